This design comes from an exercise in tuning for small area on the open sky130 flow, not from production work.
Where RTL was checked, it was by simulation tests only, not by an equivalence proof against the original.
The runs stand in the order in which they began. Some may have run side by side, so a run need not build on the results above it, and the first need not be the original design.
Not every run is shown, and edits may drop behaviour that the tests do not exercise.
No functional check of the RTL was part of runs 9 and 13.
In runs 7, 8 and 10 to 14 the design's own scripts or RTL, not TritonCTS, make the clock network.
The clock port is modelled as an ideal driver, which makes a skipped or thinned clock tree look cheaper than it is; a real chip needs a root buffer or a tree.

--- flow/config.mk ---
export PLATFORM = sky130hd
export DESIGN_NAME = glitchhammer
export DESIGN_NICKNAME = glitchhammer
export VERILOG_FILES = /design/flow/design.v
export SDC_FILE = /design/flow/constraint.sdc
export NUM_CORES = 4
export LEC_CHECK = 0
export CAP_MARGIN = 20
export CORE_MARGIN = 2
export CORE_UTILIZATION = 40
export SLEW_MARGIN = 20
--- flow/run.sh ---
#!/bin/bash
# synth_recipe.tcl (not shown) runs the flow's synth.tcl, then flattens the netlist and writes it again
# the make line also repeats each setting of config.mk as NAME=value (left out here)
make -C /OpenROAD-flow-scripts/flow DESIGN_CONFIG=/design/flow/config.mk WORK_HOME=/design/flow/orfs CLKGATE_MAP_FILE= SYNTH_SCRIPT=/design/flow/synth_recipe.tcl finish
--- flow/constraint.sdc ---
create_clock -name core_clock -period 5.0 [get_ports {clk}]
set_input_delay 1.0000 -clock core_clock [delete_from_list [all_inputs] [get_ports {clk}]]
set_output_delay 1.0000 -clock core_clock [all_outputs]
set_load 0.01 [all_outputs]
--- flow/design.v ---
module mux2x(in_a, in_b, select, out);
	parameter WIDTH = 8;
	input [WIDTH - 1:0] in_a, in_b;
	output reg [WIDTH - 1:0] out;
	input select;
	always @* begin
		if(select == 1) out = in_b;
		else out = in_a;
	end 
endmodule 
module uds_counter(up, down, set, in, out, clk);
	parameter WIDTH = 8;
	parameter MAX   = (1 << 8) - 1;
	input [WIDTH-1:0] in;
	input up, down, set, clk;
	output reg [WIDTH-1:0] out;
	wire [2:0] uds;
	assign uds = {up, down, set};
	always @(posedge clk) begin
		if(uds[0] == 1'b1)
			out <= in;
		else if((uds[2] == 1'b1) && (out < MAX))
			out <= out + 1;
		else if((uds[1] == 1'b1) && (out > 0))
			out <= out - 1;
		else
			out <= out;
	end 
endmodule  
module up_counter(en, clr, count, clk);
	parameter WIDTH = 8;
	parameter MAX = (1 << WIDTH) - 1;
	input en, clr, clk;
	output reg [WIDTH-1:0] count;
	always @(posedge clk) begin
		if(clr) begin
			count <= 0;
		end
		else if(en && (count < MAX)) begin
 			count <= count + 1;
		end
	end
endmodule
module shift_register(in, out, clk, en, clr); 
	parameter DEPTH = 9;  
	input in;
	output reg [DEPTH-1:0] out;
	input clk, en, clr;
	always @(posedge clk) begin
		if(clr == 1'b1) begin
			out <= 0;
		end 
		else if(en == 1'b1) begin
			out <= (out << 1);
			out[0] <= in;
		end
	end
endmodule
module i2c_listen(sda_glitched, sda_out, scl_glitched, sysclk, byte_ready, sop, eot, 
				   scl_posedge, sda_posedge, sda_negedge, reset);
	parameter I2C_WIDTH = 8 + 1; 
	input sda_glitched, scl_glitched, sysclk, reset;
	output reg [I2C_WIDTH-1:0] sda_out;
	wire sda_in, scl;
	assign scl = scl_glitched;
	assign sda_in = sda_glitched;
	output reg byte_ready, sop, eot;
	reg cnt_clr, cnt_en;
	reg shift_en;
	wire [7:0] count;
	wire [8:0] shift_out;
	up_counter counter(cnt_en, cnt_clr, count, sysclk);
	shift_register shift(sda_in, shift_out, sysclk,
						 shift_en, 1'b0);
	reg [2:0] state;
	parameter bus_init_wait = 0, wait_for_SOP = 1, SOP_caught = 2, sample_wait = 3, 
			  sampling = 4, end_of_byte = 5, EOT_caught = 6;
	reg prev_sda_0, prev_scl_0;
	output reg scl_posedge, sda_negedge, sda_posedge;
	always @(posedge sysclk) begin
		sda_posedge <= sda_in & ~(prev_sda_0);
		sda_negedge <= ~(sda_in) & ( prev_sda_0);
		scl_posedge <= scl & ~(prev_scl_0);
		prev_scl_0 <= scl;
		prev_sda_0 <= sda_in;
	end
	reg prev_sda_old, prev_scl_old;
	always @(posedge sysclk) begin
		if(reset) state <= bus_init_wait;
		else case(state)
			bus_init_wait: begin
				if((sda_in == 1'b1) && (scl == 1'b1)) state <= wait_for_SOP;
				else state <= bus_init_wait;
			end
			wait_for_SOP: begin
				if((sda_in == 1'b0) && (scl == 1'b1)) state <= SOP_caught;
				else state <= wait_for_SOP;
			end
			SOP_caught: state <= sample_wait;
			sample_wait: begin
				if ((scl == 1'b1) && sda_posedge) state <= EOT_caught;
				else if((scl == 1'b1) && sda_negedge) state <= SOP_caught;
				else if(scl_posedge) state <= sampling;
				else state <= sample_wait;
			end
			sampling: begin
				if(count == (I2C_WIDTH-1)) state <= end_of_byte;
				else state <= sample_wait;
			end
			end_of_byte: begin 
				sda_out <= shift_out;
				state <= sample_wait;
			end
			EOT_caught: state <= wait_for_SOP;
		endcase 
		prev_scl_old <= scl;
		prev_sda_old <= sda_in;
	end
	always @* begin
		if(state == end_of_byte) byte_ready = 1'b1;
		else byte_ready = 1'b0;
		if(state == sampling) cnt_en = 1'b1;
		else cnt_en = 1'b0;
		if(state == sampling) shift_en = 1'b1;
		else shift_en = 1'b0;
		if((state == SOP_caught) || (state == end_of_byte)) cnt_clr = 1'b1;
		else cnt_clr = 1'b0;
		if(state == SOP_caught) sop = 1'b1;
		else sop = 1'b0;
		if(state == EOT_caught) eot = 1'b1;
		else eot = 1'b0;	
	end
endmodule
module program_rom(instr_pt, instr, delay_num, delay_len);
	parameter prog_len = 14;
	parameter num_delays = 4;
	parameter DELAY = 2'b10;
	parameter DAC_UP = 2'b01;
	parameter I2C_CHK = 2'b00;
	parameter PRIV_BUS = 1'b1;
	parameter MAIN_BUS = 1'b0;
	parameter ACK = 1'b0;
	parameter NAK = 1'b1;
	input [7:0] instr_pt, delay_num;
	output reg [11:0] instr;
	output reg [31:0] delay_len; 
	always @* begin
		case(instr_pt)
			0:  instr = 12'b00_1_10000100_0;
			1:  instr = 12'b00_1_00000001_0;
			2:  instr = 12'b00_1_00001111_0;
			3:  instr = 12'b10_1_00000000_0;
			4:  instr = 12'b01_1_10001110_0;    
			5:  instr = {DELAY,   PRIV_BUS, 8'b00000101, ACK};
			6:  instr = {DAC_UP,  PRIV_BUS, 8'b01111011, ACK};
			7:  instr = {DELAY,   PRIV_BUS, 8'b00000011, ACK};
			8:  instr = {DAC_UP,  PRIV_BUS, 8'b10001110, ACK};
			default: instr = 0;
		endcase
		case(delay_num)
			0: delay_len = 32'h000000FA;
			1: delay_len = 32'h00000F42;
			2: delay_len = 32'h00000665;
			3: delay_len = 32'h00000080;
			4: delay_len = 32'h00000006;
			5: delay_len = 32'h00003B9A;
			default: delay_len = 0;
		endcase
	end
endmodule
module pmic_core(i2c_main, i2c_priv, priv_ready, main_ready, dac_out,
				 reset, clk, state, delay_count);
	input [8:0] i2c_main, i2c_priv;
	input reset, clk, main_ready, priv_ready;
	output reg [7:0] dac_out;
	reg depth_inc, depth_dec, depth_clr;
	wire [7:0] instr_pt;
	reg [7:0] parcel_start_pt;	  
	wire [7:0] parcel_depth;  
	uds_counter depth_count(depth_inc, depth_dec, depth_clr, 
							8'h00, parcel_depth, clk);
	reg [31:0] delay_len, delay_in;
	wire [31:0] delay_ref;
	reg [7:0]  delay_num;
	reg delay_en, delay_clr;
	output wire [31:0] delay_count;
	uds_counter #(32, (32'hFFFFFFFF)) delay_counter(delay_en, 1'b0, delay_clr, delay_in, delay_count, clk);
	reg [11:0] curr_instr, parcel_start_instr;
	wire [8:0] instr_data, curr_i2c_bus;
	wire [11:0] next_instr;
	wire bus_sel, dac_next, delay_next, i2c_ready;
	wire [7:0] counter_num;
	mux2x #(1) i2c_ready_mux(main_ready, priv_ready, bus_sel, i2c_ready);
	mux2x #(9) i2c_bus_mux(i2c_main, i2c_priv, bus_sel, curr_i2c_bus);
	program_rom prog(instr_pt, next_instr, delay_num, delay_ref);
	assign instr_data = curr_instr[8:0];
	assign bus_sel = curr_instr[9];
	assign dac_next = next_instr[10];
	assign delay_next = next_instr[11];
	assign instr_pt = parcel_start_pt + parcel_depth;
	parameter init = 0, load_instr = 1, i2c_wait = 2, i2c_check = 3;
	parameter dac_update = 4, delay = 5, prep_delay = 6, depth_clearing = 7;
	parameter new_parcel = 9, pointer_decrement = 10; 
	output reg [3:0] state;
	always @(posedge clk) begin 
		if(reset) state <= init;
		else case(state)
			init: begin
				parcel_start_pt <= 0;
				parcel_start_instr <= 0;
				curr_instr <= 0; 
				delay_len <= 0; 
				dac_out <= 8'h00;
				state <= new_parcel;
			end 
			pointer_decrement: begin
				state <= new_parcel; 
			end
			depth_clearing: state <= load_instr;
			new_parcel: begin
				parcel_start_pt <= instr_pt;
				parcel_start_instr <= next_instr; 
				state <= load_instr; 
			end
			load_instr: begin
				curr_instr <= parcel_start_instr;
				if(delay_next) state <= prep_delay;
				else if(dac_next) state <= dac_update;
				else state <= i2c_wait;
			end
			i2c_wait: begin
				if(i2c_ready) state <= i2c_check;
				else state <= i2c_wait;
			end
			i2c_check: begin
				if(curr_i2c_bus == instr_data) begin
					curr_instr <= next_instr; 
					if(dac_next) state <= dac_update;
					else if(delay_next) state <= prep_delay;
					else state <= i2c_wait;
				end
				else state <= depth_clearing;
			end
			dac_update: begin
				curr_instr <= next_instr;
				dac_out <= instr_data[8:1];
				if(delay_next) state <= prep_delay;
				else if(dac_next) state <= dac_update;
				else state <= pointer_decrement;
			end
			delay: begin
				if(delay_count > delay_len) begin 
					curr_instr <= next_instr;
					if(delay_next) state <= prep_delay;
					else if(dac_next) state <= dac_update;
					else state <= pointer_decrement;
				end
				else state <= delay;
			end
			prep_delay: begin
				state <= delay; 
				delay_len <= delay_ref; 
			end 
		endcase
	end 
	always @* begin 
		if((state == init) || (state == depth_clearing) || 
		   (state == new_parcel)) depth_clr = 1;
		else depth_clr = 0;
		if(state == init) delay_in = 32'hFFFFFFFF;
		else delay_in = 0;
		if((state == i2c_check) || (state == dac_update) || 
		  ((state == delay) && (delay_count > delay_len)) || 
		   (state == load_instr)) 
			depth_inc = 1;
		else depth_inc = 0;
		if(state == pointer_decrement) depth_dec = 1;
		else depth_dec = 0;
		if(state == prep_delay) delay_num = instr_data[8:1];
		else delay_num = 0;
		if(state == delay) delay_en = 1;
		else delay_en = 0;
		if(state == delay) delay_clr = 0;
		else delay_clr = 1;
	end
endmodule  
module glitchhammer(clk, reset, priv_scl, priv_sda, main_scl, main_sda,
					dac_level, pulldown_trans);
	input clk, reset;
	input priv_scl, priv_sda, main_scl, main_sda;
	output [7:0] dac_level;
	output reg pulldown_trans;
	wire [3:0] state;
	wire [31:0] delay_count;
	always @* begin
		if(dac_level == 8'b00000000) pulldown_trans = 1;
		else pulldown_trans = 0;
	end
	wire [8:0] priv_sda_dec, main_sda_dec;
	wire priv_ready, main_ready, priv_sop, priv_eot, main_sop, main_eot;
	wire priv_scl_posedge, priv_sda_posedge, priv_sda_negedge;
	wire main_scl_posedge, main_sda_posedge, main_sda_negedge;
	pmic_core core(main_sda_dec, priv_sda_dec, priv_ready, main_ready, dac_level, reset, clk, state, delay_count);
	i2c_listen sniff_priv(priv_sda, priv_sda_dec, priv_scl, clk, priv_ready, priv_sop, priv_eot,
						  priv_scl_posedge, priv_sda_posedge, priv_sda_negedge, reset);
	i2c_listen sniff_main(main_sda, main_sda_dec, main_scl, clk, main_ready, main_sop, main_eot,
						  main_scl_posedge, main_sda_posedge, main_sda_negedge, reset);
endmodule
==> results.json, run 1 <==
{
  "seq_area_um2": 4090,
  "slew-limit-headroom": 0.300,
  "max_cap_violations": 0,
  "die_w_um": 143,
  "cts_setup_buffers": 0,
  "drtAntennaViolNets": 0,
  "r2r_start": "core.delay_counter.out[9]",
  "cts_buffers": 17,
  "insertion_delay_ns": 0.43,
  "antenna_found_initial": 0,
  "fin_ws_ns": 0.563,
  "holdPathStages": 1,
  "path_max_fanout": 7,
  "place_ws_ns": 0.589,
  "layout-drive-gt1-share": 0.0619,
  "vias": 5535,
  "pin_count": 15,
  "cts-root-buf": "clkbuf_16",
  "hold_path_startpoint": "sniff_main.prev_scl_0",
  "yosys-top-cells-count": "edfxtp_1 (107), nor2_1 (75), nand2_1 (60)",
  "tightest_slew_ns": 1.04,
  "finalWirelength_um": 15400,
  "hold-path-endpoint": "sniff_main.scl_posedge",
  "port_buffers": 14,
  "yosysSeqAreaShare": 0.526,
  "gp_congestion": 0.853,
  "grt_setup_unrepaired": "no",
  "async_flop_share": 0,
  "drtIter0Drc": 313,
  "avgSynthCellArea_um2": 10.5,
  "fp.dieH_um": 143,
  "multi_input_area_um2": 3510,
  "grt_max_degree": 34,
  "synth_edf_count": 107,
  "status": "no timing/DRC/antenna violations",
  "slowest_delay_ns": 0.48,
  "ys_seq_elements": 151,
  "end_kind": "register",
  "drtPass1Iterations": 5,
  "vias_per_cell": 5.32,
  "synthCells": 743,
  "finish.instance_area_um2": 8810,
  "die_area_um2": 20600,
  "grt_use_met3": 0.0333,
  "clock.fmax_mhz": 225,
  "slowest_stage": "edfxtp_1",
  "finalSetupTns_ns": 0,
  "place_area_um2": 8220,
  "synth_top_area_frac": 0.413,
  "hpwl_um": 10800,
  "critPathKind": "register to register",
  "synthTopCellsByArea": "edfxtp_1 (41%), dfxtp_1 (11%), ha_1 (6.1%), xor2_1 (3.8%), o21ai_0 (3.7%)",
  "synth_top_flop_cell": "edfxtp_1",
  "crit_path_frequent_cell": "ha_1",
  "wire_per_inst_um": 14.8,
  "htreeDepth": 4,
  "setup_viol": 0,
  "n_fill_cell": 1829,
  "track_usage": 0.156,
  "areaGrowthSynthToFinish_pct": 13.2,
  "core_um2": 19300,
  "initial_core_util": 0.404,
  "synth_fp_nets": 789,
  "skew_ns": 0.0156,
  "grt.busiest_layer": "met2",
  "finalHoldViolations": 0,
  "crit_required_ns": 5.30,
  "critPathLaunchType": "register",
  "clk_path_buf_depth": 2,
  "timing.rr.end": "core.depth_count.out[7]",
  "yosys_warnings": 10,
  "grtUsageMet2": 0.250,
  "finalCritPeriodShare": 0.887,
  "slew_violations": 0,
  "cts_tree": "done",
  "fin_crit_ns": 4.44,
  "ctsResizeCount": 0,
  "clkTransAtPathRegs_ns": 0.07,
  "crit_chain": "ha_1 -> a21o_1 -> a2111o_1 -> a2111oi_0 -> a31oi_1 -> and2_1 -> o21ai_0 -> buf_4 -> ha_1 -> a211oi_1 -> nor2_1 -> o41ai_1 -> mux2i_1 -> nand3_1 -> nor3b_1",
  "cp.arrival_ns": 4.74,
  "drc": 0,
  "ys_types": 58,
  "synth_top_area_cell": "edfxtp_1",
  "cts.sinks": 151,
  "syn_area_um2": 7780,
  "antenna_cells": 0,
  "fin_nets": 808,
  "r2r_slack_ns": 0.56,
  "grt_pass1_vias": 5273,
  "grt_pass1_wl_um": 25400,
  "yosysMostFrequentCell": "edfxtp_1",
  "ctsHoldBuffers": 0,
  "grt-ovfl-total": 0,
  "min_path_type": "register to register",
  "grt_util_met1": 0.211,
  "reg2regPathDepth": 15,
  "row_count": 51
}
## logic make-up (layout without fill, tap and decap cells)
| group | after synthesis | in the layout | share of synthesized area |
|---|---|---|---|
| fa+ha+maj | 40 | 40 | 0.0662 |
| flops | 151 | 151 | 0.526 |
| xor+xnor | 60 | 60 | 0.0675 |
| buf+inv | 46 | 78 | 0.0232 |
| compound gates | 155 | 155 | 0.123 |
| mux | 8 | 8 | 0.0108 |
| simple gates | 283 | 283 | 0.184 |
## state kept, by name, summed over array words and instances, names as in the netlist, 8 cells and up
register,count
core.delay_counter.out,32
core.delay_len,11
sniff_main.sda_out,9
sniff_main.shift.out,9
sniff_priv.sda_out,9
sniff_priv.shift.out,9
core.depth_count.out,8
core.parcel_start_pt,8
sniff_main.counter.count,8
sniff_priv.counter.count,8
## critical path: cells and delay by family, from the launching register on
kind / cells / cell delay (ns)
buffers and inverters: 1 / 0.23
AND/OR/NAND/NOR: 4 / 0.57
flip-flops: 1 / 0.48
AO/OA/AOI/OAI: 7 / 2.11
multiplexers: 1 / 0.29
adder cells (fa/ha/maj): 2 / 0.64
## final cells by class
class                           count  area share
Sequential cell                   151       0.465
Multi-Input combinational cell    546       0.399
Clock buffer                       19      0.0516
Tap cell                          265      0.0376
Timing Repair Buffer               20      0.0210
Clock inverter                     13      0.0151
Inverter                           26      0.0111
## cell usage in the layout, fill, tap and decap left out, drive strengths merged, types with 7 or more instances in the layout
| master | instances |
|---|---|
| edfxtp | 107 |
| nor2 | 75 |
| nand2 | 60 |
| o21ai | 59 |
| dfxtp | 44 |
| a21oi | 39 |
| ha | 38 |
| xor2 | 34 |
| inv | 34 |
| xnor2 | 26 |
| nand3 | 26 |
| nor3 | 21 |
| clkbuf | 19 |
| nand4 | 17 |
| and3 | 14 |
| clkdlybuf4s50 | 14 |
| nor2b | 13 |
| and2 | 12 |
| nand2b | 10 |
| nor4 | 9 |
| a21o | 8 |
| nor3b | 7 |
## worst max-delay path by stage
stage                                    startpoint                       to  slack, ns  depth (start not counted)
after floorplan           core.delay_counter.out[9]  core.depth_count.out[7]       0.57                         15
after global placement    core.delay_counter.out[9]  core.depth_count.out[7]       0.73                         15
after detailed placement  core.delay_counter.out[9]  core.depth_count.out[7]       0.59                         15
after CTS                 core.delay_counter.out[9]  core.depth_count.out[7]       0.57                         15
after global routing      core.delay_counter.out[9]  core.depth_count.out[7]       0.20                         15
final                     core.delay_counter.out[9]  core.depth_count.out[7]       0.56                         15
## metal layers
layer,part of all wire,up-vias
met3,0.027,22
met1,0.49,2665
met2,0.47,80
met5,0,-
li1,-,2768
met4,0.013,0
## metrics by stage
stage               std cells  utilization  hold WS [ns]
finish                   1040        0.457         0.386
global route             1040        0.457         0.397
CTS                      1040        0.457         0.392
detailed placement       1008        0.427         0.381
global placement         1008        0.427         0.376
floorplan                 743            -         0.367
Power of run 1 is not shown: the default activity estimate is doubtful for this run.
==> run 2: changes to the inputs <==
==> flow/design.v (replaced) <==
module gh_listen(clk, reset, scl, sda, rdy, n, fsda, sample);
	input clk, reset, scl, sda;
	output rdy;        
	output fsda;       
	output sample;     
	reg ps, ps2, pd, pd2;
	always @(posedge clk) begin
		ps <= scl; ps2 <= ps;
		pd <= sda; pd2 <= pd;
	end
	wire scl_pe = ps & ~ps2;
	wire sda_pe = pd & ~pd2;
	wire sda_ne = ~pd & pd2;
	localparam IW = 3'd0, WS = 3'd1, SC = 3'd2, SW = 3'd3, SA = 3'd4,
	           EB = 3'd5, EC = 3'd6;
	reg [2:0] st;
	output reg [3:0] n;  
	always @(posedge clk) begin
		if (reset) st <= IW;
		else case (st)
			IW: if (sda & scl) st <= WS;
			WS: if (~sda & scl) st <= SC;
			SC: st <= SW;
			SW: begin
				if (scl & sda_pe) st <= EC;
				else if (scl & sda_ne) st <= SC;
				else if (scl_pe) st <= SA;
			end
			SA: if (n == 4'd8) st <= EB; else st <= SW;
			EB: st <= SW;
			EC: st <= WS;
			default: st <= st;
		endcase
		if (st == SC || st == EB) n <= 4'd0;
		else if (st == SA) n <= n + 4'd1;
	end
	assign rdy = (st == EB);
	assign sample = (st == SA);
	assign fsda = sda;
endmodule
module glitchhammer(clk, reset, priv_scl, priv_sda, main_scl, main_sda,
					dac_level, pulldown_trans);
	input clk, reset;
	input priv_scl, priv_sda, main_scl, main_sda;
	output [7:0] dac_level;
	output pulldown_trans;
	reg a, b;
	assign dac_level = {a, b, b, b, a | b, a, a | b, b};
	assign pulldown_trans = ~(a | b);
	wire p_rdy, p_sample, m_rdy, m_sample, p_sda, m_sda;
	wire [3:0] pn, mn;
	gh_listen lp(clk, reset, priv_scl, priv_sda, p_rdy, pn, p_sda, p_sample);
	gh_listen lm(clk, reset, main_scl, main_sda, m_rdy, mn, m_sda, m_sample);
	reg f0, f1, f2;
	wire p_n0 = (pn == 4'd0);
	wire m_n0 = (mn == 4'd0);
	wire t0 = (pn == 4'd0) | (pn == 4'd5);
	wire t1 = (pn == 4'd7);
	wire t2 = (pn >= 4'd4) & (pn <= 4'd7);
	always @(posedge clk) if (p_sample) begin
		f0 <= (p_n0 | f0) & (p_sda == t0);
		f1 <= (p_n0 | f1) & (p_sda == t1);
		f2 <= (p_n0 | f2) & (p_sda == t2);
	end
	reg z;
	always @(posedge clk) if (m_sample) z <= (m_n0 | z) & ~m_sda;
	localparam INIT = 3'd0, NP = 3'd1, LI = 3'd2, W = 3'd3, C = 3'd4,
	           DC = 3'd5, CH = 3'd6;
	reg [2:0] st;
	reg ph;
	reg [13:0] cnt;
	wire priv = cnt[8];
	wire rdy = priv ? p_rdy : m_rdy;
	wire match = priv ? (cnt[1] ? f2 : cnt[0] ? f1 : f0) : z;
	always @(posedge clk) begin
		if (reset) st <= INIT;
		else case (st)
			INIT: begin a <= 1'b0; b <= 1'b0; ph <= 1'b0; st <= NP; end
			NP: st <= LI;
			LI: begin cnt <= ph ? 14'd9 : 14'd256; st <= W; end
			W: if (rdy) st <= C;
			C: if (match) begin
					cnt <= cnt + 14'd1;
					st <= (cnt == 14'd258) ? CH : W;
				end else st <= DC;
			DC: st <= LI;
			CH: begin
				if (cnt == 14'd512) begin a <= 1'b1; b <= 1'b0; end
				if (cnt == 14'd15774) begin a <= 1'b0; b <= 1'b1; end
				if (cnt == 14'd15906) begin a <= 1'b1; b <= 1'b0; end
				if (cnt == 14'd15909) begin st <= W; cnt <= 14'd9; ph <= 1'b1; end
				else if (!(ph && cnt == 14'd15907)) cnt <= cnt + 14'd1;
			end
			default: st <= st;
		endcase
	end
endmodule
==> results.json, run 2 <==
{
  "layout_common_cells": "nor2_1 (32), nand2_1 (29), dfxtp_1 (25)",
  "row_count": 29,
  "tightest_slew_ns": 0.615,
  "synthTopCellsByArea": "edfxtp_1 (24%), dfxtp_1 (19%), a21oi_1 (4.5%), nor2_1 (4.5%), ha_1 (4.2%)",
  "slew-limit-headroom": 0.587,
  "finish.instance_area_um2": 2890,
  "synth_top_area_cell": "edfxtp_1",
  "cts-root-buf": "clkbuf_8",
  "yosys_warnings": 2,
  "synth_fa_ha_area_frac": 0.0424,
  "htreeDepth": 2,
  "fp.dieH_um": 85.5,
  "setup_viol": 0,
  "wire_per_inst_um": 13.6,
  "drc": 0,
  "final_common_cell": "nor2_1",
  "areaGrowthSynthToFinish_pct": 8.85,
  "synth_top_flop_cell": "dfxtp_1",
  "yosysMostFrequentCell": "nor2_1",
  "grt-ovfl-total": 0,
  "grt_pass1_vias": 1835,
  "clkTransAtPathRegs_ns": 0.08,
  "critPathKind": "register to output port",
  "synth_edf_count": 21,
  "cts_buffers": 5,
  "layout-drive-gt1-share": 0.0667,
  "ctsHoldBuffers": 0,
  "status": "no timing/DRC/antenna violations",
  "cts_tree": "done",
  "grt_max_degree": 19,
  "synth-xor-area-share": 0.0560,
  "largest_reg_flops": 14,
  "crit_required_ns": 4.00,
  "grt_pass1_wl_um": 8640,
  "hpwl_um": 3590,
  "finalHoldViolations": 0,
  "synthCells": 298,
  "die_w_um": 85.5,
  "skew_ns": 0.0110,
  "max_cap_violations": 0,
  "finalCritPeriodShare": 0.527,
  "drtIter0Drc": 80,
  "synth_fp_nets": 313,
  "vias": 2020,
  "grt_setup_unrepaired": "no",
  "synth-simple-area-share": 0.241,
  "async_flop_share": 0,
  "gp_congestion": 0.848,
  "end_kind": "output port",
  "initial_core_util": 0.416,
  "min_path_type": "register to register",
  "ctsResizeCount": 0,
  "clk_path_buf_depth": 2,
  "yosysSeqAreaShare": 0.426,
  "cp.arrival_ns": 1.63,
  "port_buffers": 14,
  "place_area_um2": 2790,
  "drtAntennaViolNets": 0,
  "syn_area_um2": 2660,
  "die_area_um2": 7310,
  "cts_setup_buffers": 0,
  "finalNonFillerCells": 377,
  "insertion_delay_ns": 0.30,
  "synth_top_area_frac": 0.237,
  "slew_violations": 0,
  "yosys-top-cells-count": "nor2_1 (32), nand2_1 (29), dfxtp_1 (25)",
  "path_max_fanout": 5,
  "dp_cells": 369,
  "ys_types": 53,
  "regMostFlops": "cnt",
  "core_um2": 6390,
  "fin_nets": 314,
  "finalWirelength_um": 5140,
  "synth_top_family_by_area": "simple AND/OR/NAND/NOR gates",
  "cts.sinks": 46,
  "antenna_found_initial": 0,
  "track_usage": 0.148,
  "clock.fmax_mhz": 380,
  "synth-compound-area-share": 0.159,
  "antenna_cells": 0,
  "critPathLaunchType": "register",
  "vias_per_cell": 5.36,
  "pin_count": 15,
  "finalSetupTns_ns": 0,
  "ys_seq_elements": 46,
  "synthMuxAreaShare": 0.00753,
  "reg_top3": "cnt: 14 flops, lm.n: 4 flops, lp.n: 4 flops",
  "drtPass1Iterations": 4,
  "fin_crit_ns": 2.63,
  "avgSynthCellArea_um2": 8.92
}
## run 2: cell count changes in the layout (fill, tap and decap cells not counted), moves of 13 or more
cell       before  now
nand4_1        17    2
xnor2_1        26    6
nand2_1        59   29
nor3_1         21    8
nand3_1        25   10
dfxtp_1        44   25
a21oi_1        38   24
xor2_1         34   11
o21ai_0        58   11
nor2_1         75   32
clkbuf_16      18    1
ha_1           38    9
edfxtp_1      107   21
## run 2: logic make-up after synthesis
group,count (synthesis)
adder cells (fa/ha/maj),9
XOR/XNOR,17
flip-flops,46
multiplexers,2
AND/OR/NAND/NOR,120
AO/OA/AOI/OAI,66
buffers and inverters,38
## run 2: per-stage QoR
| step | utilization | setup WS (ns) | hold slack, ns |
|---|---|---|---|
| 6_report | 0.453 | 2.37 | 0.371 |
| 5_1_grt | 0.453 | 2.28 | 0.382 |
| 4_1_cts | 0.453 | 2.34 | 0.373 |
| 3_5_place_dp | 0.437 | 2.34 | 0.361 |
| 3_3_place_gp | 0.437 | 2.37 | 0.358 |
| 2_1_floorplan | - | 1.05 | 0.351 |
## run 2: cell type report
class | count | area (um^2)
Tap cell | 77 | 96.3
Inverter | 17 | 63.8
Clock inverter | 2 | 10.0
Multi-Input combinational cell | 214 | 1350
Clock buffer | 6 | 93.8
Timing Repair Buffer | 15 | 148
Sequential cell | 46 | 1130
Fill cell | 617 | 3490
## run 2: final timing paths
| check | from | end | slack, ns | depth (start not counted) |
|---|---|---|---|---|
| worst min-delay path | lp.ps | lp.ps2 | 0.37 | 0 |
| worst max-delay path | b | pulldown_trans | 2.37 | 3 |
| worst min register to register | lp.ps | lp.ps2 | 0.37 | 0 |
| worst max register to register | cnt[8] | cnt[8] | 2.66 | 5 |
## run 2: critical path, stage by stage (launching register included)
cell             delay [ns]
edfxtp_1               0.43
or2_2                  0.33
inv_1                  0.06
clkdlybuf4s50_1        0.52
## run 2: layer usage
layer | up-vias | global-route usage | routed length [um]
li1 | 1060 | - | -
met1 | 923 | 0.207 | 2730
met2 | 35 | 0.224 | 2210
met3 | 2 | 0.0404 | 158
met4 | 0 | 0.0433 | 36
met5 | - | 0 | 0
Power of run 2 is not shown: the default activity estimate is doubtful for this run.
==> run 3: changes to the inputs <==
--- a/flow/config.mk
+++ b/flow/config.mk
@@ -8,4 +8,7 @@
 export CAP_MARGIN = 20
 export CORE_MARGIN = 2
 export CORE_UTILIZATION = 40
+export CTS_BUF_LIST = sky130_fd_sc_hd__clkbuf_8
+export CTS_CLUSTER_DIAMETER = 100
+export CTS_CLUSTER_SIZE = 50
 export SLEW_MARGIN = 20
==> results.json, run 3 <==
{
  "grt-ovfl-total": 0,
  "finalSetupTns_ns": 0,
  "r2r_start": "cnt[8]",
  "holdWs_ns": 0.371,
  "crit_required_ns": 4.00,
  "end_kind": "output port",
  "core_um2": 6390,
  "clk_path_buf_depth": 2,
  "htreeDepth": 2,
  "die_w_um": 85.5,
  "drtPass1Iterations": 4,
  "synthCells": 298,
  "insertion_delay_ns": 0.30,
  "port_buffers": 14,
  "yosys-top-cells-count": "nor2_1 (32), nand2_1 (29), dfxtp_1 (25)",
  "min_path_type": "register to register",
  "cts_setup_buffers": 0,
  "timing.rr.end": "cnt[8]",
  "vias": 2027,
  "gp_congestion": 0.848,
  "clkTransAtPathRegs_ns": 0.08,
  "reg_top3": "cnt: 14 flops, lm.n: 4 flops, lp.n: 4 flops",
  "avgSynthCellArea_um2": 8.92,
  "fin_crit_ns": 2.63,
  "yosysMostFrequentCell": "nor2_1",
  "grt_max_degree": 19,
  "layout-drive-gt1-share": 0.0667,
  "reg2regPathDepth": 5,
  "path_max_fanout": 5,
  "areaGrowthSynthToFinish_pct": 9.04,
  "slowest_stage": "clkdlybuf4s50_1",
  "die_area_um2": 7310,
  "ctsHoldBuffers": 0,
  "holdPathStages": 0,
  "async_flop_share": 0,
  "ctsResizeCount": 0,
  "layout_common_cells": "nor2_1 (32), nand2_1 (29), dfxtp_1 (25)",
  "regMostFlops": "cnt",
  "r2r_slack_ns": 2.66,
  "fp.dieH_um": 85.5,
  "endpoint": "pulldown_trans",
  "drtAntennaViolNets": 0,
  "largest_reg_flops": 14,
  "ys_types": 53,
  "synth_top_flop_cell": "dfxtp_1",
  "grt_pass1_vias": 1835,
  "synth_top_area_cell": "edfxtp_1",
  "yosysSeqAreaShare": 0.426,
  "crit_chain": "or2_2 -> inv_1 -> clkdlybuf4s50_1",
  "tightest_slew_ns": 0.614,
  "synth_edf_count": 21,
  "finalCritPeriodShare": 0.527,
  "cts.sinks": 46,
  "vias_per_cell": 5.38,
  "antenna_found_initial": 0,
  "max_cap_violations": 0,
  "cts-root-buf": "clkbuf_8",
  "skew_ns": 0.00911,
  "cp.arrival_ns": 1.63,
  "ys_seq_elements": 46,
  "antenna_cells": 0,
  "cp-startpoint": "b",
  "setup_viol": 0,
  "critPathLaunchType": "register",
  "slew_violations": 0,
  "synth_top_area_frac": 0.237,
  "slew-limit-headroom": 0.588,
  "critPathKind": "register to output port",
  "cts_tree": "done",
  "cts_buffers": 5,
  "status": "no timing/DRC/antenna violations",
  "hpwl_um": 3590,
  "row_count": 29,
  "track_usage": 0.148,
  "drc": 0,
  "slowest_delay_ns": 0.52,
  "wire_per_inst_um": 13.7,
  "synthTopCellsByArea": "edfxtp_1 (24%), dfxtp_1 (19%), a21oi_1 (4.5%), nor2_1 (4.5%), ha_1 (4.2%)",
  "drtIter0Drc": 78,
  "final_common_cell": "nor2_1",
  "fin_nets": 314,
  "grt_pass1_wl_um": 8640,
  "finalWirelength_um": 5150,
  "finalHoldViolations": 0,
  "grt_setup_unrepaired": "no",
  "syn_area_um2": 2660,
  "initial_core_util": 0.416,
  "synth_fp_nets": 313,
  "pin_count": 15,
  "clock.fmax_mhz": 380,
  "yosys_warnings": 2
}
-- run 3: area by class of cell --
type | count | area (um^2)
flip-flops and latches | 46 | 1130
multi-input cells | 214 | 1350
well taps | 77 | 96.3
repair buffers | 15 | 148
inverters | 17 | 63.8
clock inverters | 3 | 40.0
fillers | 617 | 3490
clock buffers | 5 | 68.8
-- run 3: metrics by stage --
stage          cells  instance area, um^2  utilization  worst slack [ns]
2_1_floorplan    298                 2660            -              1.05
6_report         377                 2900        0.454              2.37
3_5_place_dp     369                 2790        0.437              2.34
5_1_grt          377                 2900        0.454              2.28
3_3_place_gp     369                 2790        0.437              2.37
4_1_cts          377                 2900        0.454              2.34
-- run 3: critical path: cells and delay by family (launching register included) --
kind | cells | cell delay, ns
buf+inv | 2 | 0.58
flops | 1 | 0.43
simple gates | 1 | 0.33
-- run 3: cell families after synthesis --
group,share of synthesized area
and+or+nand+nor,0.241
adders and majority gates,0.0424
DFF,0.426
buffers and inverters,0.0687
muxes,0.00753
AOI/OAI and AO/OA,0.159
xor gates and xnor gates,0.0560
-- run 3: metal layers --
layer  part of all wire  up-vias  global-route usage  wire, um
met5                  0        -                   0         0
met4             0.0070        0              0.0433        36
met3              0.033        2              0.0404       168
met2               0.43       34               0.224      2230
met1               0.53      931               0.207      2710
li1                   -     1060                   -         -
-- run 3: how the worst min path moves through the flow --
stage | startpoint | endpoint
final | lp.ps | lp.ps2
after global routing | lp.ps | lp.ps2
after CTS | lp.ps | lp.ps2
after detailed placement | lp.ps | lp.ps2
after global placement | lp.ps | lp.ps2
after floorplan | lp.ps | lp.ps2
Power of run 3 is not shown: the default activity estimate is doubtful for this run.
==> run 4: changes to the inputs <==
==> flow/design.v (replaced) <==
module gh_listen(clk, reset, scl, sda, rdy, first, sample, n);
	input clk, reset, scl, sda;
	output rdy;        
	output first;      
	output sample;     
	reg ps, ps2, pd, pd2;
	always @(posedge clk) begin
		ps <= scl; ps2 <= ps;
		pd <= sda; pd2 <= pd;
	end
	wire scl_pe = ps & ~ps2;
	wire sda_pe = pd & ~pd2;
	wire sda_ne = ~pd & pd2;
	reg s;
	output reg [3:0] n;
	wire wait_s = ~s & (n <= 4'd8);
	always @(posedge clk) begin
		if (reset) begin s <= 1'b0; n <= 4'd12; end
		else if (s) begin
			s <= (n == 4'd8);
			n <= (n == 4'd9) ? 4'd0 : n + 4'd1;
		end else if (wait_s) begin
			if (scl & sda_pe) n <= 4'd14;
			else if (scl & sda_ne) begin s <= 1'b1; n <= 4'd15; end
			else if (scl_pe) s <= 1'b1;
		end else if (n == 4'd12) begin
			if (sda & scl) n <= 4'd13;
		end else if (n == 4'd13) begin
			if (~sda & scl) begin s <= 1'b1; n <= 4'd15; end
		end else n <= 4'd13;
	end
	assign rdy = s & (n == 4'd9);
	assign sample = s & (n <= 4'd8);
	assign first = s & (n == 4'd0);
endmodule
module glitchhammer(clk, reset, priv_scl, priv_sda, main_scl, main_sda,
					dac_level, pulldown_trans);
	input clk, reset;
	input priv_scl, priv_sda, main_scl, main_sda;
	output [7:0] dac_level;
	output pulldown_trans;
	reg nz, b;
	wire a = nz & ~b;
	assign dac_level = {a, b, b, b, nz, a, nz, b};
	assign pulldown_trans = ~nz;
	wire p_rdy, p_first, p_sample, m_rdy, m_first, m_sample;
	wire [3:0] pn, mn;
	gh_listen lp(clk, reset, priv_scl, priv_sda, p_rdy, p_first, p_sample, pn);
	gh_listen lm(clk, reset, main_scl, main_sda, m_rdy, m_first, m_sample, mn);
	reg f0, f1, f2;
	wire t0 = (pn == 4'd0) | (pn == 4'd5);
	wire t1 = (pn == 4'd7);
	wire t2 = (pn >= 4'd4) & (pn <= 4'd7);
	always @(posedge clk) if (p_sample) begin
		f0 <= (p_first | f0) & (priv_sda == t0);
		f1 <= (p_first | f1) & (priv_sda == t1);
		f2 <= (p_first | f2) & (priv_sda == t2);
	end
	reg z;
	always @(posedge clk) if (m_sample) z <= (m_first | z) & ~main_sda;
	localparam INIT = 3'd0, DC = 3'd1, LI = 3'd2, W = 3'd3, C = 3'd4,
	           CH1 = 3'd5, CH2 = 3'd6;
	reg [2:0] st;
	reg ph;
	reg [13:0] cnt;
	wire priv = cnt[8];
	wire rdy = priv ? p_rdy : m_rdy;
	wire match = priv ? (cnt[1] ? f2 : cnt[0] ? f1 : f0) : z;
	wire d0 = |cnt[13:9];
	wire d1 = &{cnt[13:10], cnt[8:7], cnt[4:1]};
	wire d2 = cnt[7] & (cnt[2] | (cnt[1] & cnt[0]));
	wire fin = cnt[7] & cnt[2];
	always @(posedge clk) begin
		if (reset) st <= INIT;
		else case (st)
			INIT: begin nz <= 1'b0; b <= 1'b0; ph <= 1'b0; st <= DC; end
			DC: st <= LI;
			LI: begin cnt <= ph ? 14'd9 : 14'd256; st <= W; end
			W: if (rdy) st <= C;
			C: if (match) begin
					cnt <= cnt + 14'd1;
					if (priv & cnt[1]) st <= CH1; else st <= W;
				end else st <= DC;
			CH1: begin
				if (d0) nz <= 1'b1;
				if (d1) begin b <= 1'b1; st <= CH2; cnt <= 14'd0; end
				else cnt <= cnt + 14'd1;
			end
			CH2: begin
				if (d2) b <= 1'b0;
				if (fin) begin
					if (!ph) begin ph <= 1'b1; st <= DC; end
				end else cnt <= cnt + 14'd1;
			end
			default: st <= st;
		endcase
	end
endmodule
--- a/flow/config.mk
+++ b/flow/config.mk
@@ -8,7 +8,4 @@
 export CAP_MARGIN = 20
 export CORE_MARGIN = 2
 export CORE_UTILIZATION = 40
-export CTS_BUF_LIST = sky130_fd_sc_hd__clkbuf_8
-export CTS_CLUSTER_DIAMETER = 100
-export CTS_CLUSTER_SIZE = 50
 export SLEW_MARGIN = 20
==> results.json, run 4 <==
{
  "layout_common_cells": "nor2_1 (29), nand2_1 (21), edfxtp_1 (21), dfxtp_1 (21), a21oi_1 (17)",
  "clkTransAtPathRegs_ns": 0.09,
  "clk_path_buf_depth": 2,
  "crit_required_ns": 4.93,
  "cp-startpoint": "reset",
  "initial_core_util": 0.413,
  "finalCritPeriodShare": 0.511,
  "ctsResizeCount": 0,
  "min_path_type": "register to register",
  "setup_viol": 0,
  "grt_max_degree": 20,
  "path_max_fanout": 18,
  "fp.dieH_um": 81.9,
  "antenna_found_initial": 0,
  "yosysSeqAreaShare": 0.433,
  "ys_seq_elements": 42,
  "cts-root-buf": "clkbuf_8",
  "yosys_warnings": 2,
  "wire_per_inst_um": 13.3,
  "regMostFlops": "cnt",
  "cp_top_family": "buffers and inverters",
  "synthTopCellsByArea": "edfxtp_1 (26%), dfxtp_1 (17%), nor2_1 (4.6%), xor2_1 (4.3%), a21oi_1 (3.7%)",
  "cp.arrival_ns": 2.49,
  "synth_fp_nets": 289,
  "avgSynthCellArea_um2": 8.65,
  "r2r_start": "cnt[1]",
  "crit_chain": "clkdlybuf4s50_1 -> nor2_2",
  "grt_pass1_vias": 1628,
  "tightest_slew_ns": 0.701,
  "grtUsageMet2": 0.220,
  "areaGrowthSynthToFinish_pct": 8.39,
  "die_area_um2": 6710,
  "end_kind": "register",
  "layout-drive-gt1-share": 0.0543,
  "clock.fmax_mhz": 391,
  "row_count": 28,
  "grt_util_met1": 0.210,
  "finalHoldViolations": 0,
  "insertion_delay_ns": 0.30,
  "slew-limit-headroom": 0.532,
  "slew_violations": 0,
  "slowest_delay_ns": 0.75,
  "fin_crit_ns": 2.56,
  "htreeDepth": 2,
  "ctsHoldBuffers": 0,
  "vias_per_cell": 5.50,
  "synth_top_flop_cell": "edfxtp_1",
  "skew_ns": 0.00619,
  "synth_edf_count": 21,
  "grt-ovfl-total": 0,
  "cts_buffers": 5,
  "finalWirelength_um": 4670,
  "grt_use_met3": 0.0363,
  "port_buffers": 14,
  "drtAntennaViolNets": 0,
  "critPathLaunchType": "primary input",
  "slowest_stage": "clkdlybuf4s50_1",
  "die_w_um": 81.9,
  "pin_count": 15,
  "synthCells": 281,
  "drc": 0,
  "yosys-top-cells-count": "nor2_1 (30), dfxtp_1 (21), edfxtp_1 (21), nand2_1 (21), a21oi_1 (18)",
  "largest_reg_flops": 14,
  "ys_types": 51,
  "async_flop_share": 0,
  "synth_top_area_cell": "edfxtp_1",
  "critPathBufInv": 1,
  "grt.busiest_layer": "met2",
  "syn_area_um2": 2430,
  "vias": 1929,
  "gp_congestion": 0.786,
  "core_um2": 5890,
  "grt_setup_unrepaired": "no",
  "cts_tree": "done",
  "utilization": 0.447,
  "hpwl_um": 3210,
  "track_usage": 0.147,
  "synth_top_area_frac": 0.260,
  "cts_setup_buffers": 0,
  "reg_top3": "cnt: 14 flops, lm.n: 4 flops, lp.n: 4 flops",
  "critPathKind": "primary input to register",
  "antenna_cells": 0,
  "hold_path_startpoint": "lm.ps",
  "drtIter0Drc": 117,
  "status": "no timing/DRC/antenna violations",
  "max_cap_violations": 0,
  "finalSetupTns_ns": 0,
  "final_common_cell": "nor2_1",
  "fin_nets": 283,
  "yosysMostFrequentCell": "nor2_1",
  "cts.sinks": 42,
  "drtPass1Iterations": 4,
  "n_fill_cell": 585,
  "grt_pass1_wl_um": 7730
}
[run 4: changes by cell type in the layout (fill, tap and decap cells not counted), sizes merged, moves of 3 or more]
cell / previous run / this run
xnor2: 6 / 3
inv: 17 / 14
dfxtp: 25 / 21
nor2b: 9 / 6
nand2: 29 / 21
nand3b: 5 / 1
o211ai: 0 / 4
o31a: 0 / 3
nand3: 10 / 13
a21oi: 24 / 19
nand2b: 3 / 6
ha: 9 / 2
[run 4: per-layer routing]
| layer | vias to the layer above | share of wire |
|---|---|---|
| met5 | - | 0 |
| met4 | 0 | 0.011 |
| met3 | 5 | 0.035 |
| met2 | 28 | 0.43 |
| met1 | 901 | 0.52 |
| li1 | 995 | - |
[run 4: path summary, 6_finish.rpt]
check            end  slack (ns)  cells past startpoint
max          cnt[11]        2.44                      2
min           lm.ps2        0.35                      0
max reg2reg  cnt[12]        2.91                      6
min reg2reg   lm.ps2        0.35                      0
[run 4: cell type report]
cell class                      instances  area, um^2  area share
Clock inverter                          2        13.8     0.00523
Clock buffer                            6        93.8      0.0356
Multi-Input combinational cell        199        1190       0.453
Tap cell                               75        93.8      0.0356
Sequential cell                        42        1050       0.399
Inverter                               13        48.8      0.0185
Timing Repair Buffer                   14         140      0.0532
[run 4: cell families (layout without fill, tap and decap cells)]
group	count (synthesis)	after routing	share of synthesized area
DFF	42	42	0.433
buffers and inverters	40	35	0.0793
AOI/OAI and AO/OA	72	72	0.192
xor gates and xnor gates	15	15	0.0541
adders and majority gates	2	2	0.0103
muxes	2	2	0.00875
and+or+nand+nor	108	108	0.223
[run 4: per-stage QoR]
step                setup slack [ns]  hold slack [ns]  area, um^2  std cells
floorplan                       2.60            0.324        2430        281
global placement                1.87            0.330        2520        343
detailed placement              1.82            0.336        2520        343
CTS                             2.13            0.355        2630        351
global route                    2.32            0.366        2630        351
finish                          2.44            0.351        2630        351
Power of run 4 is not shown: the default activity estimate is doubtful for this run.
==> run 5: changes to the inputs <==
==> flow/flow/run.sh (new file) <==
#!/bin/bash
# Layout flow: the standard flow, with the combinational logic of the standard
# synthesis re-mapped by ABC for area (every register cell is kept as the
# standard synthesis made it), minimum-size port buffers and a smaller clock tree.
set -euo pipefail
W=$(pwd)
F=$W/flow
R=$W/orfs/results/$FLOW_PLATFORM/glitchhammer/base
LIB=$FLOW_HOME/platforms/sky130hd/lib/sky130_fd_sc_hd__tt_025C_1v80.lib

# 1. the standard synthesis
bash standard.sh synth > $W/synth.log 2>&1

# 2. area re-mapping of the combinational logic
cp $R/1_2_yosys.v $W/std_1_2_yosys.v
SEQ=$(grep -oE "sky130_fd_sc_hd__\w+" $W/std_1_2_yosys.v | sort -u | grep -E "__(e?s?df|dl|sdf|edf)" | tr '\n' ' ')
cat > $W/remap.ys <<EOY
read_liberty -ignore_miss_func $LIB
read_verilog $W/std_1_2_yosys.v
hierarchy -top $FLOW_TOP
setattr -mod -set keep_hierarchy 1 $SEQ
flatten
opt -purge
abc -liberty $LIB -dont_use *probe* -dont_use *lpflow* -script $F/area.abc
opt_clean -purge
hilomap -singleton -hicell sky130_fd_sc_hd__conb_1 HI -locell sky130_fd_sc_hd__conb_1 LO
opt_clean -purge
splitnets
opt_clean -purge
stat -liberty $LIB
select $FLOW_TOP
write_verilog -noattr -nohex -nodec -selected $W/remap_all.v
EOY
yosys -s $W/remap.ys > $W/remap.log 2>&1
awk -v top="$FLOW_TOP" '$0 ~ "^module "top"\\(" {p=1} p {print} /^endmodule/ {if (p) exit}' $W/remap_all.v > $W/remap.v
# use it only if it keeps exactly the standard synthesis's registers
if diff <(grep -E "^\s*sky130_fd_sc_hd__(e?s?df|dl|sdf|edf)" $W/std_1_2_yosys.v | sort) \
        <(grep -E "^\s*sky130_fd_sc_hd__(e?s?df|dl|sdf|edf)" $W/remap.v | sort) > $W/remap_regs.diff; then
  cp $W/remap.v $R/1_2_yosys.v
  rm -f $R/1_synth.odb
else
  echo "remap changed the registers; keeping the standard netlist" >> $W/remap.log
fi

# 3. the rest of the standard flow
bash standard.sh \
  BUFFER_PORTS_ARGS="-buffer_cell sky130_fd_sc_hd__buf_1" \
  CTS_ARGS="-sink_clustering_enable -repair_clock_nets -dont_use_dummy_load -sink_clustering_size 60 -sink_clustering_max_diameter 300 -buf_list sky130_fd_sc_hd__clkbuf_8 -root_buf sky130_fd_sc_hd__clkbuf_8" \
  finish > $W/layout.log 2>&1
==> flow/flow/area.abc (new file) <==
&get -n
&st
&dch -f
&nf -a -R 1000
&put
==> flow/standard.sh (new file) <==
#!/bin/bash
# synth_recipe.tcl (not shown) runs the flow's synth.tcl, then flattens the netlist and writes it again
# the make line also repeats each setting of config.mk as NAME=value (left out here)
make -C /OpenROAD-flow-scripts/flow DESIGN_CONFIG=/design/flow/config.mk WORK_HOME=/design/flow/orfs CLKGATE_MAP_FILE= SYNTH_SCRIPT=/design/flow/synth_recipe.tcl "${@:-finish}"
removed: flow/run.sh
==> results.json, run 5 <==
{
  "skew_ns": 0.0194,
  "finalCritPeriodShare": 0.507,
  "critPathBufInv": 0,
  "grt_pass1_vias": 1552,
  "status": "no timing/DRC/antenna violations",
  "crit_required_ns": 5.02,
  "initial_core_util": 0.414,
  "n_fill_cell": 507,
  "slew-limit-headroom": 0.410,
  "fin_nets": 265,
  "layout-drive-gt1-share": 0.0233,
  "fin_crit_ns": 2.54,
  "cts_tree": "done",
  "slowest_delay_ns": 0.42,
  "clk_path_buf_depth": 2,
  "crit_path_frequent_cell": "and3_1",
  "clock.fmax_mhz": 394,
  "path_max_fanout": 5,
  "insertion_delay_ns": 0.30,
  "antenna_cells": 0,
  "row_count": 26,
  "max_cap_violations": 0,
  "syn_area_um2": 2100,
  "drtPass1Iterations": 4,
  "place_area_um2": 2250,
  "grt_use_met3": 0.0391,
  "ctsResizeCount": 0,
  "cts_buffers": 5,
  "cp.arrival_ns": 2.55,
  "grt.busiest_layer": "met2",
  "finalHoldViolations": 0,
  "finalSetupTns_ns": 0,
  "vias": 1807,
  "port_buffers": 14,
  "fin_ws_ns": 2.46,
  "gp_congestion": 0.776,
  "largest_reg_flops": 14,
  "holdPathStages": 0,
  "hpwl_um": 2960,
  "min_path_type": "register to register",
  "setup_viol": 0,
  "grt_setup_unrepaired": "no",
  "ctsHoldBuffers": 0,
  "grt_util_met1": 0.206,
  "clkTransAtPathRegs_ns": 0.07,
  "grt_max_degree": 20,
  "cts-root-buf": "clkbuf_8",
  "grt_pass1_wl_um": 7100,
  "synth_fp_nets": 243,
  "finalNonFillerCells": 327,
  "critPathLaunchType": "register",
  "pin_count": 15,
  "antenna_found_initial": 0,
  "critPathKind": "register to register",
  "htreeDepth": 2,
  "cp.depth": 8,
  "cts.sinks": 42,
  "fp.dieH_um": 76.5,
  "crit_chain": "and2_0 -> and3_1 -> and3_1 -> and3_1 -> and3_1 -> nor2b_1 -> and3_1 -> nor3_1",
  "areaGrowthSynthToFinish_pct": 10.3,
  "yosys_warnings": 2,
  "core_um2": 5070,
  "drtAntennaViolNets": 0,
  "finish.instance_area_um2": 2320,
  "final_common_cell": "nor2_1",
  "die_area_um2": 5840,
  "grtUsageMet2": 0.221,
  "slew_violations": 0,
  "wire_per_inst_um": 13.0,
  "finalWirelength_um": 4240,
  "synthCells": 237,
  "grt-ovfl-total": 0,
  "drc": 0,
  "drtIter0Drc": 112,
  "cp_top_family": "simple AND/OR/NAND/NOR gates",
  "cts_setup_buffers": 0,
  "end_kind": "register",
  "slowest_stage": "edfxtp_1",
  "regMostFlops": "cnt",
  "dp_cells": 322,
  "reg2regPathDepth": 8,
  "tightest_slew_ns": 0.886,
  "avgSynthCellArea_um2": 8.86,
  "reg_top3": "cnt: 14 flops, lm.n: 4 flops, lp.n: 4 flops",
  "layout_common_cells": "nor2_1 (34), nand2_1 (25), a21oi_1 (24)",
  "vias_per_cell": 5.53,
  "track_usage": 0.149,
  "place_ws_ns": 2.49,
  "die_w_um": 76.5
}
[run 5: final timing paths]
kind | start | endpoint | slack, ns
setup reg to reg | cnt[0] | cnt[13] | 2.46
setup / recovery | cnt[0] | cnt[13] | 2.46
hold / removal | lp.ps | lp.ps2 | 0.35
hold reg to reg | lp.ps | lp.ps2 | 0.35
[run 5: layout make-up]
cell class	count	area, um^2	share of cell area
Sequential cell	42	1050	0.454
Tap cell	70	87.6	0.0378
Clock buffer	5	68.8	0.0297
Multi-Input combinational cell	185	1010	0.437
Timing Repair Buffer	15	60.1	0.0259
Inverter	10	37.5	0.0162
[run 5: through the flow]
stage	util	hold slack, ns
after detailed placement	0.443	0.344
after CTS	0.456	0.356
after global placement	0.443	0.340
after floorplan	-	0.331
after global routing	0.456	0.360
final	0.456	0.354
[run 5: routing by layer]
metal  vias up  routed length [um]
met2        34                1840
met4         0                  70
met5         -                   0
li1        922                   -
met3         6                 166
met1       845                2160
Power of run 5 is not shown: the default activity estimate is doubtful for this run.
==> run 6: changes to the inputs <==
==> flow/design.v (replaced) <==
module gh_listen(clk, reset, scl, sda, rdy, first, sample, n);
	input clk, reset, scl, sda;
	output rdy;        
	output first;      
	output sample;     
	reg ps, ps2, pd, pd2;
	always @(posedge clk) begin
		ps <= scl; ps2 <= ps;
		pd <= sda; pd2 <= pd;
	end
	wire scl_pe = ps & ~ps2;
	wire sda_pe = pd & ~pd2;
	wire sda_ne = ~pd & pd2;
	reg s;
	output reg [3:0] n;
	wire wait_s = ~s & (~n[3] | (n[2:0] == 3'd0));
	always @(posedge clk) begin
		if (reset) begin s <= 1'b0; n <= 4'd14; end
		else if (s) begin
			s <= 1'b0;
			n <= n + 4'd1;
		end else if (wait_s) begin
			if (scl & sda_pe) n <= 4'd13;
			else if (scl & sda_ne) begin s <= 1'b1; n <= 4'd15; end
			else if (scl_pe) s <= 1'b1;
		end else if (n == 4'd9) n <= 4'd0;
		else if (n == 4'd14) begin
			if (sda & scl) n <= 4'd12;
		end else if (n == 4'd12) begin
			if (~sda & scl) begin s <= 1'b1; n <= 4'd15; end
		end else n <= 4'd12;
	end
	assign rdy = ~s & (n == 4'd9);
	assign sample = s & ~(n == 4'd15);
	assign first = s & (n == 4'd0);
endmodule
module glitchhammer(clk, reset, priv_scl, priv_sda, main_scl, main_sda,
					dac_level, pulldown_trans);
	input clk, reset;
	input priv_scl, priv_sda, main_scl, main_sda;
	output [7:0] dac_level;
	output pulldown_trans;
	reg nz, b;
	wire a = nz & ~b;
	assign dac_level = {a, b, b, b, nz, a, nz, b};
	assign pulldown_trans = ~nz;
	wire p_rdy, p_first, p_sample, m_rdy, m_first, m_sample;
	wire [3:0] pn, mn;
	gh_listen lp(clk, reset, priv_scl, priv_sda, p_rdy, p_first, p_sample, pn);
	gh_listen lm(clk, reset, main_scl, main_sda, m_rdy, m_first, m_sample, mn);
	reg [1:0] m;
	wire pe = (m == 2'd0) ? (pn == 4'd5) :
	          (m == 2'd1) ? (pn == 4'd7) : (pn[3:2] == 2'b01);
	always @(posedge clk) if (p_sample) begin
		if (p_first) m <= {1'b0, ~priv_sda};
		else if (m == 2'd1 && pn == 4'd4 && priv_sda) m <= 2'd2;
		else if (priv_sda != pe) m <= 2'd3;
	end
	reg z;
	always @(posedge clk) if (m_sample) z <= (m_first | z) & ~main_sda;
	localparam INIT = 3'd0, DC = 3'd1, LI = 3'd2, W = 3'd3, C = 3'd4,
	           CH1 = 3'd5, CH2 = 3'd6;
	reg [2:0] st;
	reg ph;
	reg [13:0] cnt;
	wire priv = cnt[8];
	wire rdy = priv ? p_rdy : m_rdy;
	wire match = priv ? (m == cnt[1:0]) : z;
	wire d0 = |cnt[13:9];
	wire d1 = &{cnt[13:10], cnt[8:7], cnt[4:1]};
	wire d2 = cnt[7] & (cnt[2] | (cnt[1] & cnt[0]));
	wire fin = cnt[7] & cnt[2];
	wire s_init = (st == INIT), s_dc = (st == DC), s_li = (st == LI),
	     s_w = (st == W), s_c = (st == C), s_ch1 = (st == CH1), s_ch2 = (st == CH2);
	always @(posedge clk) begin
		if (reset) st <= INIT;
		else case (st)
			INIT: st <= DC;
			DC: st <= LI;
			LI: st <= W;
			W: if (rdy) st <= C;
			C: if (!match) st <= DC;
			   else if (priv & cnt[1]) st <= CH1;
			   else st <= W;
			CH1: if (d1) st <= CH2;
			CH2: if (fin & ~ph) st <= DC;
			default: st <= INIT;
		endcase
	end
	wire inc = ~s_w & ~(s_ch2 & fin);
	always @(posedge clk)
		cnt <= s_li ? (ph ? 14'd9 : 14'd256) :
		       (s_ch1 & d1) ? 14'd0 : cnt + {13'd0, inc};
	always @(posedge clk) begin
		nz <= (~reset & s_ch1 & d0) | (nz & (reset | ~s_init));
		b <= (~reset & s_ch1 & d1) | (b & (reset | ~(s_init | (s_ch2 & d2))));
		ph <= ~s_init & (ph | (s_ch2 & fin));
	end
endmodule
==> results.json, run 6 <==
{
  "antenna_cells": 0,
  "status": "no timing/DRC/antenna violations",
  "hpwl_um": 2680,
  "fin_crit_ns": 2.69,
  "htreeDepth": 2,
  "max_cap_violations": 0,
  "critPathKind": "register to register",
  "cts_buffers": 5,
  "drtPass1Iterations": 4,
  "ctsHoldBuffers": 0,
  "grt-ovfl-total": 0,
  "crit_required_ns": 5.17,
  "antenna_found_initial": 0,
  "insertion_delay_ns": 0.29,
  "vias": 1660,
  "setup_viol": 0,
  "critPathLaunchType": "register",
  "min_path_type": "register to register",
  "largest_reg_flops": 14,
  "track_usage": 0.153,
  "clkTransAtPathRegs_ns": 0.08,
  "gp_congestion": 0.823,
  "cts_tree": "done",
  "synthCells": 227,
  "vias_per_cell": 5.53,
  "dp_cells": 295,
  "fp.dieH_um": 73.0,
  "clk_path_buf_depth": 2,
  "finish.instance_area_um2": 2090,
  "regMostFlops": "cnt",
  "ctsResizeCount": 0,
  "cts.sinks": 41,
  "skew_ns": 0.0151,
  "grt_max_degree": 19,
  "holdWs_ns": 0.343,
  "initial_core_util": 0.408,
  "finalSetupTns_ns": 0,
  "layout-drive-gt1-share": 0.0203,
  "cts-root-buf": "clkbuf_8",
  "slew_violations": 0,
  "areaGrowthSynthToFinish_pct": 9.93,
  "core_um2": 4660,
  "grt_pass1_vias": 1530,
  "final_common_cell": "dfxtp_1",
  "clock.fmax_mhz": 372,
  "finalWirelength_um": 3720,
  "cp.arrival_ns": 2.86,
  "yosys_warnings": 2,
  "grt_setup_unrepaired": "no",
  "drc": 0,
  "drtAntennaViolNets": 0,
  "fin_nets": 254,
  "path_max_fanout": 13,
  "syn_area_um2": 1900,
  "end_kind": "register",
  "wire_per_inst_um": 12.4,
  "grt_pass1_wl_um": 6540,
  "cts_setup_buffers": 0,
  "layout_common_cells": "dfxtp_1 (38), nor2_1 (22), a21oi_1 (22)",
  "reg_top3": "cnt: 14 flops, lm.n: 4 flops, lp.n: 4 flops",
  "synth_fp_nets": 233,
  "die_w_um": 73.0,
  "pin_count": 15,
  "finalCritPeriodShare": 0.538,
  "avgSynthCellArea_um2": 8.38,
  "die_area_um2": 5320,
  "slew-limit-headroom": 0.511,
  "row_count": 25,
  "n_fill_cell": 468,
  "drtIter0Drc": 78,
  "tightest_slew_ns": 0.734,
  "finalHoldViolations": 0,
  "port_buffers": 14,
  "place_area_um2": 2020,
  "finalNonFillerCells": 300
}
-- run 6: area by class of cell --
type,instances,area (um^2),share of cell area
multi-input combinational,182,1040,0.496
sequential,41,851,0.407
clock buffer,5,68.8,0.0329
tap,54,67.6,0.0323
timing repair buffer,14,52.6,0.0251
inverter,4,15.0,0.00718
-- run 6: stage by stage --
stage,worst slack (ns),util
final,2.31,0.449
after global routing,2.04,0.449
after CTS,2.30,0.449
after detailed placement,2.32,0.434
after global placement,2.40,0.434
after floorplan,2.58,-
-- run 6: worst paths after layout --
check | from | endpoint | slack [ns] | cells after the start
setup / recovery | st[1] | cnt[12] | 2.31 | 11
hold / removal | lm.ps | lm.ps2 | 0.34 | 0
setup reg to reg | st[1] | cnt[12] | 2.31 | 11
hold reg to reg | lm.ps | lm.ps2 | 0.34 | 0
-- run 6: metal layers --
layer / vias up / share of wire / GRT usage
li1: 896 / - / -
met5: - / 0 / 0
met4: 0 / 0.012 / 0.0494
met1: 748 / 0.51 / 0.203
met3: 7 / 0.020 / 0.0373
met2: 9 / 0.46 / 0.246
-- run 6: worst max-delay path, cell delays in order, from the launching register on --
cell and delay [ns]:
dfxtp_1 0.56, nor2b_1 0.30, nand2_1 0.09, nor2_1 0.14, a21oi_1 0.09, and3_1 0.26
and3_1 0.22, and3_1 0.26, and3_1 0.23, and2_0 0.21, a21oi_1 0.15, nor3_1 0.06
Power of run 6 is not shown: the default activity estimate is doubtful for this run.
==> run 7: changes to the inputs <==
--- a/flow/flow/run.sh
+++ b/flow/flow/run.sh
@@ -1,7 +1,8 @@
 #!/bin/bash
 # Layout flow: the standard flow, with the combinational logic of the standard
 # synthesis re-mapped by ABC for area (every register cell is kept as the
-# standard synthesis made it), minimum-size port buffers and a smaller clock tree.
+# standard synthesis made it), minimum-size port buffers and a clock tree of
+# one small root buffer and a few leaf buffers (clocktree.tcl).
 set -euo pipefail
 W=$(pwd)
 F=$W/flow
@@ -46,4 +47,8 @@
 bash standard.sh \
   BUFFER_PORTS_ARGS="-buffer_cell sky130_fd_sc_hd__buf_1" \
   CTS_ARGS="-sink_clustering_enable -repair_clock_nets -dont_use_dummy_load -sink_clustering_size 60 -sink_clustering_max_diameter 300 -buf_list sky130_fd_sc_hd__clkbuf_8 -root_buf sky130_fd_sc_hd__clkbuf_8" \
+  POST_CTS_TCL=$F/clocktree.tcl \
+  CLK_TREE_SLEW_PS=112 \
+  CLK_TREE_CHOICES="2:buf_8:clkbuf_2 3:buf_6:clkbuf_1 3:buf_6:clkbuf_2 2:buf_12:clkbuf_1 3:clkbuf_8:clkbuf_2 4:clkbuf_8:clkbuf_2" \
+  GPL_TIMING_DRIVEN=0 \
   finish > $W/layout.log 2>&1
==> flow/flow/area.abc (replaced) <==
&get -n
&deepsyn -I 10 -J 100
&dch -f
&nf -a -R 1000
&put
==> flow/flow/clocktree.tcl (new file) <==
# Rebuild the clock tree that CTS made as one root buffer driving a few leaf
# buffers, each placed in the middle of a cluster of nearby registers. The
# smallest choice whose estimated clock-pin slew is within CLK_TREE_SLEW_PS
# is kept. Every register still gets its clock through a buffer.
set block [ord::get_db_block]
set db [ord::get_db]
set root [$block findInst clkbuf_0_clk]

proc ct_sinks {net skip} {
  set r {}
  foreach it [$net getITerms] { if {[$it getInst] != $skip} { lappend r $it } }
  return $r
}
proc ct_center {it} {
  set bb [[$it getInst] getBBox]
  return [list [expr {([$bb xMin] + [$bb xMax]) / 2}] [expr {([$bb yMin] + [$bb yMax]) / 2}]]
}
proc ct_max_slew {} {
  set mx 0
  foreach pin [all_registers -clock_pins -edge_triggered] {
    foreach edge {rise fall} { foreach an {min max} {
      set s [expr {[sta::time_ui_sta [get_property $pin slew_${an}_$edge]] * 1e12}]
      if {$s > $mx} { set mx $s }
    } }
  }
  return $mx
}
# move every clock sink below the root onto the root's net, deleting the leaves
proc ct_flatten {block root rootnet} {
  foreach it [ct_sinks $rootnet $root] {
    set inst [$it getInst]
    if {[string match "sky130_fd_sc_hd__*buf_*" [[$inst getMaster] getName]]} {
      set onet [[$inst findITerm X] getNet]
      foreach s [ct_sinks $onet $inst] { $s disconnect; $s connect $rootnet }
      foreach t [$inst getITerms] { $t disconnect }
      odb::dbInst_destroy $inst
      odb::dbNet_destroy $onet
    }
  }
}
# k-means on the sinks' positions; returns a list of k lists of iterms
proc ct_cluster {sinks k} {
  set pts {}
  foreach s $sinks { lappend pts [ct_center $s] }
  set sorted [lsort -integer -index 0 [lmap p $pts {set p}]]
  set cent {}
  set n [llength $pts]
  for {set i 0} {$i < $k} {incr i} { lappend cent [lindex $sorted [expr {($n * (2 * $i + 1)) / (2 * $k)}]] }
  for {set iter 0} {$iter < 20} {incr iter} {
    set groups {}
    for {set i 0} {$i < $k} {incr i} { lappend groups {} }
    for {set j 0} {$j < $n} {incr j} {
      set p [lindex $pts $j]
      set best 0; set bd 1e30
      for {set i 0} {$i < $k} {incr i} {
        set c [lindex $cent $i]
        set d [expr {abs([lindex $p 0] - [lindex $c 0]) + abs([lindex $p 1] - [lindex $c 1])}]
        if {$d < $bd} { set bd $d; set best $i }
      }
      lset groups $best [concat [lindex $groups $best] $j]
    }
    set cent {}
    foreach g $groups {
      set sx 0; set sy 0
      foreach j $g { set sx [expr {$sx + [lindex $pts $j 0]}]; set sy [expr {$sy + [lindex $pts $j 1]}] }
      set m [expr {max(1, [llength $g])}]
      lappend cent [list [expr {$sx / $m}] [expr {$sy / $m}]]
    }
  }
  set out {}
  foreach g $groups { lappend out [lmap j $g {lindex $sinks $j}] }
  return [list $out $cent]
}

if {$root != "NULL"} {
  set rootnet [[$root findITerm X] getNet]
  set limit $::env(CLK_TREE_SLEW_PS)
  set done 0
  foreach choice $::env(CLK_TREE_CHOICES) {
    lassign [split $choice :] k leafcell rootcell
    ct_flatten $block $root $rootnet
    set sinks [ct_sinks $rootnet $root]
    replace_cell [$root getName] sky130_fd_sc_hd__$rootcell
    if {$k > 0} {
      lassign [ct_cluster $sinks $k] groups cent
      set master [$db findMaster sky130_fd_sc_hd__$leafcell]
      for {set i 0} {$i < $k} {incr i} {
        set g [lindex $groups $i]
        if {[llength $g] == 0} { continue }
        set inst [odb::dbInst_create $block $master "clkleaf_$i"]
        set net [odb::dbNet_create $block "clknet_leaf_$i"]
        $net setSigType CLOCK
        [$inst findITerm A] connect $rootnet
        [$inst findITerm X] connect $net
        foreach s $g { $s disconnect; $s connect $net }
        $inst setLocation [lindex $cent $i 0] [lindex $cent $i 1]
        $inst setPlacementStatus PLACED
      }
    } else {
      set sx 0; set sy 0
      foreach s $sinks { lassign [ct_center $s] x y; set sx [expr {$sx + $x}]; set sy [expr {$sy + $y}] }
      $root setLocation [expr {$sx / [llength $sinks]}] [expr {$sy / [llength $sinks]}]
    }
    detailed_placement
    estimate_parasitics -placement
    set slew [ct_max_slew]
    puts "clock tree choice $choice: estimated clock-pin slew $slew ps"
    if {$slew <= $limit} { set done 1; break }
  }
  if {!$done} { puts "clock tree: no choice met $limit ps; keeping the last" }
}
==> results.json, run 7 <==
{
  "synthCells": 202,
  "gp_congestion": 0.839,
  "regMostFlops": "cnt",
  "vias": 1498,
  "multi_input_area_um2": 870,
  "skew_ns": 0.0153,
  "min_path_type": "register to register",
  "end_kind": "register",
  "vias_per_cell": 5.53,
  "clock.fmax_mhz": 298,
  "slowest_stage": "dfxtp_1",
  "grt_use_met3": 0.0390,
  "finalWirelength_um": 3440,
  "clkTransAtPathRegs_ns": 0.09,
  "critPathLaunchType": "register",
  "seq_area_um2": 851,
  "fp.dieH_um": 70.2,
  "yosys_warnings": 2,
  "syn_area_um2": 1750,
  "track_usage": 0.153,
  "cts.sinks": 41,
  "antenna_cells": 0,
  "grt_util_met1": 0.199,
  "slew_violations": 0,
  "grt_pass1_vias": 1418,
  "fin_nets": 227,
  "crit_chain": "clkinv_1 -> nor3b_1 -> nand3_1 -> and3_1 -> and3_1 -> and2_0 -> and3_1 -> and2_0 -> and3_1 -> and2_0 -> and3_1 -> and3_1 -> nor3_1",
  "drtAntennaViolNets": 0,
  "initial_core_util": 0.408,
  "tightest_slew_ns": 0.760,
  "crit_required_ns": 5.37,
  "insertion_delay_ns": 0.44,
  "grt_max_degree": 24,
  "holdWs_ns": 0.340,
  "finalSetupTns_ns": 0,
  "grt_setup_unrepaired": "no",
  "layout_common_cells": "dfxtp_1 (38), nor2_1 (20), nand2_1 (19)",
  "reg_top3": "cnt: 14 flops, lm.n: 4 flops, lp.n: 4 flops",
  "drtIter0Drc": 69,
  "areaGrowthSynthToFinish_pct": 9.22,
  "synth_fp_nets": 208,
  "wire_per_inst_um": 12.7,
  "grt.busiest_layer": "met2",
  "slew-limit-headroom": 0.481,
  "row_count": 24,
  "die_area_um2": 4920,
  "grt_pass1_wl_um": 6200,
  "grt-ovfl-total": 0,
  "die_w_um": 70.2,
  "max_cap_violations": 0,
  "largest_reg_flops": 14,
  "final_common_cell": "dfxtp_1",
  "status": "no timing/DRC/antenna violations",
  "setup_viol": 0,
  "grtUsageMet2": 0.255,
  "avgSynthCellArea_um2": 8.67,
  "fin_crit_ns": 3.36,
  "hpwl_um": 2480,
  "slowest_delay_ns": 0.41,
  "layout-drive-gt1-share": 0.00913,
  "crit_path_frequent_cell": "and3_1",
  "cp.arrival_ns": 3.73,
  "drtPass1Iterations": 4,
  "finalHoldViolations": 0,
  "critPathKind": "register to register",
  "port_buffers": 14,
  "antenna_found_initial": 0,
  "drc": 0,
  "pin_count": 15,
  "path_max_fanout": 6,
  "critPathBufInv": 1,
  "core_um2": 4290,
  "finalCritPeriodShare": 0.671,
  "n_fill_cell": 427,
  "cp_top_family": "simple AND/OR/NAND/NOR gates"
}
## run 7: cell type report, without the clock buffers
| cell class | count | area share |
|---|---|---|
| multi-input combinational | 153 | 0.455 |
| tap | 52 | 0.0340 |
| sequential | 41 | 0.445 |
| buffer | 2 | 0.0209 |
| timing repair buffer | 14 | 0.0275 |
| inverter | 8 | 0.0157 |
## run 7: worst paths after layout
path / from / cells past startpoint / endpoint / slack (ns)
worst max-delay path: st[2] / 13 / cnt[13] / 1.64
worst min-delay path: lm.ps / 0 / lm.ps2 / 0.34
worst min register to register: lm.ps / 0 / lm.ps2 / 0.34
worst max register to register: st[2] / 13 / cnt[13] / 1.64
## run 7: layer usage
| metal | wire length (um) | share of wire |
|---|---|---|
| met1 | 1720 | 0.50 |
| met2 | 1610 | 0.47 |
| met3 | 87 | 0.025 |
| met4 | 26 | 0.0076 |
| met5 | 0 | 0 |
## run 7: metrics by stage
stage,instances,area (um^2),util,setup WS [ns]
after floorplan,202,1750,-,2.06
after global placement,268,1870,0.435,1.73
after detailed placement,268,1870,0.435,1.71
after global routing,271,1910,0.445,1.32
final,271,1910,0.445,1.64
Power of run 7 is not shown: the default activity estimate is doubtful for this run.
==> run 8: changes to the inputs <==
--- a/flow/config.mk
+++ b/flow/config.mk
@@ -7,5 +7,6 @@
 export LEC_CHECK = 0
 export CAP_MARGIN = 20
 export CORE_MARGIN = 2
-export CORE_UTILIZATION = 40
+export CORE_UTILIZATION = 70
+export PLACE_DENSITY = 0.8
 export SLEW_MARGIN = 20
==> results.json, run 8 <==
{
  "die_area_um2": 2920,
  "fin_crit_ns": 3.38,
  "finish.instance_area_um2": 1880,
  "gp_congestion": 0.805,
  "critPathKind": "register to register",
  "drtIter0Drc": 53,
  "track_usage": 0.275,
  "cts.sinks": 41,
  "critPathLaunchType": "register",
  "grt_pass1_wl_um": 5670,
  "vias_per_cell": 6.39,
  "clkTransAtPathRegs_ns": 0.09,
  "seq_area_um2": 851,
  "grt_pass1_vias": 1400,
  "pin_count": 15,
  "areaGrowthSynthToFinish_pct": 7.29,
  "min_path_type": "register to register",
  "regMostFlops": "cnt",
  "insertion_delay_ns": 0.45,
  "vias": 1598,
  "finalSetupTns_ns": 0,
  "grt_max_degree": 17,
  "skew_ns": 0.0129,
  "grt-ovfl-total": 0,
  "multi_input_area_um2": 870,
  "crit_required_ns": 5.36,
  "n_fill_cell": 186,
  "largest_reg_flops": 14,
  "path_max_fanout": 6,
  "slew-limit-headroom": 0.280,
  "antenna_found_initial": 0,
  "synthCells": 202,
  "wire_per_inst_um": 14.5,
  "fin_nets": 228,
  "core_um2": 2430,
  "finalWirelength_um": 3620,
  "layout-drive-gt1-share": 0.0136,
  "die_w_um": 54.0,
  "initial_core_util": 0.720,
  "tightest_slew_ns": 1.07,
  "grt_setup_unrepaired": "no",
  "reg_top3": "cnt: 14 flops, lm.n: 4 flops, lp.n: 4 flops",
  "cp.arrival_ns": 3.74,
  "clock.fmax_mhz": 296,
  "synth_fp_nets": 208,
  "final_common_cell": "dfxtp_1",
  "drtPass1Iterations": 4,
  "row_count": 18,
  "antenna_cells": 0,
  "yosys_warnings": 2,
  "fp.dieH_um": 54.0,
  "drtAntennaViolNets": 0,
  "hpwl_um": 2570,
  "avgSynthCellArea_um2": 8.67,
  "port_buffers": 14,
  "drc": 0,
  "finalCritPeriodShare": 0.676,
  "layout_common_cells": "dfxtp_1 (38), nor2_1 (20), nand2_1 (19)",
  "end_kind": "register",
  "place_area_um2": 1840,
  "setup_viol": 0,
  "slew_violations": 0,
  "syn_area_um2": 1750,
  "max_cap_violations": 0,
  "status": "no timing/DRC/antenna violations",
  "finalHoldViolations": 0
}
-- run 8: metrics by stage --
stage / hold slack (ns) / util / setup slack, ns / instances
3_5_place_dp: 0.346 / 0.757 / 1.71 / 246
2_1_floorplan: 0.331 / - / 2.06 / 202
5_1_grt: 0.379 / 0.772 / 1.36 / 250
6_report: 0.369 / 0.772 / 1.62 / 250
3_3_place_gp: 0.340 / 0.757 / 1.79 / 246
-- run 8: metal layers --
| metal | share of wire | GRT usage |
|---|---|---|
| met4 | 0.016 | 0.133 |
| met2 | 0.50 | 0.486 |
| met3 | 0.055 | 0.0694 |
| met1 | 0.43 | 0.305 |
| met5 | 0 | 0 |
-- run 8: final timing paths --
kind	start	endpoint	slack, ns	depth (start not counted)
min reg2reg	lm.ps	lm.ps2	0.37	0
max reg2reg	st[2]	cnt[13]	1.62	13
max	st[2]	cnt[13]	1.62	13
min	lm.ps	lm.ps2	0.37	0
-- run 8: area by class of cell, without the clock buffers --
cell class | instances | share of cell area
Buffer | 3 | 0.0180
Timing Repair Buffer | 14 | 0.0280
Tap cell | 30 | 0.0200
Inverter | 8 | 0.0160
Sequential cell | 41 | 0.453
Multi-Input combinational cell | 153 | 0.463
-- run 8: critical path, cell delays in order, from the launching register on --
cell      delay (ns)
dfxtp_1         0.41
clkinv_1        0.18
nor3b_1         0.32
nand3_1         0.19
and3_1          0.27
and3_1          0.22
and2_0          0.22
and3_1          0.23
and2_0          0.20
and3_1          0.22
and2_0          0.21
and3_1          0.26
and3_1          0.20
nor3_1          0.15
Power of run 8 is not shown: the default activity estimate is doubtful for this run.
==> run 9: changes to the inputs <==
--- a/flow/design.v
+++ b/flow/design.v
@@ -48,14 +48,11 @@
 	wire [3:0] pn, mn;
 	gh_listen lp(clk, reset, priv_scl, priv_sda, p_rdy, p_first, p_sample, pn);
 	gh_listen lm(clk, reset, main_scl, main_sda, m_rdy, m_first, m_sample, mn);
-	reg [1:0] m;
-	wire pe = (m == 2'd0) ? (pn == 4'd5) :
-	          (m == 2'd1) ? (pn == 4'd7) : (pn[3:2] == 2'b01);
-	always @(posedge clk) if (p_sample) begin
-		if (p_first) m <= {1'b0, ~priv_sda};
-		else if (m == 2'd1 && pn == 4'd4 && priv_sda) m <= 2'd2;
-		else if (priv_sda != pe) m <= 2'd3;
-	end
+	reg pm;
+	wire [1:0] tj;
+	wire pe = (tj == 2'd0) ? ((pn == 4'd0) | (pn == 4'd5)) :
+	          (tj == 2'd1) ? (pn == 4'd7) : (pn[3:2] == 2'b01);
+	always @(posedge clk) if (p_sample) pm <= (p_first | pm) & (priv_sda == pe);
 	reg z;
 	always @(posedge clk) if (m_sample) z <= (m_first | z) & ~main_sda;
 	localparam INIT = 3'd0, DC = 3'd1, LI = 3'd2, W = 3'd3, C = 3'd4,
@@ -65,13 +62,14 @@
 	reg [13:0] cnt;
 	wire priv = cnt[8];
 	wire rdy = priv ? p_rdy : m_rdy;
-	wire match = priv ? (m == cnt[1:0]) : z;
+	wire match = priv ? pm : z;
 	wire d0 = |cnt[13:9];
 	wire d1 = &{cnt[13:10], cnt[8:7], cnt[4:1]};
-	wire d2 = cnt[7] & (cnt[2] | (cnt[1] & cnt[0]));
-	wire fin = cnt[7] & cnt[2];
+	wire d2 = cnt[9] & cnt[5] & cnt[1];
+	wire fin = d2 & cnt[0];
 	wire s_init = (st == INIT), s_dc = (st == DC), s_li = (st == LI),
 	     s_w = (st == W), s_c = (st == C), s_ch1 = (st == CH1), s_ch2 = (st == CH2);
+	assign tj = ((s_w | s_c) & priv) ? cnt[1:0] : 2'd0;
 	always @(posedge clk) begin
 		if (reset) st <= INIT;
 		else case (st)
@@ -89,8 +87,7 @@
 	end
 	wire inc = ~s_w & ~(s_ch2 & fin);
 	always @(posedge clk)
-		cnt <= s_li ? (ph ? 14'd9 : 14'd256) :
-		       (s_ch1 & d1) ? 14'd0 : cnt + {13'd0, inc};
+		cnt <= s_li ? (ph ? 14'd9 : 14'd256) : cnt + {13'd0, inc};
 	always @(posedge clk) begin
 		nz <= (~reset & s_ch1 & d0) | (nz & (reset | ~s_init));
 		b <= (~reset & s_ch1 & d1) | (b & (reset | ~(s_init | (s_ch2 & d2))));
--- a/flow/config.mk
+++ b/flow/config.mk
@@ -7,6 +7,6 @@
 export LEC_CHECK = 0
 export CAP_MARGIN = 20
 export CORE_MARGIN = 2
-export CORE_UTILIZATION = 70
-export PLACE_DENSITY = 0.8
+export CORE_UTILIZATION = 85
+export PLACE_DENSITY = 0.9
 export SLEW_MARGIN = 20
==> results.json, run 9 <==
{
  "synth_fp_nets": 221,
  "yosys_warnings": 2,
  "status": "did not finish",
  "syn_area_um2": 1740,
  "synthCells": 215,
  "initial_core_util": 0.894,
  "row_count": 16,
  "stop_stage": "global placement without I/O (3_1_place_gp_skip_io)",
  "fp.dieH_um": 49.2,
  "die_w_um": 49.2,
  "avgSynthCellArea_um2": 8.08,
  "error": "[ERROR GPL-0301] Utilization 103.762 % exceeds 100%."
}
==> run 10: changes to the inputs <==
--- a/flow/design.v
+++ b/flow/design.v
@@ -40,10 +40,6 @@
 	input priv_scl, priv_sda, main_scl, main_sda;
 	output [7:0] dac_level;
 	output pulldown_trans;
-	reg nz, b;
-	wire a = nz & ~b;
-	assign dac_level = {a, b, b, b, nz, a, nz, b};
-	assign pulldown_trans = ~nz;
 	wire p_rdy, p_first, p_sample, m_rdy, m_first, m_sample;
 	wire [3:0] pn, mn;
 	gh_listen lp(clk, reset, priv_scl, priv_sda, p_rdy, p_first, p_sample, pn);
@@ -56,24 +52,29 @@
 	reg z;
 	always @(posedge clk) if (m_sample) z <= (m_first | z) & ~main_sda;
 	localparam INIT = 3'd0, DC = 3'd1, LI = 3'd2, W = 3'd3, C = 3'd4,
-	           CH1 = 3'd5, CH2 = 3'd6;
+	           CH1 = 3'd5, CH2 = 3'd6, R7B = 3'd7;
 	reg [2:0] st;
-	reg ph;
+	reg x;
 	reg [13:0] cnt;
 	wire priv = cnt[8];
 	wire rdy = priv ? p_rdy : m_rdy;
 	wire match = priv ? pm : z;
 	wire d0 = |cnt[13:9];
-	wire d1 = &{cnt[13:10], cnt[8:7], cnt[4:1]};
-	wire d2 = cnt[9] & cnt[5] & cnt[1];
-	wire fin = d2 & cnt[0];
+	wire d1 = &{cnt[13:10], cnt[8:7], cnt[4:2], cnt[0]};
+	wire fin = cnt[9] & cnt[5] & cnt[1];
 	wire s_init = (st == INIT), s_dc = (st == DC), s_li = (st == LI),
-	     s_w = (st == W), s_c = (st == C), s_ch1 = (st == CH1), s_ch2 = (st == CH2);
+	     s_w = (st == W), s_c = (st == C), s_ch1 = (st == CH1), s_ch2 = (st == CH2),
+	     s_r7b = (st == R7B);
 	assign tj = ((s_w | s_c) & priv) ? cnt[1:0] : 2'd0;
+	wire nz = x | (s_ch1 & d0) | s_ch2;
+	wire b = (s_ch2 & ~fin) | s_r7b;
+	wire a = nz & ~b;
+	assign dac_level = {a, b, b, b, nz, a, nz, b};
+	assign pulldown_trans = ~nz;
 	always @(posedge clk) begin
-		if (reset) st <= INIT;
+		if (reset) st <= b ? R7B : INIT;
 		else case (st)
-			INIT: st <= DC;
+			INIT, R7B: st <= DC;
 			DC: st <= LI;
 			LI: st <= W;
 			W: if (rdy) st <= C;
@@ -81,16 +82,13 @@
 			   else if (priv & cnt[1]) st <= CH1;
 			   else st <= W;
 			CH1: if (d1) st <= CH2;
-			CH2: if (fin & ~ph) st <= DC;
+			CH2: if (fin & ~x) st <= DC;
 			default: st <= INIT;
 		endcase
 	end
-	wire inc = ~s_w & ~(s_ch2 & fin);
+	wire inc = ~s_w & ~(s_c & priv & cnt[1]) & ~(s_ch2 & fin);
 	always @(posedge clk)
-		cnt <= s_li ? (ph ? 14'd9 : 14'd256) : cnt + {13'd0, inc};
-	always @(posedge clk) begin
-		nz <= (~reset & s_ch1 & d0) | (nz & (reset | ~s_init));
-		b <= (~reset & s_ch1 & d1) | (b & (reset | ~(s_init | (s_ch2 & d2))));
-		ph <= ~s_init & (ph | (s_ch2 & fin));
-	end
+		cnt <= s_li ? (x ? 14'd9 : 14'd256) : cnt + {13'd0, inc};
+	always @(posedge clk)
+		x <= reset ? nz : ~(s_init | s_r7b) & (x | (s_ch2 & fin));
 endmodule
==> flow/flow/run.sh (replaced) <==
#!/bin/bash
# Layout flow: the standard flow, with
#  - the combinational logic of the standard synthesis re-mapped by ABC for
#    area (a few seeds tried in parallel, the smallest kept); every register
#    cell stays exactly as the standard synthesis made it,
#  - minimum-size port buffers,
#  - a clock tree of one small root buffer and a few leaf buffers
#    (clocktree.tcl, run after CTS).
# Each tool's output goes to a log file in the work folder.
set -euo pipefail
W=$(pwd)
F=$W/flow
R=$W/orfs/results/$FLOW_PLATFORM/glitchhammer/base
LIB=$FLOW_HOME/platforms/sky130hd/lib/sky130_fd_sc_hd__tt_025C_1v80.lib

# 1. the standard synthesis
bash standard.sh synth > $W/synth.log 2>&1

# 2. area re-mapping of the combinational logic
cp $R/1_2_yosys.v $W/std_1_2_yosys.v
SEQ=$(grep -oE "sky130_fd_sc_hd__\w+" $W/std_1_2_yosys.v | sort -u | grep -E "__(e?s?df|dl|sdf|edf)" | tr '\n' ' ')
regs() { grep -E "^\s*sky130_fd_sc_hd__(e?s?df|dl|sdf|edf)" "$1" | sort; }
for S in 0 1 2 3; do
  sed "s/@SEED@/$S/" $F/area.abc > $W/area_$S.abc
  cat > $W/remap_$S.ys <<EOY
read_liberty -ignore_miss_func $LIB
read_verilog $W/std_1_2_yosys.v
hierarchy -top $FLOW_TOP
setattr -mod -set keep_hierarchy 1 $SEQ
flatten
opt -purge
abc -liberty $LIB -dont_use *probe* -dont_use *lpflow* -script $W/area_$S.abc
opt_clean -purge
hilomap -singleton -hicell sky130_fd_sc_hd__conb_1 HI -locell sky130_fd_sc_hd__conb_1 LO
opt_clean -purge
splitnets
opt_clean -purge
stat -liberty $LIB
select $FLOW_TOP
write_verilog -noattr -nohex -nodec -selected $W/remap_all_$S.v
EOY
  ( yosys -s $W/remap_$S.ys > $W/remap_$S.log 2>&1 || true ) &
done
wait
best=""; best_area=""
for S in 0 1 2 3; do
  [[ -f $W/remap_all_$S.v ]] || continue
  awk -v top="$FLOW_TOP" '$0 ~ "^module "top"\\(" {p=1} p {print} /^endmodule/ {if (p) exit}' $W/remap_all_$S.v > $W/remap_$S.v
  a=$( (grep "Chip area for top module" $W/remap_$S.log || true) | tail -1 | awk '{print $NF}')
  if [[ -n "$a" ]] && diff <(regs $W/std_1_2_yosys.v) <(regs $W/remap_$S.v) > /dev/null; then
    echo "seed $S: area $a" >> $W/remap_pick.log
    if [[ -z "$best" ]] || awk -v a="$a" -v b="$best_area" 'BEGIN {exit !(a < b)}'; then best=$S; best_area=$a; fi
  else
    echo "seed $S: not used" >> $W/remap_pick.log
  fi
done
if [[ -n "$best" ]]; then
  echo "using seed $best" >> $W/remap_pick.log
  cp $W/remap_$best.v $R/1_2_yosys.v
  rm -f $R/1_synth.odb
else
  echo "no re-mapping kept; using the standard netlist" >> $W/remap_pick.log
fi

# 3. the rest of the standard flow
bash standard.sh \
  BUFFER_PORTS_ARGS="-buffer_cell sky130_fd_sc_hd__buf_1" \
  CTS_ARGS="-sink_clustering_enable -repair_clock_nets -dont_use_dummy_load -sink_clustering_size 60 -sink_clustering_max_diameter 300 -buf_list sky130_fd_sc_hd__clkbuf_8 -root_buf sky130_fd_sc_hd__clkbuf_8" \
  POST_CTS_TCL=$F/clocktree.tcl \
  CLK_TREE_SLEW_PS=112 \
  CLK_TREE_CHOICES="0::clkbuf_16 2:buf_8:clkbuf_2 3:buf_6:clkbuf_1 3:buf_6:clkbuf_2 2:buf_12:clkbuf_1 3:clkbuf_8:clkbuf_2 4:clkbuf_8:clkbuf_2" \
  GPL_TIMING_DRIVEN=0 \
  finish > $W/layout.log 2>&1
==> flow/flow/area.abc (replaced) <==
&get -n
&deepsyn -I 10 -J 100 -S @SEED@
&dch -f
&nf -a -R 1000
&put
--- a/flow/config.mk
+++ b/flow/config.mk
@@ -7,6 +7,5 @@
 export LEC_CHECK = 0
 export CAP_MARGIN = 20
 export CORE_MARGIN = 2
-export CORE_UTILIZATION = 85
-export PLACE_DENSITY = 0.9
+export CORE_UTILIZATION = 40
 export SLEW_MARGIN = 20
==> results.json, run 10 <==
{
  "grt_pass1_vias": 1263,
  "critPathKind": "register to register",
  "synthCells": 203,
  "path_max_fanout": 10,
  "synth_fp_nets": 209,
  "drtPass1Iterations": 4,
  "die_w_um": 68.6,
  "crit_chain": "nand3b_1 -> o21ai_0 -> nor2b_1 -> and3_1 -> o21ai_0 -> and3_1 -> and3_1 -> and3_1 -> and3_1 -> and3_1 -> and2_0 -> and3_1 -> o21ai_0 -> a21oi_1",
  "critPathLaunchType": "register",
  "drtAntennaViolNets": 0,
  "setup_viol": 0,
  "insertion_delay_ns": 0.43,
  "hpwl_um": 2450,
  "syn_area_um2": 1670,
  "avgSynthCellArea_um2": 8.21,
  "finalSetupTns_ns": 0,
  "track_usage": 0.152,
  "grt-ovfl-total": 0,
  "regMostFlops": "cnt",
  "cts.sinks": 38,
  "pin_count": 15,
  "areaGrowthSynthToFinish_pct": 9.16,
  "critPathBufInv": 0,
  "n_fill_cell": 411,
  "drc": 0,
  "gp_congestion": 0.828,
  "end_kind": "register",
  "clock.fmax_mhz": 281,
  "finalHoldViolations": 0,
  "antenna_cells": 0,
  "core_um2": 4000,
  "skew_ns": 0.0155,
  "max_cap_violations": 0,
  "final_common_cell": "dfxtp_1",
  "slowest_stage": "edfxtp_1",
  "finalWirelength_um": 3340,
  "largest_reg_flops": 14,
  "antenna_found_initial": 0,
  "min_path_type": "register to register",
  "vias_per_cell": 5.32,
  "yosys_warnings": 2,
  "initial_core_util": 0.417,
  "layout-drive-gt1-share": 0.0136,
  "finalCritPeriodShare": 0.712,
  "clkTransAtPathRegs_ns": 0.09,
  "grt_setup_unrepaired": "no",
  "slowest_delay_ns": 0.54,
  "layout_common_cells": "dfxtp_1 (33), nor2_1 (27), a21oi_1 (26)",
  "tightest_slew_ns": 0.559,
  "status": "no timing/DRC/antenna violations",
  "grt_pass1_wl_um": 5360,
  "fin_crit_ns": 3.56,
  "die_area_um2": 4700,
  "port_buffers": 14,
  "reg_top3": "cnt: 14 flops, lm.n: 4 flops, lp.n: 4 flops",
  "grt_max_degree": 16,
  "crit_path_frequent_cell": "and3_1",
  "cp_top_family": "simple AND/OR/NAND/NOR gates",
  "wire_per_inst_um": 12.3,
  "slew-limit-headroom": 0.627,
  "cp.arrival_ns": 3.91,
  "vias": 1442,
  "fin_nets": 229,
  "slew_violations": 0,
  "drtIter0Drc": 70,
  "fp.dieH_um": 68.6,
  "r2r_slack_ns": 1.44,
  "crit_required_ns": 5.35,
  "row_count": 23
}
==> run 10: path summary, 6_finish.rpt <==
kind	start	endpoint	cells after the start
worst max-delay path	st[1]	cnt[13]	14
worst min-delay path	lp.ps	lp.ps2	0
worst max register to register	st[1]	cnt[13]	14
worst min register to register	lp.ps	lp.ps2	0
==> run 10: cell type report, without the clock buffers <==
cell class | instances | area, um^2 | area share
Sequential cell | 38 | 811 | 0.446
Timing Repair Buffer | 14 | 52.6 | 0.0289
Buffer | 3 | 33.8 | 0.0186
Multi-Input combinational cell | 156 | 822 | 0.452
Tap cell | 50 | 62.6 | 0.0344
Inverter | 9 | 33.8 | 0.0186
==> run 10: through the flow <==
| step | cell area, um^2 | setup slack, ns | std cells | hold WS, ns | util |
|---|---|---|---|---|---|
| after global routing | 1820 | 1.13 | 271 | 0.367 | 0.455 |
| after global placement | 1780 | 1.53 | 267 | 0.335 | 0.445 |
| after floorplan | 1670 | 1.93 | 203 | 0.331 | - |
| final | 1820 | 1.44 | 271 | 0.355 | 0.455 |
| after detailed placement | 1780 | 1.48 | 267 | 0.337 | 0.445 |
==> run 10: worst reg2reg max path, delay by kind of cell (launching register included) <==
family	cells	cell delay, ns
AOI/OAI and AO/OA	4	0.66
and+or+nand+nor	10	2.26
DFF	1	0.54
==> run 10: metal layers <==
layer / routed length [um] / global-route usage / vias to the layer above / part of all wire
met5: 0 / 0 / - / 0
met4: 20 / 0.0375 / 0 / 0.0060
li1: - / - / 776 / -
met3: 131 / 0.0536 / 2 / 0.039
met2: 1520 / 0.254 / 20 / 0.45
met1: 1670 / 0.185 / 644 / 0.50
Power of run 10 is not shown: the default activity estimate is doubtful for this run.
==> run 11: changes to the inputs <==
--- a/flow/config.mk
+++ b/flow/config.mk
@@ -8,4 +8,5 @@
 export CAP_MARGIN = 20
 export CORE_MARGIN = 2
 export CORE_UTILIZATION = 40
+export PLACE_DENSITY = 0.9
 export SLEW_MARGIN = 20
==> results.json, run 11 <==
{
  "status": "no timing/DRC/antenna violations",
  "critPathKind": "register to register",
  "regMostFlops": "cnt",
  "fin_crit_ns": 3.46,
  "synthCells": 203,
  "layout-drive-gt1-share": 0.0136,
  "hpwl_um": 2380,
  "max_cap_violations": 0,
  "areaGrowthSynthToFinish_pct": 9.01,
  "layout_common_cells": "dfxtp_1 (33), nor2_1 (27), a21oi_1 (26)",
  "pin_count": 15,
  "tightest_slew_ns": 0.581,
  "vias_per_cell": 5.61,
  "finalWirelength_um": 3220,
  "initial_core_util": 0.417,
  "slowest_delay_ns": 0.54,
  "insertion_delay_ns": 0.34,
  "finish.instance_area_um2": 1820,
  "antenna_found_initial": 0,
  "min_path_type": "register to register",
  "fin_ws_ns": 1.54,
  "cts.sinks": 38,
  "yosys_warnings": 2,
  "drtIter0Drc": 118,
  "slowest_stage": "edfxtp_1",
  "finalHoldViolations": 0,
  "finalNonFillerCells": 270,
  "dp_cells": 267,
  "final_common_cell": "dfxtp_1",
  "finalCritPeriodShare": 0.693,
  "synth_fp_nets": 209,
  "slew_violations": 0,
  "core_um2": 4000,
  "crit_path_frequent_cell": "and3_1",
  "path_max_fanout": 10,
  "end_kind": "register",
  "critPathLaunchType": "register",
  "place_ws_ns": 1.56,
  "crit_required_ns": 5.27,
  "vias": 1516,
  "syn_area_um2": 1670,
  "gp_congestion": 0.822,
  "finalSetupTns_ns": 0,
  "cp.arrival_ns": 3.74,
  "place_area_um2": 1780,
  "die_w_um": 68.6,
  "avgSynthCellArea_um2": 8.21,
  "clkTransAtPathRegs_ns": 0.10,
  "row_count": 23,
  "grt_pass1_vias": 1315,
  "grt_max_degree": 21,
  "largest_reg_flops": 14,
  "die_area_um2": 4700,
  "crit_chain": "nand3b_1 -> o21ai_0 -> nor2b_1 -> and3_1 -> o21ai_0 -> and3_1 -> and3_1 -> and3_1 -> and3_1 -> and3_1 -> and2_0 -> and3_1 -> o21ai_0 -> a21oi_1",
  "drtPass1Iterations": 4,
  "wire_per_inst_um": 11.9,
  "grt-ovfl-total": 0,
  "drc": 0,
  "antenna_cells": 0,
  "fp.dieH_um": 68.6,
  "slew-limit-headroom": 0.613,
  "fin_nets": 228,
  "track_usage": 0.157,
  "reg_top3": "cnt: 14 flops, lm.n: 4 flops, lp.n: 4 flops",
  "grt_pass1_wl_um": 5640,
  "clock.fmax_mhz": 289,
  "grt_setup_unrepaired": "no",
  "setup_viol": 0,
  "port_buffers": 14,
  "skew_ns": 0.00347,
  "drtAntennaViolNets": 0
}
[run 11: cell types whose count changed in the layout (fill, tap and decap cells not counted), sizes merged]
cell,previous run,this run
buf,17,16
[run 11: area by class of cell, without the clock buffers]
class | count | area, um^2
Fill cell | 388 | 2180
Tap cell | 50 | 62.6
Buffer | 2 | 30.0
Inverter | 9 | 33.8
Multi-Input combinational cell | 156 | 822
Timing Repair Buffer | 14 | 52.6
Sequential cell | 38 | 811
[run 11: worst paths after layout]
| kind | startpoint | endpoint | slack (ns) | cells past startpoint |
|---|---|---|---|---|
| setup reg to reg | st[1] | cnt[13] | 1.54 | 14 |
| setup / recovery | st[1] | cnt[13] | 1.54 | 14 |
| hold / removal | lm.pd | lm.pd2 | 0.36 | 0 |
| hold reg to reg | lm.pd | lm.pd2 | 0.36 | 0 |
[run 11: stage by stage]
step	utilization	hold slack [ns]
2_1_floorplan	-	0.331
3_3_place_gp	0.445	0.340
3_5_place_dp	0.445	0.345
5_1_grt	0.454	0.374
6_report	0.454	0.360
[run 11: layer usage]
| layer | track usage | vias up | wire length [um] |
|---|---|---|---|
| met3 | 0.0406 | 5 | 144 |
| li1 | - | 772 | - |
| met5 | 0 | - | 0 |
| met2 | 0.260 | 34 | 1520 |
| met4 | 0.0525 | 0 | 34 |
| met1 | 0.198 | 705 | 1520 |
[run 11: worst max-delay path, delay by kind of cell (launching register included)]
kind	cells	cell delay (ns)
AO/OA/AOI/OAI	4	0.61
AND/OR/NAND/NOR	10	2.25
flip-flops	1	0.54
Power of run 11 is not shown: the default activity estimate is doubtful for this run.
==> run 12: changes to the inputs <==
--- a/flow/design.v
+++ b/flow/design.v
@@ -48,9 +48,9 @@
 	wire [1:0] tj;
 	wire pe = (tj == 2'd0) ? ((pn == 4'd0) | (pn == 4'd5)) :
 	          (tj == 2'd1) ? (pn == 4'd7) : (pn[3:2] == 2'b01);
-	always @(posedge clk) if (p_sample) pm <= (p_first | pm) & (priv_sda == pe);
+	always @(posedge clk) pm <= (pm & ~p_sample) | (p_sample & (p_first | pm) & (priv_sda == pe));
 	reg z;
-	always @(posedge clk) if (m_sample) z <= (m_first | z) & ~main_sda;
+	always @(posedge clk) z <= (z & ~m_sample) | (m_sample & (m_first | z) & ~main_sda);
 	localparam INIT = 3'd0, DC = 3'd1, LI = 3'd2, W = 3'd3, C = 3'd4,
 	           CH1 = 3'd5, CH2 = 3'd6, R7B = 3'd7;
 	reg [2:0] st;
@@ -71,21 +71,20 @@
 	wire a = nz & ~b;
 	assign dac_level = {a, b, b, b, nz, a, nz, b};
 	assign pulldown_trans = ~nz;
-	always @(posedge clk) begin
-		if (reset) st <= b ? R7B : INIT;
-		else case (st)
-			INIT, R7B: st <= DC;
-			DC: st <= LI;
-			LI: st <= W;
-			W: if (rdy) st <= C;
-			C: if (!match) st <= DC;
-			   else if (priv & cnt[1]) st <= CH1;
-			   else st <= W;
-			CH1: if (d1) st <= CH2;
-			CH2: if (fin & ~x) st <= DC;
-			default: st <= INIT;
+	reg [2:0] st_n;
+	always @* begin
+		case (st)
+			INIT, R7B: st_n = DC;
+			DC: st_n = LI;
+			LI: st_n = W;
+			W: st_n = rdy ? C : W;
+			C: st_n = !match ? DC : (priv & cnt[1]) ? CH1 : W;
+			CH1: st_n = d1 ? CH2 : CH1;
+			CH2: st_n = (fin & ~x) ? DC : CH2;
+			default: st_n = INIT;
 		endcase
 	end
+	always @(posedge clk) st <= reset ? (b ? R7B : INIT) : st_n;
 	wire inc = ~s_w & ~(s_c & priv & cnt[1]) & ~(s_ch2 & fin);
 	always @(posedge clk)
 		cnt <= s_li ? (x ? 14'd9 : 14'd256) : cnt + {13'd0, inc};
==> results.json, run 12 <==
{
  "skew_ns": 0.0280,
  "largest_reg_flops": 14,
  "vias": 1533,
  "max_cap_violations": 0,
  "n_fill_cell": 389,
  "timing.rr.end": "cnt[13]",
  "layout-drive-gt1-share": 0.0137,
  "track_usage": 0.150,
  "regMostFlops": "cnt",
  "critPathKind": "register to register",
  "grt_pass1_wl_um": 5380,
  "drc": 0,
  "yosys_warnings": 2,
  "port_buffers": 14,
  "min_path_type": "register to register",
  "grt_pass1_vias": 1299,
  "reg_top3": "cnt: 14 flops, lm.n: 4 flops, lp.n: 4 flops",
  "drtIter0Drc": 138,
  "row_count": 23,
  "hpwl_um": 2350,
  "initial_core_util": 0.417,
  "grt_max_degree": 18,
  "core_um2": 4000,
  "die_area_um2": 4710,
  "gp_congestion": 0.857,
  "syn_area_um2": 1670,
  "grt_setup_unrepaired": "no",
  "fin_crit_ns": 3.31,
  "insertion_delay_ns": 0.48,
  "endpoint": "cnt[13]",
  "crit_required_ns": 5.31,
  "status": "no timing/DRC/antenna violations",
  "clock.fmax_mhz": 302,
  "path_max_fanout": 8,
  "finalSetupTns_ns": 0,
  "grt-ovfl-total": 0,
  "synthCells": 201,
  "fin_nets": 227,
  "vias_per_cell": 5.70,
  "slew-limit-headroom": 0.345,
  "tightest_slew_ns": 0.980,
  "r2r_slack_ns": 1.69,
  "r2r_start": "st[2]",
  "fp.dieH_um": 68.6,
  "clkTransAtPathRegs_ns": 0.08,
  "drtAntennaViolNets": 0,
  "setup_viol": 0,
  "end_kind": "register",
  "critPathLaunchType": "register",
  "finalHoldViolations": 0,
  "areaGrowthSynthToFinish_pct": 9.15,
  "finalCritPeriodShare": 0.663,
  "slew_violations": 0,
  "drtPass1Iterations": 4,
  "layout_common_cells": "dfxtp_1 (38), a21oi_1 (28), nand2_1 (20)",
  "antenna_found_initial": 0,
  "avgSynthCellArea_um2": 8.30,
  "die_w_um": 68.6,
  "final_common_cell": "dfxtp_1",
  "antenna_cells": 0,
  "reg2regPathDepth": 14,
  "synth_fp_nets": 207,
  "finalWirelength_um": 3230,
  "cp-startpoint": "st[2]",
  "cp.arrival_ns": 3.63,
  "pin_count": 15,
  "cts.sinks": 38,
  "wire_per_inst_um": 12.0
}
run 12: how the worst min path moves through the flow:
stage               slack, ns  endpoint  cells after the start  startpoint
floorplan                0.33    lm.ps2                      0       lm.ps
global placement         0.34    lp.ps2                      0       lp.ps
detailed placement       0.34    lp.ps2                      0       lp.ps
global route             0.36    lp.ps2                      0       lp.ps
finish                   0.35    lp.ps2                      0       lp.ps
run 12: final cells by class, without the clock buffers:
cell class	instances	area (um^2)	share of cell area
multi-input cells	158	890	0.488
repair buffers	14	52.6	0.0288
flip-flops and latches	38	761	0.418
inverters	5	18.8	0.0103
well taps	50	62.6	0.0343
plain buffers	3	33.8	0.0185
run 12: layer usage:
metal	part of all wire	wire length, um	GRT usage
met3	0.047	152	0.0244
met2	0.49	1590	0.244
met1	0.44	1430	0.187
met5	0	0	0
met4	0.017	56	0.0850
run 12: stage by stage:
stage                     hold slack [ns]  instances  utilization  cell area, um^2  setup slack, ns
after global routing                0.361        269        0.455             1820             1.33
after global placement              0.336        265        0.446             1780             1.82
after floorplan                     0.330        201            -             1670             2.11
after detailed placement            0.341        265        0.446             1780             1.73
final                               0.352        269        0.455             1820             1.69
run 12: critical path: stages (launching register included):
cell and delay [ns]:
dfxtp_1 0.46, nor2b_1 0.11, nand2_1 0.11, o21ai_0 0.12, and3_1 0.22, nor2_1 0.20, and3_1 0.25, and3_1 0.26
and3_1 0.22, and2_0 0.26, and3_1 0.24, and2_0 0.25, and3_1 0.27, and3_1 0.17, nor3_1 0.04
Power of run 12 is not shown: the default activity estimate is doubtful for this run.
==> run 13: changes to the inputs <==
--- a/flow/design.v
+++ b/flow/design.v
@@ -13,22 +13,25 @@
 	wire sda_ne = ~pd & pd2;
 	reg s;
 	output reg [3:0] n;
-	wire wait_s = ~s & (~n[3] | (n[2:0] == 3'd0));
+	wire sw = ~s & (~n[3] | (n[2:0] == 3'd0));
+	wire eb = ~s & (n == 4'd9);
+	wire iw = ~s & (n == 4'd14);
+	wire ws = ~s & (n == 4'd12);
+	wire e = scl & sda_pe, f = scl & sda_ne;
+	wire sc_n = (sw & ~e & f) | (ws & ~sda & scl);
+	wire s_n = sc_n | (sw & ~e & ~f & scl_pe);
+	reg [3:0] n_n;
+	always @* begin
+		if (s) n_n = n + 4'd1;
+		else if (sw) n_n = e ? 4'd13 : f ? 4'd15 : n;
+		else if (eb) n_n = 4'd0;
+		else if (iw) n_n = (sda & scl) ? 4'd12 : 4'd14;
+		else if (ws) n_n = (~sda & scl) ? 4'd15 : 4'd12;
+		else n_n = 4'd12;
+	end
 	always @(posedge clk) begin
-		if (reset) begin s <= 1'b0; n <= 4'd14; end
-		else if (s) begin
-			s <= 1'b0;
-			n <= n + 4'd1;
-		end else if (wait_s) begin
-			if (scl & sda_pe) n <= 4'd13;
-			else if (scl & sda_ne) begin s <= 1'b1; n <= 4'd15; end
-			else if (scl_pe) s <= 1'b1;
-		end else if (n == 4'd9) n <= 4'd0;
-		else if (n == 4'd14) begin
-			if (sda & scl) n <= 4'd12;
-		end else if (n == 4'd12) begin
-			if (~sda & scl) begin s <= 1'b1; n <= 4'd15; end
-		end else n <= 4'd12;
+		s <= ~reset & s_n;
+		n <= reset ? 4'd14 : n_n;
 	end
 	assign rdy = ~s & (n == 4'd9);
 	assign sample = s & ~(n == 4'd15);
--- a/flow/flow/run.sh
+++ b/flow/flow/run.sh
@@ -1,7 +1,8 @@
 #!/bin/bash
 # Layout flow: the standard flow, with
 #  - the combinational logic of the standard synthesis re-mapped by ABC for
-#    area (a few seeds tried in parallel, the smallest kept); every register
+#    area (four ABC scripts, flow/area_*.abc, tried in parallel, the
+#    smallest result kept); every register
 #    cell stays exactly as the standard synthesis made it,
 #  - minimum-size port buffers,
 #  - a clock tree of one small root buffer and a few leaf buffers
@@ -21,7 +22,6 @@
 SEQ=$(grep -oE "sky130_fd_sc_hd__\w+" $W/std_1_2_yosys.v | sort -u | grep -E "__(e?s?df|dl|sdf|edf)" | tr '\n' ' ')
 regs() { grep -E "^\s*sky130_fd_sc_hd__(e?s?df|dl|sdf|edf)" "$1" | sort; }
 for S in 0 1 2 3; do
-  sed "s/@SEED@/$S/" $F/area.abc > $W/area_$S.abc
   cat > $W/remap_$S.ys <<EOY
 read_liberty -ignore_miss_func $LIB
 read_verilog $W/std_1_2_yosys.v
@@ -29,7 +29,7 @@
 setattr -mod -set keep_hierarchy 1 $SEQ
 flatten
 opt -purge
-abc -liberty $LIB -dont_use *probe* -dont_use *lpflow* -script $W/area_$S.abc
+abc -liberty $LIB -dont_use *probe* -dont_use *lpflow* -script $F/area_$S.abc
 opt_clean -purge
 hilomap -singleton -hicell sky130_fd_sc_hd__conb_1 HI -locell sky130_fd_sc_hd__conb_1 LO
 opt_clean -purge
@@ -48,14 +48,14 @@
   awk -v top="$FLOW_TOP" '$0 ~ "^module "top"\\(" {p=1} p {print} /^endmodule/ {if (p) exit}' $W/remap_all_$S.v > $W/remap_$S.v
   a=$( (grep "Chip area for top module" $W/remap_$S.log || true) | tail -1 | awk '{print $NF}')
   if [[ -n "$a" ]] && diff <(regs $W/std_1_2_yosys.v) <(regs $W/remap_$S.v) > /dev/null; then
-    echo "seed $S: area $a" >> $W/remap_pick.log
+    echo "script $S: area $a" >> $W/remap_pick.log
     if [[ -z "$best" ]] || awk -v a="$a" -v b="$best_area" 'BEGIN {exit !(a < b)}'; then best=$S; best_area=$a; fi
   else
-    echo "seed $S: not used" >> $W/remap_pick.log
+    echo "script $S: not used" >> $W/remap_pick.log
   fi
 done
 if [[ -n "$best" ]]; then
-  echo "using seed $best" >> $W/remap_pick.log
+  echo "using script $best" >> $W/remap_pick.log
   cp $W/remap_$best.v $R/1_2_yosys.v
   rm -f $R/1_synth.odb
 else
==> flow/flow/area_0.abc (new file) <==
&get -n
&deepsyn -I 10 -J 100
&dch -f
&nf -a -R 1000
&put
==> flow/flow/area_1.abc (new file) <==
&get -n
&deepsyn -I 10 -J 100 -S 1
&dch -f
&nf -a -R 1000
&put
==> flow/flow/area_2.abc (new file) <==
&get -n
&st
&syn2
&deepsyn -I 10 -J 100
&dch -f
&nf -a -R 1000
&put
==> flow/flow/area_3.abc (new file) <==
&get -n
&st
&dc2
&deepsyn -I 10 -J 100 -S 3
&dch -f
&nf -a -R 1000
&put
removed: flow/flow/area.abc
==> results.json, run 13 <==
{
  "finalWirelength_um": 3350,
  "core_um2": 4000,
  "critPathBufInv": 0,
  "grt_setup_unrepaired": "no",
  "slowest_stage": "dfxtp_1",
  "cp.arrival_ns": 3.53,
  "slowest_delay_ns": 0.51,
  "wire_per_inst_um": 12.2,
  "grt-ovfl-total": 0,
  "max_cap_violations": 0,
  "finalSetupTns_ns": 0,
  "avgSynthCellArea_um2": 8.05,
  "crit_path_frequent_cell": "and3_1",
  "finish.instance_area_um2": 1820,
  "drtAntennaViolNets": 0,
  "place_area_um2": 1780,
  "clock.fmax_mhz": 314,
  "gp_congestion": 0.872,
  "insertion_delay_ns": 0.45,
  "vias_per_cell": 5.56,
  "largest_reg_flops": 14,
  "setup_viol": 0,
  "syn_area_um2": 1670,
  "die_area_um2": 4700,
  "synth_fp_nets": 213,
  "critPathKind": "register to register",
  "slew-limit-headroom": 0.569,
  "end_kind": "register",
  "grt_max_degree": 16,
  "finalCritPeriodShare": 0.637,
  "finalHoldViolations": 0,
  "vias": 1529,
  "antenna_cells": 0,
  "status": "no timing/DRC/antenna violations",
  "final_common_cell": "dfxtp_1",
  "min_path_type": "register to register",
  "synthCells": 207,
  "die_w_um": 68.6,
  "pin_count": 15,
  "crit_chain": "and2_0 -> nor3_1 -> and3_1 -> a21oi_1 -> and3_1 -> and3_1 -> and3_1 -> and2_0 -> and3_1 -> and3_1 -> and2_0 -> nand2_1 -> nand3_1 -> o21ai_0",
  "layout_common_cells": "dfxtp_1 (38), o21ai_0 (23), nor2_1 (23)",
  "n_fill_cell": 390,
  "initial_core_util": 0.417,
  "skew_ns": 0.0162,
  "drtPass1Iterations": 4,
  "areaGrowthSynthToFinish_pct": 9.16,
  "layout-drive-gt1-share": 0.0133,
  "grt_pass1_vias": 1430,
  "hpwl_um": 2420,
  "tightest_slew_ns": 0.646,
  "path_max_fanout": 10,
  "drtIter0Drc": 196,
  "yosys_warnings": 2,
  "fp.dieH_um": 68.6,
  "clkTransAtPathRegs_ns": 0.09,
  "critPathLaunchType": "register",
  "reg_top3": "cnt: 14 flops, lm.n: 4 flops, lp.n: 4 flops",
  "row_count": 23,
  "slew_violations": 0,
  "port_buffers": 14,
  "cts.sinks": 38,
  "grt_pass1_wl_um": 5830,
  "antenna_found_initial": 0,
  "regMostFlops": "cnt",
  "crit_required_ns": 5.34,
  "fin_crit_ns": 3.18,
  "drc": 0,
  "cp_top_family": "simple AND/OR/NAND/NOR gates",
  "fin_nets": 233,
  "track_usage": 0.163
}
## run 13: stage by stage
stage,std cells,hold WS [ns],util,setup WS [ns]
floorplan,207,0.331,-,2.22
global placement,271,0.336,0.445,1.97
detailed placement,271,0.337,0.445,1.90
global route,275,0.367,0.455,1.48
finish,275,0.355,0.455,1.82
## run 13: worst paths after layout
path,start,end,slack [ns],depth (start not counted)
worst max register to register,st[1],cnt[13],1.82,14
worst min register to register,lp.ps,lp.ps2,0.36,0
worst max-delay path,st[1],cnt[13],1.82,14
worst min-delay path,lp.ps,lp.ps2,0.36,0
## run 13: routing by layer
layer,global-route usage,share of wire,vias up
met1,0.204,0.48,687
met4,0.0850,0.018,0
met5,0,0,-
met2,0.261,0.46,40
met3,0.0390,0.047,5
li1,-,-,797
## run 13: final cells by class, without the clock buffers
type / instances / area (um^2) / share of cell area
Multi-Input combinational cell: 164 / 887 / 0.488
Timing Repair Buffer: 14 / 52.6 / 0.0289
Sequential cell: 38 / 761 / 0.418
Inverter: 5 / 18.8 / 0.0103
Tap cell: 50 / 62.6 / 0.0344
Buffer: 3 / 33.8 / 0.0186
Power of run 13 is not shown: the default activity estimate is doubtful for this run.
==> run 14: changes to the inputs <==
==> flow/design.v: back to that of run 10 <==
==> results.json, run 14 <==
{
  "status": "no timing/DRC/antenna violations",
  "hold_path_startpoint": "lm.pd",
  "antenna_found_initial": 0,
  "drtAntennaViolNets": 0,
  "yosys_warnings": 2,
  "min_path_type": "register to register",
  "crit_required_ns": 5.27,
  "cp.arrival_ns": 3.74,
  "max_cap_violations": 0,
  "drc": 0,
  "hpwl_um": 2380,
  "layout_common_cells": "dfxtp_1 (33), nor2_1 (27), a21oi_1 (26)",
  "drtIter0Drc": 118,
  "antenna_cells": 0,
  "row_count": 23,
  "fin_crit_ns": 3.46,
  "setup_viol": 0,
  "finalSetupTns_ns": 0,
  "grt-ovfl-total": 0,
  "port_buffers": 14,
  "initial_core_util": 0.417,
  "r2r_slack_ns": 1.54,
  "synth_fp_nets": 209,
  "slew-limit-headroom": 0.613,
  "vias_per_cell": 5.61,
  "grt_max_degree": 21,
  "insertion_delay_ns": 0.34,
  "path_max_fanout": 10,
  "grt_setup_unrepaired": "no",
  "grt_pass1_vias": 1315,
  "avgSynthCellArea_um2": 8.21,
  "layout-drive-gt1-share": 0.0136,
  "grt_pass1_wl_um": 5640,
  "finalHoldViolations": 0,
  "slew_violations": 0,
  "largest_reg_flops": 14,
  "wire_per_inst_um": 11.9,
  "skew_ns": 0.00347,
  "syn_area_um2": 1670,
  "end_kind": "register",
  "final_common_cell": "dfxtp_1",
  "timing.rr.end": "cnt[13]",
  "holdPathStages": 0,
  "tightest_slew_ns": 0.581,
  "track_usage": 0.157,
  "die_area_um2": 4700,
  "hold-path-endpoint": "lm.pd2",
  "reg_top3": "cnt: 14 flops, lm.n: 4 flops, lp.n: 4 flops",
  "drtPass1Iterations": 4,
  "clkTransAtPathRegs_ns": 0.10,
  "reg2regPathDepth": 14,
  "finalCritPeriodShare": 0.693,
  "pin_count": 15,
  "finalWirelength_um": 3220,
  "clock.fmax_mhz": 289,
  "r2r_start": "st[1]",
  "areaGrowthSynthToFinish_pct": 9.01,
  "synthCells": 203,
  "critPathLaunchType": "register",
  "fin_nets": 228,
  "n_fill_cell": 388,
  "die_w_um": 68.6,
  "gp_congestion": 0.822,
  "core_um2": 4000,
  "fp.dieH_um": 68.6,
  "critPathKind": "register to register",
  "regMostFlops": "cnt",
  "cts.sinks": 38,
  "vias": 1516
}
[run 14: final cells by class, without the clock buffers]
type,count,area (um^2),area share
multi-input combinational,156,822,0.452
sequential,38,811,0.446
tap,50,62.6,0.0344
timing repair buffer,14,52.6,0.0289
inverter,9,33.8,0.0186
buffer,2,30.0,0.0165
[run 14: layer usage]
| metal | share of wire | global-route usage |
|---|---|---|
| met3 | 0.045 | 0.0406 |
| met4 | 0.011 | 0.0525 |
| met5 | 0 | 0 |
| met2 | 0.47 | 0.260 |
| met1 | 0.47 | 0.198 |
[run 14: metrics by stage]
step | area (um^2) | utilization | std cells | hold slack [ns] | setup WS [ns]
2_1_floorplan | 1670 | - | 203 | 0.331 | 1.93
3_3_place_gp | 1780 | 0.445 | 267 | 0.340 | 1.65
3_5_place_dp | 1780 | 0.445 | 267 | 0.345 | 1.56
5_1_grt | 1820 | 0.454 | 270 | 0.374 | 1.04
6_report | 1820 | 0.454 | 270 | 0.360 | 1.54
[run 14: worst max path at each step]
stage / from / endpoint / slack [ns] / depth (start not counted)
finish: st[1] / cnt[13] / 1.54 / 14
global route: st[1] / cnt[13] / 1.04 / 14
detailed placement: st[0] / cnt[13] / 1.56 / 13
global placement: st[1] / cnt[13] / 1.65 / 14
floorplan: st[1] / cnt[13] / 1.93 / 14
[run 14: worst max-delay path: stages, from the launching register on]
cell      delay [ns]
edfxtp_1        0.54
nand3b_1        0.16
o21ai_0         0.12
nor2b_1         0.18
and3_1          0.22
o21ai_0         0.29
and3_1          0.28
and3_1          0.24
and3_1          0.25
and3_1          0.25
and3_1          0.21
and2_0          0.24
and3_1          0.22
o21ai_0         0.08
a21oi_1         0.12
Power of run 14 is not shown: the default activity estimate is doubtful for this run.

## port drivers added, routing unchanged
How much do the figures lean on ideal ports? The routed layouts below were timed once more, with nothing changed but the port constraints. Step 1 assumes that a clkbuf_16 drives the clock port and a buf_2 every other input. Step 2 moves the port delays by t, midway between the first and last clock arrival at a register: inputs arrive t later, outputs are due t later. That takes back most of the time a late clock gives input paths. Slacks: ideal / step 1 / step 2; pairs: ideal / step 1.
run	t, ns	setup slack, ns	clock arrival spread, ns	slew at the worst register clock pin (ns)	pins driven straight from the clock port
run 1	0.463	0.563 / 0.563 / 0.563	0.016 / 0.016	0.07 / 0.07	1
run 2	0.325	2.367 / 2.337 / 2.330	0.011 / 0.011	0.09 / 0.09	1
run 3	0.324	2.367 / 2.336 / 2.337	0.009 / 0.009	0.09 / 0.09	1
run 4	0.323	2.444 / 2.447 / 2.125	0.007 / 0.007	0.09 / 0.09	1
run 5	0.316	2.463 / 2.463 / 2.463	0.021 / 0.020	0.08 / 0.08	1
run 6	0.309	2.309 / 2.309 / 2.309	0.015 / 0.015	0.08 / 0.08	1
run 7	0.459	1.643 / 1.643 / 1.643	0.015 / 0.015	0.09 / 0.09	1
run 8	0.468	1.622 / 1.622 / 1.622	0.013 / 0.013	0.10 / 0.10	1
run 10	0.446	1.441 / 1.441 / 1.441	0.015 / 0.016	0.09 / 0.09	1
run 11	0.357	1.537 / 1.537 / 1.537	0.004 / 0.004	0.10 / 0.10	1
run 12	0.484	1.685 / 1.685 / 1.685	0.028 / 0.029	0.10 / 0.10	1
run 13	0.464	1.817 / 1.817 / 1.817	0.016 / 0.016	0.09 / 0.09	1
run 14	0.357	1.537 / 1.537 / 1.537	0.004 / 0.004	0.10 / 0.10	1
After both steps setup and hold are still met in every run listed. The setup slack of run 4, which loses most, moves by +0.003 ns with the drivers and by -0.319 ns with both steps.
